This design comes from an exercise in tuning for a short achievable clock period on the open sky130 flow, not from production work. Only simulation tests tie the RTL to the original design; equivalence was not proved. Order is by start time. A run may have started before the one above it ended, and the first run may already hold edits. The series may have gaps, and a smaller design here may also do less where the tests do not look. Power is estimated from default activity; no workload was simulated.

[flow/run.sh]
#!/bin/bash
# synth_recipe.tcl (not shown) runs the flow's synth.tcl, then flattens the netlist and writes it again
# the make line also repeats each setting of config.mk as NAME=value (left out here)
make -C /OpenROAD-flow-scripts/flow DESIGN_CONFIG=/design/flow/config.mk WORK_HOME=/design/flow/orfs CLKGATE_MAP_FILE= SYNTH_SCRIPT=/design/flow/synth_recipe.tcl finish
[flow/config.mk]
export PLATFORM = sky130hd
export DESIGN_NAME = mips_core
export DESIGN_NICKNAME = mips_core
export VERILOG_FILES = /design/flow/design.v
export SDC_FILE = /design/flow/constraint.sdc
export NUM_CORES = 4
export LEC_CHECK = 0
export CAP_MARGIN = 20
export CORE_MARGIN = 2
export CORE_UTILIZATION = 40
export SLEW_MARGIN = 20
[flow/design.v]
module pc(
    input [31:0] newpc,
    input clk,
    input reset,
    output [31:0] oldpc
    );
	reg [31:0] _pc;
	always@(posedge clk or posedge reset)
	begin
		if(reset) _pc <= 32'h00003000;
		else begin
			_pc  <= newpc;
		end
	end
	assign oldpc = _pc;
endmodule
module npc(
   	input [31:0] oldPC,
	input [15:0] beq_imm,
	input [25:0] addr,
	input [31:0] reg_in,
	input [31:0] PC_ID,
	input beq_zero,    
    input [1:0] PC_sel,   
    output reg [31:0] newPC,
	output reg Flush,
	input Stall1,
	input Stall2
    );
   wire [31:0] PC4;
   wire [31:0] PC4_ID;
   assign PC4 = oldPC + 4;
   assign PC4_ID = PC_ID + 4;
	always @(*) begin
		if(Stall1 || Stall2) begin
			newPC = oldPC;
			Flush = 0;
		end
		else
			case(PC_sel)
				2'b00:	begin
					newPC = PC4;
					Flush = 0;
				end
				2'b01:	begin			
					if(beq_zero == 1) begin
						newPC = PC4_ID + {{14{beq_imm[15]}},beq_imm[15:0],2'b00}; 
						Flush = 1;
					end
					else begin
						newPC = PC4;	
						Flush = 0;
					end
				end
				2'b10:  
					begin
						newPC = {{PC4[31:28]},addr[25:0],2'b00};
						Flush = 1;
					end
				2'b11:  
				begin
					newPC = reg_in; 
					Flush = 1;
				end
			endcase
	 end	 
endmodule
module IF_ID (clk, rst, IRWr, Flush,
PC_in, im_dout, 
PC, instr);
   input clk;
   input rst;
   input IRWr; 
   input Flush;
   input  [31:0] PC_in;
   input  [31:0] im_dout;
   output reg [31:0] PC;
   output reg [31:0] instr;
   always @(posedge clk or posedge rst) begin
      if ( rst ) begin
         PC <= 0;
         instr <= 0;
      end
      else if (IRWr) begin
         if(Flush) begin
            PC <= PC_in;
            instr <= 32'b0;
         end
         else begin
            PC <= PC_in;
            instr <= im_dout;
         end
      end
   end  
endmodule
module ctrl(
    input [5:0] opcode,
    input [5:0] func,
    output reg [1:0] RegDst,
    output reg ALUSrc,
    output reg MemRead,
    output reg RegWrite,
    output reg MemWrite,
    output reg [1:0] DatatoReg,
    output reg [1:0] PC_sel,
    output reg ExtOp,
    output reg [4:0] ALUCtrl,
    output reg ShamtSrc,
	output reg Branch
    );
	always @(opcode or func ) begin
		case(opcode)
		6'b000000:    
				case(func)
				  6'b100001:
				  begin
					  RegDst = 2'b01;
					  ALUSrc = 0;
					  MemRead = 0;
					  RegWrite = 1;
					  MemWrite = 0;
					  DatatoReg = 2'b00;
					  PC_sel = 2'b00;
					  ExtOp = 0;
					  ALUCtrl = 5'b00001;		
					  ShamtSrc = 0;
					  Branch = 0;
				  end
				  6'b100011:
				  begin
					  RegDst = 2'b01;
				    ALUSrc = 0;
					  MemRead = 0;
					  RegWrite = 1;
					  MemWrite = 0;
					  DatatoReg = 2'b00;
					  PC_sel = 2'b00;
					  ExtOp = 0;
					  ALUCtrl = 5'b00011;		
					  ShamtSrc = 0;
					  Branch = 0;
				  end								
					6'b100000:
					begin
					  RegDst = 2'b01;
						ALUSrc = 0;
						MemRead = 0;
						RegWrite = 1;
						MemWrite = 0;
						DatatoReg = 2'b00;
						PC_sel = 2'b00;
						ExtOp = 0;
						ALUCtrl = 5'b00010;		
						ShamtSrc = 0;
						Branch = 0;
					end								
					6'b100010:
					begin
					  RegDst = 2'b01;
						ALUSrc = 0;
						MemRead = 0;
						RegWrite = 1;
						MemWrite = 0;
						DatatoReg = 2'b00;
						PC_sel = 2'b00;
						ExtOp = 0;
						ALUCtrl = 5'b00100;		
						ShamtSrc = 0;
						Branch = 0;
					end
					6'b100101:
					begin
					  RegDst = 2'b01;
						ALUSrc = 0;
						MemRead = 0;
						RegWrite = 1;
						MemWrite = 0;
						DatatoReg = 2'b00;
						PC_sel = 2'b00;
						ExtOp = 0;
						ALUCtrl = 5'b00110;		
						ShamtSrc = 0;
						Branch = 0;
					end
					6'b100100:
					begin
					  RegDst = 2'b01;
						ALUSrc = 0;
						MemRead = 0;
						RegWrite = 1;
						MemWrite = 0;
						DatatoReg = 2'b00;
						PC_sel = 2'b00;
						ExtOp = 0;
						ALUCtrl = 5'b00101;		
						ShamtSrc = 0;
						Branch = 0;
					end
					6'b000000:
					begin
					  RegDst = 2'b01;
						ALUSrc = 0;
						MemRead = 0;
						RegWrite = 1;
						MemWrite = 0;
						DatatoReg = 2'b00;
						PC_sel = 2'b00;
						ExtOp = 0;
						ALUCtrl = 5'b10001;
						ShamtSrc = 1;
						Branch = 0;
					end
					6'b000010:
					begin
					  RegDst = 2'b01;
						ALUSrc = 0;
						MemRead = 0;
						RegWrite = 1;
						MemWrite = 0;
						DatatoReg = 2'b00;
						PC_sel = 2'b00;
						ExtOp = 0;
						ALUCtrl = 5'b10010;
						ShamtSrc = 1;
						Branch = 0;
					end
					6'b000011:
					begin
					  RegDst = 2'b01;
						ALUSrc = 0;
						MemRead = 0;
						RegWrite = 1;
						MemWrite = 0;
						DatatoReg = 2'b00;
						PC_sel = 2'b00;
						ExtOp = 0;
						ALUCtrl = 5'b10011;
						ShamtSrc = 1;
						Branch = 0;
					end
			    6'b001000:
			    begin
			      RegDst = 2'b00;
				    ALUSrc = 0;
				    MemRead = 0;
				    RegWrite = 0;
				    MemWrite = 0;
				    DatatoReg = 2'b00;
				    PC_sel = 2'b11;
				    ExtOp = 0;
				    ALUCtrl = 3'b000;			
				    ShamtSrc = 0;
					Branch = 1;
			    end
			    6'b101010:
			    begin
					  RegDst = 2'b01;
						ALUSrc = 0;
						MemRead = 0;
						RegWrite = 1;
						MemWrite = 0;
						DatatoReg = 2'b00;
						PC_sel = 2'b00;
						ExtOp = 0;
						ALUCtrl = 5'b01001;		
						ShamtSrc = 0;
						Branch = 0;
					end
					default:
					begin
						RegDst = 2'b00;
						ALUSrc = 0;
						MemRead = 0;
						RegWrite = 0;
						MemWrite = 0;
						DatatoReg = 2'b00;
						PC_sel = 2'b00;
						ExtOp = 0;
						ALUCtrl = 3'b000;
						ShamtSrc = 0;
						Branch = 0;
					end
				endcase  
			6'b001000:
			begin
			  RegDst = 2'b00;
				ALUSrc = 1;
				MemRead = 0;
				RegWrite = 1;
				MemWrite = 0;
				DatatoReg = 2'b00;
				PC_sel = 2'b00;
				ExtOp = 1;
				ALUCtrl = 5'b00010;		
				ShamtSrc = 0;
				Branch = 0;
			end
			6'b001010:
			begin
			  RegDst = 2'b00;
				ALUSrc = 1;
				MemRead = 0;
				RegWrite = 1;
				MemWrite = 0;
				DatatoReg = 2'b00;
				PC_sel = 2'b00;
				ExtOp = 1;
				ALUCtrl = 5'b01001;		
				ShamtSrc = 0;
				Branch = 0;
			end
			6'b001101:   
			 begin
				 RegDst = 2'b00;
				 ALUSrc = 1;
				 MemRead = 0;
				 RegWrite = 1;
				 MemWrite = 0;
				 DatatoReg = 2'b00;
				 PC_sel = 2'b00;
				 ExtOp = 0;
				 ALUCtrl = 5'b00110;				
				 ShamtSrc = 0;
				 Branch = 0;
			 end
			 6'b001111:
			 begin
			   RegDst = 2'b00;
				 ALUSrc = 1;
				 MemRead = 0;
				 RegWrite = 1;
				 MemWrite = 0;
				 DatatoReg = 2'b00;
				 PC_sel = 2'b00;
				 ExtOp = 0;
				 ALUCtrl = 5'b10100;		
				 ShamtSrc = 0;
				 Branch = 0;
			 end
			6'b000100:  
			begin
				RegDst = 2'b00;
				ALUSrc = 0;
				MemRead = 0;
				RegWrite = 0;
				MemWrite = 0;
				DatatoReg = 2'b00;
				PC_sel = 2'b01;
				ExtOp = 0;
				ALUCtrl = 5'b01011;			
				ShamtSrc = 0;
				Branch = 1;
			end
			6'b000101:  
			begin
				RegDst = 2'b00;
				ALUSrc = 0;
				MemRead = 0;
				RegWrite = 0;
				MemWrite = 0;
				DatatoReg = 2'b00;
				PC_sel = 2'b01;
				ExtOp = 0;
				ALUCtrl = 5'b01100;			
				ShamtSrc = 0;
				Branch = 1;
			end
			6'b000010:
			begin
			  RegDst = 2'b00;
				ALUSrc = 0;
				MemRead = 0;
				RegWrite = 0;
				MemWrite = 0;
				DatatoReg = 2'b00;
				PC_sel = 2'b10;
				ExtOp = 0;
				ALUCtrl = 3'b000;			
				ShamtSrc = 0;
				Branch = 1;
			end
			6'b000011:
			begin
			  RegDst = 2'b10;
				ALUSrc = 0;
				MemRead = 0;
				RegWrite = 1;
				MemWrite = 0;
				DatatoReg = 2'b10;
				PC_sel = 2'b10;
				ExtOp = 0;
				ALUCtrl = 3'b000;			
				ShamtSrc = 0;
				Branch = 1;
			end
			6'b100011:
			begin
			  RegDst = 2'b00;
				ALUSrc = 1;
				MemRead = 1;
				RegWrite = 1;
				MemWrite = 0;
				DatatoReg = 2'b01;
				PC_sel = 2'b00;
				ExtOp = 0;
				ALUCtrl = 5'b11111;			
				ShamtSrc = 0;
				Branch = 0;
			end
			6'b101011:
			begin
			  RegDst = 2'b00;
				ALUSrc = 1;
				MemRead = 0;
				RegWrite = 0;
				MemWrite = 1;
				DatatoReg = 2'b00;
				PC_sel = 2'b00;
				ExtOp = 0;
				ALUCtrl = 5'b11110;			
				ShamtSrc = 0;
				Branch = 0;
			end
			default:
					begin
						RegDst = 2'b00;
						ALUSrc = 0;
						MemRead = 0;
						RegWrite = 0;
						MemWrite = 0;
						DatatoReg = 2'b00;
						PC_sel = 2'b00;
						ExtOp = 0;
						ALUCtrl = 3'b000;
					  ShamtSrc = 0;
					  Branch = 0;
					end
		endcase
	 end
endmodule
module RegDst_mux(
		input [1:0] RegDst,
		input [20:16] Instrl_rs,
		input [15:11] Instrl_rt,
		output reg [4:0] Reg_rd
    );
	always@(RegDst or Instrl_rs or Instrl_rt)begin
		case(RegDst)
			2'b00: Reg_rd = Instrl_rs[20:16];
			2'b01: Reg_rd = Instrl_rt[15:11];		
			2'b10: Reg_rd = 5'b11111;
			default: Reg_rd = 5'b00000;
		endcase
	end
endmodule
module ALUSrc_mux(
	input [31:0] grf_out,
	input [31:0] extend_out,
	input ALUSrc,
	output reg [31:0] ALUSrc_mux_out
	);	
	always@(grf_out or extend_out or ALUSrc)begin
		if(ALUSrc == 1) ALUSrc_mux_out = extend_out;
		else ALUSrc_mux_out = grf_out;
	end
endmodule
module ShamtSrc_mux(
  input [4:0] in,
  input ShamtSrc,
  output reg [4:0] out);
  always@(in or ShamtSrc) begin
    if(ShamtSrc == 1) out = in;
    else out = 5'b00000;
  end
endmodule
module DatatoReg_mux(
	input [31:0] ALU_data,
	input [31:0] Mem_data,
	input [31:0] PC_data,
	input [1:0]  DatatoReg,
	output reg [31:0] DatatoReg_out
	);
	always@(ALU_data or Mem_data or DatatoReg or PC_data) begin
		case(DatatoReg)
			2'b00: DatatoReg_out = ALU_data;
			2'b01: DatatoReg_out = Mem_data;	
			2'b10: DatatoReg_out = PC_data - 4;		
			default: DatatoReg_out = 32'h0000_0000;
		endcase
	end
endmodule
module ForwardA_mux(
	input [1:0] ForwardA,
	input [31:0] grf_out_A,  
	input [31:0] dm,  
	input [31:0] ALURes,  
	output reg [31:0] out
);
	always@(*) begin
		if(ForwardA == 2'b00)
			out <= grf_out_A;
		else if(ForwardA == 2'b01)
			out <= dm;
		else if(ForwardA == 2'b10)
			out <= ALURes;
		else
			out <= grf_out_A;
	end
endmodule
module ForwardB_mux(
	input [1:0] ForwardB,
	input [31:0] grf_out_B,
	input [31:0] dm, 
	input [31:0] ALURes,
	output reg [31:0] out
);
	always@(*) begin
		if(ForwardB == 2'b00)
			out <= grf_out_B;
		else if(ForwardB == 2'b01)
			out <= dm;
		else if(ForwardB == 2'b10)
			out <= ALURes;
		else
			out <= grf_out_B;
	end
endmodule
module Mux_Gpr(
	input Gpr_sel,
	input [31:0] WrData,
	input [31:0] GprData,
	output reg [31:0] out
);
	always @(*) begin
		if(Gpr_sel)
			out <= WrData;
		else
			out <= GprData;
	end
endmodule
module gpr(
    input clk,
	input rst,
	input [4:0] rs,
    input [4:0] rt,
    input [4:0] rd,
    input [31:0] wd,
    input we,
    output [31:0] outa,
    output [31:0] outb
    );
	reg [31:0] Gpr[31:0];
	wire [31:0] out1;
	wire [31:0] out2;
	genvar g;
	generate
		for(g = 0; g < 32; g = g+1) begin : regs
			always @(posedge clk or posedge rst) begin
				if(rst)
					Gpr[g] <= 0;
				else if(we && rd == g)
					Gpr[g] <= (rd == 0)?0:wd;
			end
		end
	endgenerate
	assign Gpr_sel1 = wd && (rd == rs);
	assign Gpr_sel2 = wd && (rd == rt);
	Mux_Gpr mux1(Gpr_sel1,wd,Gpr[rs],out1);
	Mux_Gpr mux2(Gpr_sel2,wd,Gpr[rt],out2);
	assign outa = (rs == 0) ? 0: out1;
	assign outb = (rt == 0) ? 0: out2;
endmodule
module extend(
    input [15:0] in,
    input ExtOp,
    output reg[31:0] out
    );
	always@(in or ExtOp)begin
		if(ExtOp == 1) out = {{16{in[15]}},in[15:0]};
		else out = {{16{1'b0}},in[15:0]};
	end
endmodule
module Forward_EX(EX_MEM_RegRd, MEM_WB_RegRd, EX_MEM_RegWr, MEM_WB_RegWr, ID_EX_RegRs, ID_EX_RegRt,
ForwardA_EX, ForwardB_EX);
    input [4:0] EX_MEM_RegRd;
    input [4:0] MEM_WB_RegRd;
    input EX_MEM_RegWr;
    input MEM_WB_RegWr;
    input [4:0] ID_EX_RegRs;
    input [4:0] ID_EX_RegRt;
    output reg [1:0] ForwardA_EX;
    output reg [1:0] ForwardB_EX;
    always @(*) begin
        if(EX_MEM_RegWr && EX_MEM_RegRd != 5'b00000 && EX_MEM_RegRd == ID_EX_RegRs ) begin
            ForwardA_EX <= 2'b10;
            ForwardB_EX <= 2'b00;
        end
        else if (EX_MEM_RegWr && EX_MEM_RegRd != 5'b00000 && EX_MEM_RegRd == ID_EX_RegRt) begin
            ForwardA_EX <= 2'b00;
            ForwardB_EX <= 2'b10;
        end
        else if (MEM_WB_RegWr && MEM_WB_RegRd != 5'b00000 && MEM_WB_RegRd == ID_EX_RegRs) begin
            ForwardA_EX <= 2'b01;
            ForwardB_EX <= 2'b00;
        end
        else if (MEM_WB_RegWr && MEM_WB_RegRd != 5'b00000 && MEM_WB_RegRd == ID_EX_RegRt) begin
            ForwardA_EX <= 2'b00;
            ForwardB_EX <= 2'b01;
        end
        else begin
            ForwardA_EX <= 2'b00;
            ForwardB_EX <= 2'b00;
        end
    end
endmodule
module Forward_ID(EX_MEM_RegRd, MEM_WB_RegRd, EX_MEM_RegWr, MEM_WB_RegWr, IF_ID_RegRs, IF_ID_RegRt,
ForwardA_ID, ForwardB_ID);
    input [4:0] EX_MEM_RegRd;
    input [4:0] MEM_WB_RegRd;
    input EX_MEM_RegWr;
    input MEM_WB_RegWr;
    input [4:0] IF_ID_RegRs;
    input [4:0] IF_ID_RegRt;
    output reg [1:0] ForwardA_ID;
    output reg [1:0] ForwardB_ID;
    always @(*) begin
        if(EX_MEM_RegWr && EX_MEM_RegRd != 5'b00000 && EX_MEM_RegRd == IF_ID_RegRs ) begin
            ForwardA_ID <= 2'b10;
            ForwardB_ID <= 2'b00;
        end
        else if (EX_MEM_RegWr && EX_MEM_RegRd != 5'b00000 && EX_MEM_RegRd == IF_ID_RegRt) begin
            ForwardA_ID <= 2'b00;
            ForwardB_ID <= 2'b10;
        end
        else if (MEM_WB_RegWr && MEM_WB_RegRd != 5'b00000 && MEM_WB_RegRd == IF_ID_RegRs) begin
            ForwardA_ID <= 2'b01;
            ForwardB_ID <= 2'b00;
        end
        else if (MEM_WB_RegWr && MEM_WB_RegRd != 5'b00000 && MEM_WB_RegRd == IF_ID_RegRt) begin
            ForwardA_ID <= 2'b00;
            ForwardB_ID <= 2'b01;
        end
        else begin
            ForwardA_ID <= 2'b00;
            ForwardB_ID <= 2'b00;
        end
    end
endmodule
module ID_comp(Instr_Type,in_A,in_B,isValid);
    input [5:0] Instr_Type;
    input [31:0] in_A;
    input [31:0] in_B;
    output reg isValid;
    always @(*) begin
        if(Instr_Type == 6'b000100)
            isValid <= ~|(in_A ^ in_B)?1'b1:1'b0;
        else if(Instr_Type == 6'b000101)
            isValid <= ~|(in_A ^ in_B)?1'b0:1'b1;
        else
            isValid <= 1'b0;
    end
endmodule
module Hazard_Data(IF_ID_RegRs, IF_ID_RegRt, ID_EX_RegRt, ID_EX_MemRead, Stall);
    input [4:0] IF_ID_RegRs;
    input [4:0] IF_ID_RegRt;
    input [4:0] ID_EX_RegRt;
    input ID_EX_MemRead;
    output reg Stall;
    always @(*) begin
        if(ID_EX_MemRead && 
        ((ID_EX_RegRt == IF_ID_RegRs) || (ID_EX_RegRt == IF_ID_RegRt)))
            Stall <= 1;
        else
            Stall <= 0;
    end
endmodule
module Hazard_Ctrl_1(IF_ID_RegRs1, IF_ID_RegRt1, ID_EX_RegRd1, ID_EX_RegWrite, Branch, Stall1);
    input [4:0] IF_ID_RegRs1;
    input [4:0] IF_ID_RegRt1;
    input [4:0] ID_EX_RegRd1;
    input ID_EX_RegWrite;
    input Branch;
    output reg Stall1;
    always @(*) begin
        if(ID_EX_RegWrite && Branch &&
        ((ID_EX_RegRd1 == IF_ID_RegRs1) || (ID_EX_RegRd1 == IF_ID_RegRt1)))
            Stall1 <= 1;
        else
            Stall1 <= 0;
    end
endmodule
module Hazard_Ctrl_2(IF_ID_RegRs2, IF_ID_RegRt2, ID_EX_RegRt2, ID_EX_MemRead2, IRWr_IF,IRWr_ID,IRWr_EX,IRWr_MEM,Branch2);
    input [4:0] IF_ID_RegRs2;
    input [4:0] IF_ID_RegRt2;
    input [4:0] ID_EX_RegRt2;
    input ID_EX_MemRead2;
    input Branch2;
    output reg IRWr_IF;
    output reg IRWr_ID;
    output reg IRWr_EX;
    output reg IRWr_MEM;
    always @(*) begin
        if(ID_EX_MemRead2 && Branch2 &&
        ((ID_EX_RegRt2 == IF_ID_RegRs2) || (ID_EX_RegRt2 == IF_ID_RegRt2))) begin
            IRWr_IF <= 1'b0;
            IRWr_ID <= 1'b0;
            IRWr_EX <= 1'b1;
            IRWr_MEM <= 1'b1;
        end
        else begin
            IRWr_IF <= 1'b1;
            IRWr_ID <= 1'b1;
            IRWr_EX <= 1'b1;
            IRWr_MEM <= 1'b1;
        end
    end
endmodule
module ID_EX (clk, rst, IRWr, Stall1, Stall2,
PC_in, im_dout, grf_out_A_in, grf_out_B_in, reg_write_no_in, RegDst_in, ALUOp_in, ALUSrc_in, Branch_in, MemRead_in, MemWrite_in, RegWrite_in, DatatoReg_in,ext_in,ShamtSrc_in,
PC, instr, grf_out_A, grf_out_B, reg_write_no , RegDst, ALUOp, ALUSrc, Branch, MemRead, MemWrite, RegWrite, DatatoReg, ext, ShamtSrc);               
   input clk;
   input rst;
   input IRWr; 
   input Stall1;
   input Stall2;
   input [31:0] PC_in;
   input [31:0] im_dout;
   input [31:0] grf_out_A_in;
   input [31:0] grf_out_B_in;
   input [31:0] ext_in;
   input [4:0] reg_write_no_in;
   input [1:0] RegDst_in;
   input [4:0] ALUOp_in;
   input ALUSrc_in;
   input Branch_in;
   input MemRead_in;
   input MemWrite_in;
   input RegWrite_in;
   input [1:0] DatatoReg_in;
   input ShamtSrc_in;
   output reg [31:0] PC;
   output reg [31:0] instr;
   output reg [31:0] grf_out_A;
   output reg [31:0] grf_out_B;
   output reg [31:0] ext;
   output reg [4:0] reg_write_no;
   output reg [1:0] RegDst;
   output reg [4:0] ALUOp;
   output reg ALUSrc;
   output reg Branch;
   output reg MemRead;
   output reg MemWrite;
   output reg RegWrite;
   output reg [1:0] DatatoReg;
   output reg ShamtSrc;
   always @(posedge clk or posedge rst) begin
      if ( rst ) begin
         PC <= 0;
         instr <= 0;
         grf_out_A <= 0;
         grf_out_B <= 0;
         reg_write_no <= 0;
         RegDst <= 0;
         ALUOp <= 5'b00000;
         ALUSrc <= 0;
         Branch <= 0;
         MemRead <= 0;
         MemWrite <= 0;
         RegWrite <= 0;
         DatatoReg <= 2'b00;
         ext <= 0;
         ShamtSrc <= 0;
      end
      else if (IRWr) begin
         if(Stall1 || Stall2) begin
            PC <= PC_in;
            instr <= im_dout;
            grf_out_A <= grf_out_A_in;
            grf_out_B <= grf_out_B_in;
            reg_write_no <= reg_write_no_in;
            RegDst <= RegDst_in;
            ALUOp <= ALUOp_in;
            ALUSrc <= ALUSrc_in;
            Branch <= Branch_in;
            MemRead <= 0;
            MemWrite <= 0;
            RegWrite <= 0;
            DatatoReg <= DatatoReg_in;
            ext <= ext_in;
            ShamtSrc <= ShamtSrc_in;
         end
         else begin
            PC <= PC_in;
            instr <= im_dout;
            grf_out_A <= grf_out_A_in;
            grf_out_B <= grf_out_B_in;
            reg_write_no <= reg_write_no_in;
            RegDst <= RegDst_in;
            ALUOp <= ALUOp_in;
            ALUSrc <= ALUSrc_in;
            Branch <= Branch_in;
            MemRead <= MemRead_in;
            MemWrite <= MemWrite_in;
            RegWrite <= RegWrite_in;
            DatatoReg <= DatatoReg_in;
            ext <= ext_in;
            ShamtSrc <= ShamtSrc_in;
         end
      end
   end  
endmodule
module alu(
    input [31:0] A,
    input [31:0] B,  
    input [4:0] ALUOp,
    input [4:0] shamt,
    input [15:0] offset,
    output reg [31:0] C
    );
	 always @(*) begin
		case(ALUOp)
			5'b00001: C = A + B;  
			5'b00011: C = A - B;  
			5'b00010: C = $signed(A) + $signed(B);  
			5'b00100: C = $signed(A) - $signed(B);  
			5'b00110: C = A | B;  
			5'b00101: C = A & B;  
			5'b10100: C = {B[15:0],16'h0000};  
			5'b10001: C = B << shamt;  
			5'b10010: C = B >> shamt;  
			5'b10011: C = $signed(B) >>> shamt;  
			5'b01001: begin  
			     if($signed(A)<$signed(B)) C = 32'h0001;
			     else C = 32'h0000;
			   end
			5'b11110: C = $signed(A) + {{16{offset[15]}},offset[15:0]};
			5'b11111: C = $signed(A) + {{16{offset[15]}},offset[15:0]};
			default: C = 32'h0000_0000;
		endcase
	 end
endmodule
module EX_MEM (clk, rst, IRWr, 
ext_in, ALURes_in,   grf_out_B_in, reg_write_no_in, Branch_in, MemRead_in, MemWrite_in, RegWrite_in, DatatoReg_in,
ext, ALURes,   grf_out_B, reg_write_no, Branch, MemRead, MemWrite, RegWrite, DatatoReg);
   input clk;
   input rst;
   input IRWr;
   input [31:0] ext_in;
   input [31:0] ALURes_in;
   input [31:0] grf_out_B_in;
   input [4:0] reg_write_no_in;
   input Branch_in;
   input MemRead_in;
   input MemWrite_in;
   input RegWrite_in;
   input [1:0] DatatoReg_in;
   output reg [31:0] ext;
   output reg [31:0] ALURes;
   output reg [31:0] grf_out_B;
   output reg [4:0] reg_write_no;
   output reg Branch;
   output reg MemRead;
   output reg MemWrite;
   output reg RegWrite;
   output reg [1:0] DatatoReg;
   always @(posedge clk or posedge rst) begin
      if ( rst ) begin
         ext <= 0;
         ALURes <= 0;
         grf_out_B <= 0;
         reg_write_no <= 0;
         Branch <= 0;
         MemRead <= 0;
         MemWrite <= 0;
         RegWrite <= 0;
         DatatoReg <= 0;
      end
      else if (IRWr) begin
         ext <= ext_in;
         ALURes <= ALURes_in;
         grf_out_B <= grf_out_B_in;
         reg_write_no <= reg_write_no_in;
         Branch <= Branch_in;
         MemRead <= MemRead_in;
         MemWrite <= MemWrite_in;
         RegWrite <= RegWrite_in;
         DatatoReg <= DatatoReg_in;
      end
   end  
endmodule
module MEM_WB (clk, rst, IRWr, 
MemAddr_in, Mem_out_in, reg_write_no_in, RegWrite_in, DatatoReg_in,
MemAddr, Mem_out, reg_write_no, RegWrite, DatatoReg);
   input clk;
   input rst;
   input IRWr; 
   input [31:0] MemAddr_in;
   input [31:0] Mem_out_in;
   input [4:0] reg_write_no_in;
   input RegWrite_in;
   input [1:0] DatatoReg_in;
   output reg [31:0] MemAddr;
   output reg [31:0] Mem_out;
   output reg [4:0] reg_write_no;
   output reg RegWrite;
   output reg [1:0] DatatoReg;
   always @(posedge clk or posedge rst) begin
      if ( rst ) begin
         MemAddr <= 0;
         Mem_out <= 0;
         reg_write_no <= 0;
         RegWrite <= 0;
         DatatoReg <= 0;
      end
      else if (IRWr) begin
         MemAddr <= MemAddr_in;
         Mem_out <= Mem_out_in;
         reg_write_no <= reg_write_no_in;
         RegWrite <= RegWrite_in;
         DatatoReg <= DatatoReg_in;
      end
   end  
endmodule
module mips_core(
	input         clk,
	input         reset,
	output [31:0] imem_addr,
	input  [31:0] imem_rdata,
	output [31:0] dmem_addr,
	output [31:0] dmem_wdata,
	output        dmem_we,
	output        dmem_re,
	input  [31:0] dmem_rdata
	);
	wire [31:0] old_PC;
	wire [31:0] new_PC;
	wire beq_zero;
	wire [1:0]  PC_sel;
	wire [31:0] Instrl;
	wire ExtOp;
	wire [31:0] ext_out;
	wire [1:0]  Data_to_Reg_sel;
	wire [31:0] Data_to_Reg;
	wire [1:0]  RegDst;
	wire [4:0]  Reg_rd;
	wire RegWrite;
	wire [31:0] grf_out_A;
	wire [31:0] grf_out_B;
	wire ShamtSrc;
	wire ALUSrc;
	wire [31:0] ALUSrc_out;
	wire [4:0]  ALUCtr;
	wire [4:0]  Shamt;
	wire [31:0] ALU_out;	 
	wire [31:0] dm_data_out;
	wire MemWrite;
	wire MemRead;
	wire [31:0] PC_ID;
	wire [31:0] Instrl_ID;
	wire IRWr_IF;
	wire Flush;
	wire [31:0] grf_out_A_comp;
	wire [31:0] grf_out_B_comp;
	wire [1:0] ForwardA_ID;
	wire [1:0] ForwardB_ID;
	wire IRWr_ID;
	wire Stall1;
	wire Stall2;
	wire Branch;
	wire [31:0] PC_EX;
	wire [31:0] Instrl_EX;
	wire [31:0] grf_out_A_EX;
	wire [31:0] grf_out_B_EX;
	wire [4:0] reg_write_no_EX;
	wire [1:0] RegDst_EX;
	wire [4:0] ALUOp_EX;
	wire ALUSrc_EX;
	wire Branch_EX;
	wire MemRead_EX;
	wire MemWrite_EX;
	wire RegWrite_EX;
	wire [1:0] DatatoReg_EX;
	wire [31:0] ext_EX;
	wire ShmatSrc_EX;
	wire [31:0] grf_out_A_alu;
	wire [31:0] grf_out_B_alu;
	wire [1:0] ForwardA_EX;
	wire [1:0] ForwardB_EX;
	wire IRWr_EX;
	wire IRWr_MEM;
	wire [31:0] ext_MEM;
	wire [31:0] ALURes_MEM;
	wire [31:0] grf_out_B_MEM;
	wire [4:0] reg_write_no_MEM;
	wire Branch_MEM;
	wire MemRead_MEM;
	wire MemWrite_MEM;
	wire RegWrite_MEM;
	wire [1:0] DatatoReg_MEM;
	wire [31:0] ALURes_WB;
	wire [31:0] Mem_out_WB;
	wire [4:0] reg_write_no_WB;
	wire RegWrite_WB;
	wire [1:0] DatatoReg_WB;
	assign imem_addr = old_PC;
	assign Instrl = imem_rdata;
	npc NPC(old_PC,Instrl_ID[15:0],Instrl_ID[25:0],grf_out_A,PC_ID,beq_zero,PC_sel,new_PC,Flush,Stall1,Stall2);
	pc  PC(new_PC,clk,reset,old_PC);
	IF_ID if_id(clk,reset,IRWr_IF,Flush,old_PC,Instrl,PC_ID,Instrl_ID);
	ctrl CTRL(Instrl_ID[31:26],Instrl_ID[5:0],RegDst,ALUSrc,MemRead,RegWrite,MemWrite,Data_to_Reg_sel,PC_sel,ExtOp,ALUCtr,ShamtSrc,Branch);
	RegDst_mux REGDST(RegDst,Instrl_ID[20:16],Instrl_ID[15:11],Reg_rd);
	gpr GRF(clk,reset,Instrl_ID[25:21],Instrl_ID[20:16],reg_write_no_WB,Data_to_Reg,RegWrite_WB,grf_out_A,grf_out_B);
	extend EXTEND(Instrl_ID[15:0],ExtOp,ext_out);
	Forward_ID FrID(reg_write_no_EX,reg_write_no_MEM,RegWrite_MEM,RegWrite_WB,Instrl_ID[25:21],Instrl_ID[20:16],ForwardA_ID, ForwardB_ID);
	ForwardA_mux FrA_ID(ForwardA_ID,grf_out_A,Data_to_Reg,ALU_out,grf_out_A_comp);
	ForwardB_mux FrB_ID(ForwardB_ID,grf_out_B,Data_to_Reg,ALU_out,grf_out_B_comp);
	ID_comp comp(Instrl_ID[31:26],grf_out_A_comp,grf_out_B_comp,beq_zero);
	Hazard_Data HzDt(Instrl_ID[25:21],Instrl_ID[20:16],Instrl_EX[20:16],MemRead_EX,Stall1);
	Hazard_Ctrl_1 HzCt1(Instrl_ID[25:21],Instrl_ID[20:16],reg_write_no_EX,RegWrite_EX,Branch_EX,Stall2);
	Hazard_Ctrl_2 HzCt2(Instrl_ID[25:21],Instrl_ID[20:16],Instrl_EX[20:16],MemRead_EX,IRWr_IF,IRWr_ID,IRWr_EX,IRWr_MEM,Branch_EX);
	ID_EX id_ex(clk,reset,IRWr_ID,Stall1,Stall2,PC_ID,Instrl_ID,grf_out_A,grf_out_B,Reg_rd,RegDst,ALUCtr,ALUSrc,Branch,MemRead,MemWrite,RegWrite,Data_to_Reg_sel,ext_out, ShamtSrc,
				PC_EX,Instrl_EX,grf_out_A_EX,grf_out_B_EX,reg_write_no_EX,RegDst_EX,ALUOp_EX,ALUSrc_EX,Branch_EX,MemRead_EX,MemWrite_EX,RegWrite_EX,DatatoReg_EX,ext_EX, ShmatSrc_EX);  
	Forward_EX FrEX(reg_write_no_MEM,reg_write_no_WB,RegWrite_MEM,RegWrite_WB,Instrl_EX[25:21],Instrl_EX[20:16],ForwardA_EX,ForwardB_EX);
	ForwardA_mux FrA_EX(ForwardA_EX,grf_out_A_EX,Data_to_Reg,ALURes_MEM,grf_out_A_alu);
	ForwardB_mux FrB_EX(ForwardB_EX,grf_out_B_EX,Data_to_Reg,ALURes_MEM,grf_out_B_alu);
	ALUSrc_mux ALUSRC(grf_out_B_alu,ext_EX,ALUSrc_EX,ALUSrc_out);
	ShamtSrc_mux SHAMTSRC(Instrl_EX[10:6],ShmatSrc_EX,Shamt);
	alu ALU(grf_out_A_alu,ALUSrc_out,ALUOp_EX,Shamt,Instrl_EX[15:0],ALU_out);
	EX_MEM ex_mem(clk,reset,IRWr_EX,ext_EX,ALU_out,grf_out_B_alu,reg_write_no_EX,Branch_EX,MemRead_EX,MemWrite_EX,RegWrite_EX,DatatoReg_EX,
					ext_MEM,ALURes_MEM,grf_out_B_MEM,reg_write_no_MEM,Branch_MEM,MemRead_MEM,MemWrite_MEM,RegWrite_MEM,DatatoReg_MEM);
	assign dmem_addr  = ALURes_MEM;
	assign dmem_wdata = grf_out_B_MEM;
	assign dmem_we    = MemWrite_MEM;
	assign dmem_re    = MemRead_MEM;
	assign dm_data_out = dmem_rdata;
	MEM_WB mem_wb(clk,reset,IRWr_MEM,ALURes_MEM,dm_data_out,reg_write_no_MEM,RegWrite_MEM,DatatoReg_MEM,
					ALURes_WB,Mem_out_WB,reg_write_no_WB,RegWrite_WB,DatatoReg_WB);
	DatatoReg_mux DATATOREG(ALURes_WB,Mem_out_WB,PC_EX,DatatoReg_WB,Data_to_Reg);
endmodule
[flow/constraint.sdc]
create_clock -name core_clock -period 12.5 [get_ports {clk}]
set_input_delay 2.5000 -clock core_clock [delete_from_list [all_inputs] [get_ports {clk}]]
set_output_delay 2.5000 -clock core_clock [all_outputs]
set_load 0.01 [all_outputs]
==> run summary, run 1 <==
Finish:
- The finished cells cover 95,220 um2.
- The area growth from synthesis to layout is 13.88%.
- The fraction of final layout cells with drive strength greater than 1 is 9.191%.
- The final net count is 10,270.

CTS:
- The number of buffers created by CTS is 156.
- The TritonCTS clock tree is done.
- The number of sinks on the clock net is 1,375.
- The root buffer selected by CTS is clkbuf_16.
- After clock tree synthesis, the clock-pin slew on the worst setup and hold paths is 60 ps.
- The clock reaches the later pin of the worst-skew pair after 870 ps.
- The deepest clock path buffer count is 3.
- The setup fix buffers added after clock tree synthesis is 0.
- The H-tree generated during clock tree synthesis spans 4 levels.
- Hold repair after CTS inserted 0 buffers.
- Gates resized during post-CTS repair numbered 0.

Power:
- The worst-case IR drop observed on VDD is 157.7 uV.
- For this design the static power due to leakage is 40.50 nW.
- The design draws 12.63 mW.
- The ratio of total power to cell area is 132.7 nW/um2.

STA:
- The post-route clock period utilization is 95.34%.
- Static timing analysis puts the maximum clock frequency at 83.91 MHz.
- In this run the tightest slew margin relative to its limit is 14.13%.
- At the pin with the least slew margin, the transition time is 1288 ps.
- The count of endpoints failing hold in the final timing report is 0.
- Between clock sinks in the finished design, the worst skew comes to 56.78 ps.
- The total count of max-transition violations in the final report is 0.
- The total negative slack is 0 ps.
- The setup violation total in the final timing report is 0.
- The final-layout worst hold slack is 350.4 ps.
- The post-layout minimum cycle time is 11,920 ps.
- Setup repair after global routing left no endpoint under its margin.

Logic synthesis:
- The synthesized area divided by synthesized cell count is 8.293 um2.
- The register bit count reported by yosys is 1,375.
- The sequential fraction of the synthesis area is 41.15%.
- The leading cell type by number of instances after synthesis is nand2_1.
- The number of unique standard cell types used by synthesis is 107.
- The netlist area before placement is 83,620 um2.
- Counting every net in the synthesized netlist gives 10,370.
- After synthesis, the share of flip-flops with an asynchronous set or reset is 100.0%.
- In the synthesized netlist, the cells that appear most often are nand2_1, dfrtp_1, o21ai_0.
- The number of warning messages in the yosys log is 29.
- The cell count after synthesis came out at 10,080.
- In the post-synthesis netlist, the biggest area contributors are dfrtp_1, nand2_1, o21ai_0.
- Counting flops with a built-in enable in the synthesized netlist gives 0.
- The area fraction of the dominant cell type after synthesis is 41.09%.
- Among all flip-flop cells after synthesis, the most frequent one is dfrtp_1.
- The cell taking the most area after synthesis is dfrtp_1.

Worst setup path:
- Counting stages on the worst path, the most repeated cell is a21oi_1.
- The maximum fanout along the worst path is 17.
- The required time of the worst setup path is 13,210 ps.
- STA classifies the critical path startpoint as a register.
- The cell with the largest stage delay on the worst path is o41ai_2.
- Data arrives at the worst endpoint at 12,620 ps.
- The worst setup path is of the reg2reg kind.
- The length in cells of the worst reg-to-reg path is 34.
- The delay contributed by the slowest stage of the critical path is 1070 ps.
- The critical path endpoint category is a register.

Global route:
- The number of antenna violations at the first check in global routing is 49.
- The wire length of the first global-routing pass is 697,900 um.
- The residual overflow from global routing is 0.
- Global routing used 46.92% of the available tracks.
- The pin count of the biggest net entering global routing is 166.
- The number of global-route vias before repair was 84,890.

Drt:
- The wire length after detailed routing is 513,100 um.
- The number of iterations in the first detailed-routing pass is 13.
- In the final routed layout, each cell accounts on average for 39.72 um.
- In the routed design, unresolved DRC markers number 0.
- The via-per-instance ratio is 7.082.
- The detail route stage leaves a number of antenna-violating nets equal to 0.
- The overall via count from detail_route is 91,470.
- The first-iteration detailed-routing DRC count is 15,860.

Placement:
- The placed instances occupy a cell area of 89,620 um2.
- Once detailed placement completed, the half-perimeter wirelength came to 344,400 um.
- Routability-driven placement finished with a final weighted congestion of 1.045.
- The count of buffers inserted at the top-level ports is 163.

Floorplanning:
- The floorplan step set the die height to 461.2 um.
- The die is 461.2 um wide.
- The floorplan step defined a die boundary enclosing 212,700 um2.
- The I/O pin total is 164.
- The number of rows in the core area is 167.
- The floorplan step defined a core boundary enclosing 207,500 um2.
- The starting density of the core is 40.30%.

Flow run:
- The tool flagged a number of max-cap violations equal to 0.

Worst hold path:
- The min-delay analysis places its worst path in the category reg2reg.
- The cell depth of the worst min-delay path is 0.

Outcome:
- The run finished with no timing, DRC or antenna violations.
==> power breakdown <==
| group | internal (mW) | leakage [nW] | switching, mW |
|---|---|---|---|
| combinational | 0.910 | 19.1 | 1.75 |
| clock | 2.84 | 2.65 | 2.11 |
| sequential | 4.67 | 18.8 | 0.359 |
==> flip-flops by register name, summed over array words and instances, names as in the netlist, 2 cells and up <==
| register | count |
|---|---|
| ex_mem.reg_write_no | 5 |
| ex_mem.grf_out_B | 32 |
| id_ex.grf_out_A | 32 |
| id_ex.grf_out_B | 32 |
| ex_mem.ALURes | 32 |
| mem_wb.Mem_out | 32 |
| id_ex.instr | 26 |
| mem_wb.MemAddr | 32 |
| id_ex.ALUOp | 5 |
| mem_wb.DatatoReg | 2 |
| mem_wb.reg_write_no | 5 |
| id_ex.PC | 32 |
| if_id.PC | 32 |
| id_ex.DatatoReg | 2 |
| id_ex.reg_write_no | 5 |
| ex_mem.DatatoReg | 2 |
| PC._pc | 32 |
| if_id.instr | 32 |
| GRF.Gpr | 992 |
==> critical path: cells and delay by family, from the launching register on <==
kind            cells  cell delay (ps)
simple gates       13             4960
compound gates     15             4910
buf+inv             3              810
fa+ha+maj           1              390
flops               1              320
mux                 1              160
xor+xnor            1              140
==> cells in the final DEF (no fill, tap or decap), drive strengths merged, types with 48 or more instances in the layout <==
cell,Yosys,layout
a21o,55,55
a21oi,394,394
a221oi,98,98
a22o,90,90
a22oi,793,793
a31oi,73,73
and3,68,68
buf,133,410
clkbuf,703,213
clkdlybuf4s50,0,163
dfrtp,1373,1373
ha,218,218
inv,146,148
mux2i,125,125
nand2,2013,2013
nand3,231,231
nand4,161,161
nor2,541,541
nor3,175,175
nor4,65,65
o211ai,57,57
o21ai,1350,1350
o221ai,50,50
o22ai,74,74
o31ai,53,53
or3,48,48
xnor2,154,154
xor2,67,67
==> kinds of logic after synthesis <==
family	share of synthesized area, %
xor+xnor	2.315
compound gates	27.95
simple gates	18.83
buf+inv	4.522
fa+ha+maj	3.358
flops	41.15
mux	1.873
==> final timing paths <==
kind,startpoint,endpoint,slack [ps]
worst max-delay path,mem_wb.reg_write_no[3],if_id.instr[23],580
worst min-delay path,ex_mem.DatatoReg[1],mem_wb.DatatoReg[1],350
worst max register to register,mem_wb.reg_write_no[3],if_id.instr[23],580
worst min register to register,ex_mem.DatatoReg[1],mem_wb.DatatoReg[1],350
max in group asynchronous,reset,id_ex.instr[10],7830
min in group asynchronous,reset,GRF.Gpr[11][14],2170
==> metal layers <==
layer / up-vias / part of all wire (%) / track usage (%)
met5: - / 0.12 / 0.6429
met4: 47 / 9.3 / 35.08
met3: 2431 / 14 / 19.26
met2: 7787 / 40 / 64.83
met1: 44420 / 37 / 58.04
li1: 36790 / - / -
==> layout make-up <==
type                       instances  area, um2
clock buffer                     213       4481
tap                             2788       3488
inverter                         148      559.3
sequential                      1375      34420
fill                           20310     112300
antenna                           31      77.57
clock inverter                    64      947.2
timing repair buffer             573       4866
multi-input combinational       7724      46390
==> per-stage QoR <==
step	utilization, %	worst slack, ps	instances
after global routing	45.86	72.37	12890
after detailed placement	43.19	958.7	12610
final	45.89	583.0	12920
after floorplan	-	-9022	10080
after global placement	43.17	1131	12600
after CTS	45.81	898.8	12880
==> run 2: changes to the inputs <==
==> flow/design.v (replaced) <==
module mips_core(
	input         clk,
	input         reset,
	output [31:0] imem_addr,
	input  [31:0] imem_rdata,
	output [31:0] dmem_addr,
	output [31:0] dmem_wdata,
	output        dmem_we,
	output        dmem_re,
	input  [31:0] dmem_rdata
	);
	reg [31:0] pc;
	reg [31:0] pc_id;
	reg [31:0] ins;
	reg [31:1] rs_oh, rt_oh;      
	reg        wt_a, wt_b;        
	reg [31:0] a_x;               
	reg [31:0] b_x;               
	reg [31:0] s_x;               
	reg [4:0]  sh_x;
	reg        op_add, op_sub, op_or, op_and, op_lui, op_sll, op_srl, op_sra, op_slt;
	reg [4:0]  rwn_x, rt_x;
	reg        rw_x, mr_x, mw_x, br_x;
	reg [1:0]  d2r_x;
	reg [31:0] alu_m, st_m;
	reg [4:0]  rwn_m;
	reg        rw_m, mr_m, mw_m;
	reg [1:0]  d2r_m;
	reg [31:0] wnm_w;             
	reg [31:0] mem_w;             
	reg        selm_w, nznm_w;
	reg [4:0]  rwn_w;
	reg        rw_w;
	reg [31:0] gpr [1:31];
	wire [31:0] wd = selm_w ? mem_w : wnm_w;
	wire        wd_nz = selm_w ? (|mem_w) : nznm_w;
	wire [5:0] op = ins[31:26];
	wire [5:0] fn = ins[5:0];
	wire [4:0] rs = ins[25:21];
	wire [4:0] rt = ins[20:16];
	wire [4:0] rd = ins[15:11];
	wire [15:0] imm = ins[15:0];
	wire rtype  = (op == 6'b000000);
	wire i_addu = rtype & (fn == 6'b100001);
	wire i_subu = rtype & (fn == 6'b100011);
	wire i_add  = rtype & (fn == 6'b100000);
	wire i_sub  = rtype & (fn == 6'b100010);
	wire i_or   = rtype & (fn == 6'b100101);
	wire i_and  = rtype & (fn == 6'b100100);
	wire i_sll  = rtype & (fn == 6'b000000);
	wire i_srl  = rtype & (fn == 6'b000010);
	wire i_sra  = rtype & (fn == 6'b000011);
	wire i_jr   = rtype & (fn == 6'b001000);
	wire i_slt  = rtype & (fn == 6'b101010);
	wire i_addi = (op == 6'b001000);
	wire i_slti = (op == 6'b001010);
	wire i_ori  = (op == 6'b001101);
	wire i_lui  = (op == 6'b001111);
	wire i_beq  = (op == 6'b000100);
	wire i_bne  = (op == 6'b000101);
	wire i_j    = (op == 6'b000010);
	wire i_jal  = (op == 6'b000011);
	wire i_lw   = (op == 6'b100011);
	wire i_sw   = (op == 6'b101011);
	wire r_alu   = i_addu | i_subu | i_add | i_sub | i_or | i_and | i_sll | i_srl | i_sra | i_slt;
	wire c_rw    = r_alu | i_addi | i_slti | i_ori | i_lui | i_jal | i_lw;
	wire c_br    = i_jr | i_beq | i_bne | i_j | i_jal;
	wire [4:0] reg_rd = r_alu ? rd : (i_jal ? 5'd31 : rt);
	wire [1:0] c_d2r = {i_jal, i_lw};
	wire [31:0] sext = {{16{imm[15]}}, imm};
	wire [31:0] zext = {16'b0, imm};
	reg [31:0] ga, gb;
	integer k;
	always @(*) begin
		ga = 32'b0; gb = 32'b0;
		for (k = 1; k < 32; k = k + 1) begin
			ga = ga | ({32{rs_oh[k]}} & gpr[k]);
			gb = gb | ({32{rt_oh[k]}} & gpr[k]);
		end
	end
	wire [31:0] outa = (wt_a & wd_nz) ? wd : ga;
	wire [31:0] outb = (wt_b & wd_nz) ? wd : gb;
	wire stall = (mr_x & ((rt_x == rs) | (rt_x == rt))) |
	             (rw_x & br_x & ((rwn_x == rs) | (rwn_x == rt)));
	wire fa_ex = rw_m & (rwn_x != 5'd0) & (rwn_x == rs);
	wire fb_ex = ~fa_ex & rw_m & (rwn_x != 5'd0) & (rwn_x == rt);
	wire fa_wb = ~fa_ex & ~fb_ex & rw_w & (rwn_m != 5'd0) & (rwn_m == rs);
	wire fb_wb = ~fa_ex & ~fb_ex & ~fa_wb & rw_w & (rwn_m != 5'd0) & (rwn_m == rt);
	wire [31:0] alu_out;
	wire [31:0] cx = (fa_ex | fa_wb) ? outb : outa;
	wire [31:0] cy = (fa_ex | fb_ex) ? alu_out : ((fa_wb | fb_wb) ? wd : outb);
	wire eq = (cx == cy);
	wire take = ~stall & ((i_beq & eq) | (i_bne & ~eq));
	wire flush = take | (~stall & (i_j | i_jal | i_jr));
	wire [31:0] pc4 = pc + 32'd4;
	wire [31:0] btgt = pc_id + 32'd4 + {sext[29:0], 2'b00};
	wire [31:0] npc_nb = stall ? pc :
	                     (i_j | i_jal) ? {pc4[31:28], ins[25:0], 2'b00} :
	                     i_jr ? outa : pc4;
	wire [31:0] npc = take ? btgt : npc_nb;
	wire ma = rw_x & (rwn_x != 5'd0) & (rwn_x == rs);
	wire mb = rw_x & (rwn_x != 5'd0) & (rwn_x == rt);
	wire wa = rw_m & (rwn_m != 5'd0) & (rwn_m == rs);
	wire wb = rw_m & (rwn_m != 5'd0) & (rwn_m == rt);
	wire [31:0] pcm4 = pc_id - 32'd4;
	wire [31:0] wnm_n = (d2r_m == 2'b00) ? alu_m : ((d2r_m == 2'b10) ? pcm4 : 32'b0);
	wire [31:0] wd_n = (d2r_m == 2'b01) ? dmem_rdata : wnm_n;
	wire [31:0] a_n = ma ? alu_out : ((~mb & wa) ? wd_n : outa);
	wire [31:0] s_n = (~ma & mb) ? alu_out : ((~ma & ~mb & ~wa & wb) ? wd_n : outb);
	wire [31:0] b_n = (i_lw | i_sw | i_addi | i_slti) ? sext : ((i_ori | i_lui) ? zext : s_n);
	reg [31:0] alu_r;
	always @(*) begin
		alu_r = 32'b0;
		if (op_add) alu_r = a_x + b_x;
		if (op_sub) alu_r = a_x - b_x;
		if (op_or)  alu_r = a_x | b_x;
		if (op_and) alu_r = a_x & b_x;
		if (op_lui) alu_r = {b_x[15:0], 16'b0};
		if (op_sll) alu_r = b_x << sh_x;
		if (op_srl) alu_r = b_x >> sh_x;
		if (op_sra) alu_r = $signed(b_x) >>> sh_x;
		if (op_slt) alu_r = {31'b0, $signed(a_x) < $signed(b_x)};
	end
	assign alu_out = alu_r;
	assign imem_addr  = pc;
	assign dmem_addr  = alu_m;
	assign dmem_wdata = st_m;
	assign dmem_we    = mw_m;
	assign dmem_re    = mr_m;
	wire [4:0] nrs = imem_rdata[25:21];
	wire [4:0] nrt = imem_rdata[20:16];
	wire [31:1] nrs_oh, nrt_oh;
	genvar d;
	generate
		for (d = 1; d < 32; d = d + 1) begin : dec
			assign nrs_oh[d] = (nrs == d);
			assign nrt_oh[d] = (nrt == d);
		end
	endgenerate
	always @(posedge clk or posedge reset) begin
		if (reset) begin
			pc <= 32'h00003000;
			pc_id <= 32'b0;
			ins <= 32'b0;
			rs_oh <= 31'b0;
			rt_oh <= 31'b0;
			wt_a <= 1'b0;
			wt_b <= 1'b0;
		end else begin
			pc <= npc;
			pc_id <= pc;
			ins <= flush ? 32'b0 : imem_rdata;
			rs_oh <= ~{31{flush}} & nrs_oh;
			rt_oh <= ~{31{flush}} & nrt_oh;
			wt_a <= ~flush & (nrs != 5'd0) & (nrs == rwn_m);
			wt_b <= ~flush & (nrt != 5'd0) & (nrt == rwn_m);
		end
	end
	always @(posedge clk or posedge reset) begin
		if (reset) begin
			a_x <= 32'b0; b_x <= 32'b0; s_x <= 32'b0; sh_x <= 5'b0;
			op_add <= 1'b0; op_sub <= 1'b0; op_or <= 1'b0; op_and <= 1'b0; op_lui <= 1'b0;
			op_sll <= 1'b0; op_srl <= 1'b0; op_sra <= 1'b0; op_slt <= 1'b0;
			rwn_x <= 5'b0; rt_x <= 5'b0;
			rw_x <= 1'b0; mr_x <= 1'b0; mw_x <= 1'b0; br_x <= 1'b0;
			d2r_x <= 2'b0;
		end else begin
			a_x <= a_n; b_x <= b_n; s_x <= s_n;
			sh_x <= (i_sll | i_srl | i_sra) ? ins[10:6] : 5'b0;
			op_add <= i_addu | i_add | i_addi | i_lw | i_sw;
			op_sub <= i_subu | i_sub;
			op_or  <= i_or | i_ori;
			op_and <= i_and;
			op_lui <= i_lui;
			op_sll <= i_sll;
			op_srl <= i_srl;
			op_sra <= i_sra;
			op_slt <= i_slt | i_slti;
			rwn_x <= reg_rd; rt_x <= rt;
			rw_x <= c_rw & ~stall;
			mr_x <= i_lw & ~stall;
			mw_x <= i_sw & ~stall;
			br_x <= c_br;
			d2r_x <= c_d2r;
		end
	end
	always @(posedge clk or posedge reset) begin
		if (reset) begin
			alu_m <= 32'b0; st_m <= 32'b0; rwn_m <= 5'b0;
			rw_m <= 1'b0; mr_m <= 1'b0; mw_m <= 1'b0; d2r_m <= 2'b0;
		end else begin
			alu_m <= alu_out; st_m <= s_x; rwn_m <= rwn_x;
			rw_m <= rw_x; mr_m <= mr_x; mw_m <= mw_x; d2r_m <= d2r_x;
		end
	end
	always @(posedge clk or posedge reset) begin
		if (reset) begin
			wnm_w <= 32'b0; mem_w <= 32'b0; selm_w <= 1'b0; nznm_w <= 1'b0;
			rwn_w <= 5'b0; rw_w <= 1'b0;
		end else begin
			wnm_w <= wnm_n; mem_w <= dmem_rdata; selm_w <= (d2r_m == 2'b01);
			nznm_w <= |wnm_n;
			rwn_w <= rwn_m; rw_w <= rw_m;
		end
	end
	genvar g;
	generate
		for (g = 1; g < 32; g = g + 1) begin : regs
			always @(posedge clk or posedge reset) begin
				if (reset)
					gpr[g] <= 32'b0;
				else if (rw_w && rwn_w == g)
					gpr[g] <= wd;
			end
		end
	endgenerate
endmodule
==> run 2 against run 1 <==
  * Still clean
  * Combinational power rose by 39%
  * Clock power increased by 3%
  * Critical path depth is 19 lower
  * Setup slack gained 3300 ps
  * Die area down 7.5%
  * Cell count down 14%
  * Global-route usage fell by 5.5 points
  * Hold slack worse by 3.9 ps
  * Count of clock-buffer cells in the layout rose by 7
  * Total power grew 17%
  * Clock skew is 18 ps higher
  * Synthesized cell count is 15% lower
  * Critical path type unchanged
==> run summary, run 2 <==
Worst setup path:
- For the worst setup path, the data arrival time is 9330 ps.
- Of all nets on the critical path, the largest fanout is 74.
- The startpoint identified for the worst register-to-register timing path is selm_w.
- The cell class contributing the biggest share of worst-path delay is simple AND/OR/NAND/NOR gates.
- The critical path endpoint category is a register.
- For flop-to-flop paths, the worst setup slack is 3870 ps.
- The critical path class is reg2reg.
- The slowest stage of the critical path is the nor4b_1 cell.
- The worst register-to-register path ends at rt_oh[6].
- STA puts the critical path data required time at 13,190 ps.
- On the worst path, the slowest cell contributes a delay of 1000 ps.
- The length in cells of the worst reg-to-reg path is 15.
- In this design, the critical path's most frequently occurring cell is buf_4.
- The worst setup path is launched from a register.
- The combined buffer and inverter count along the critical path is 3.
- Walking the worst path, the cells encountered are buf_4 -> o21a_1 -> o31a_2 -> buf_4 -> mux2i_4 -> o221ai_2 -> a21oi_1 -> nor4b_1 -> o221a_2 -> nand4_1 -> or4b_1 -> nor3_4 -> o21a_4 -> buf_4 -> nor3_1.

CTS:
- The later-pin clock latency in the skew report is 870 ps.
- After clock tree synthesis, the clock-pin slew on the worst setup and hold paths is 60 ps.
- The root buffer selected by CTS is clkbuf_16.
- The H-tree level count is 4.
- Counting along the longest clock path gives a buffer depth of 3.
- The number of buffers created by CTS is 161.
- TritonCTS built the clock tree.
- In this run, post-CTS hold repair placed 0 buffers.
- After clock tree synthesis, the repair step resized 0 gates.
- Once the clock tree was built, the setup fixing pass inserted 0 buffers.
- The tree built by TritonCTS fans out to 1,424 sinks.

Logic synthesis:
- Yosys mapped a number of flops with a built-in enable equal to 0.
- The commonest cells after synthesis are dfrtp_1, nand2_1, nor2_1.
- The dominant synthesized flop cell is dfrtp_1.
- When the netlist entered floorplanning its net count stood at 8,759.
- The number of unique standard cell types used by synthesis is 96.
- Counting every instance in the synthesized netlist gives 8,535.
- The most common cell in the synthesized netlist is dfrtp_1.
- The netlist area before placement is 77,330 um2.
- By area the synthesized netlist is led by dfrtp_1, a22oi_1, a21oi_1.
- The area fraction of the dominant cell type after synthesis is 46.02%.
- The fraction of registers with async set or reset after synthesis is 100.0%.
- The cell taking the most area after synthesis is dfrtp_1.
- The number of warning messages in the yosys log is 2.
- The register bit count reported by yosys is 1,424.
- The sequential fraction of the synthesis area is 46.09%.
- The synthesized area divided by synthesized cell count is 9.060 um2.

Global route:
- The number of antenna violations at the first check in global routing came to 45.
- Global routing finished with a remaining overflow of 0.
- The total track usage is 41.40%.
- The wire length of the first global-routing pass is 578,900 um.
- The number of global-route vias before repair is 72,780.
- The pin count of the biggest net entering global routing is 164.

Power:
- The clock network burns 34.7% of the power.
- The fraction of power consumed by sequential logic is 40.2%.
- The final total power is 14.78 mW.
- Combinational cells account for 25.1% of the total power.
- In this run the power spent charging and discharging nets is 5.291 mW.
- The standby leakage power is 37.10 nW.
- The switching fraction of total power is 35.81%.
- The worst ir drop on vdd is 119.5 uV.
- Power spread over the standard cell area amounts to 168.0 nW/um2.
- Cell internal power was estimated by the tool at 9.485 mW.

Drt:
- In the routed design, unresolved DRC markers number 0.
- The via-per-instance ratio is 7.102.
- The number of iterations in the first detailed-routing pass is 15.
- The number of nets still failing antenna checks after routing is 0.
- In the final routed layout, each cell accounts on average for 37.84 um.
- The overall via count from detail_route is 78,620.
- The wire length after detailed routing is 418,900 um.
- The first-iteration detailed-routing DRC count is 13,400.

Flow run:
- The max-capacitance violation count is 0.

STA:
- Setup repair after global routing left no endpoint under its margin.
- On the final layout, the worst hold slack is 346.5 ps.
- For the pin with the worst max-slew slack, the measured transition is 1291 ps.
- The total negative slack is 0 ps.
- The post-route clock period utilization is 69.07%.
- The post-layout minimum cycle time is 8634 ps.
- The count of endpoints failing hold in the final timing report came to 0.
- Across all setup checks in the final design, the least slack found is 3866 ps.
- The clock arrives with 74.52 ps of skew.
- The total count of max-transition violations in the final report was 0.
- The setup violation total in the final timing report is 0.
- For this run, the top clock speed supported by timing is 115.8 MHz.
- The worst-case headroom to the max-slew limit is 12.86%.

Placement:
- The placed instances occupy a cell area of 82,060 um2.
- Timing analysis after detailed placement gives a worst setup slack of 4149 ps.
- The placer congestion estimate is 1.061.
- Including well taps, the total number of placed cells is 10,740.
- The half-perimeter wire length of the detailed placement result is 275,100 um.
- During placement, the flow inserted port buffers numbering 163.

Finish:
- Counting flops per register, the top entry is gpr.
- The final net count is 8,603.
- The library cell used most frequently in the layout, excluding fill and tap cells, is dfrtp_1.
- The combined area of the multi-input logic cells is 38,950 um2.
- Cells with a size suffix above 1 make up 10.33% of the layout.
- The share of the core filled with cells in the final layout is 45.73%.
- In the layout the commonest cells are dfrtp_1, nand2_1, nor2_1.
- The design area is 87,970 um2.
- The area growth from synthesis to layout is 13.76%.
- For this run, the number of standard cells in the final layout without fillers is 11,070.
- The combined flip-flop and latch cell area is 35,730 um2.
- The number of flip-flops under the largest register name is 992.
- The fill cell total of the finished layout is 18,390.

Outcome:
- The run finished with no timing, DRC or antenna violations.

Floorplanning:
- For this design the top-level I/O count stands at 164.
- The die is 443.7 um tall.
- The area enclosed by the die boundary is 196,800 um2.
- The total area inside the core boundary comes to 192,400 um2.
- The number of rows in the core area is 161.
- The width of the chip is 443.7 um.
- The starting density of the core is 40.20%.

Worst hold path:
- The start point of the worst hold path is s_x[23].
- The cell depth of the worst min-delay path is 0.
- The class of the tightest hold or removal check is reg2reg.
- The worst hold endpoint is st_m[23].
[run 2: worst max path at each step]
| stage | endpoint | slack [ps] | from | depth (start not counted) |
|---|---|---|---|---|
| floorplan | a_x[0] | -9710 | reset | 1 |
| global placement | rt_oh[3] | 4330 | selm_w | 16 |
| detailed placement | rt_oh[6] | 4150 | selm_w | 16 |
| CTS | rt_oh[25] | 4120 | selm_w | 16 |
| global route | rt_oh[5] | 3590 | selm_w | 16 |
| finish | rt_oh[6] | 3870 | selm_w | 15 |
[run 2: layout make-up]
type	instances	share of cell area [%]
antenna	35	0.09956
clock buffer	220	5.231
clock inverter	73	1.225
inverter	148	0.6358
multi-input combinational	6214	44.28
sequential	1424	40.62
tap	2526	3.593
timing repair buffer	430	4.317
[run 2: cells by family (layout without fill, tap and decap cells)]
group	Yosys count	count (layout)	synth area share [%]
muxes	214	214	3.867
other	0	35	0
DFF	1424	1424	46.09
buffers and inverters	897	871	4.498
adders and majority gates	158	158	2.586
xor gates and xnor gates	161	161	1.824
and+or+nand+nor	2650	2650	15.50
AOI/OAI and AO/OA	3031	3031	25.64
[run 2: per-layer routing]
metal | up-vias | GRT usage, % | part of all wire (%) | wire (um)
met5 | - | 1.001 | 0.13 | 558
met4 | 44 | 29.25 | 9.2 | 38530
met3 | 2299 | 16.23 | 14 | 59140
met2 | 6810 | 58.02 | 40 | 168600
met1 | 38250 | 51.81 | 36 | 152100
li1 | 31210 | - | - | -
[run 2: power by group through the flow]
stage / registers (mW) / clock network (mW) / logic [mW]
global placement: 5.96 / 0 / 3.48
finish: 5.94 / 5.12 / 3.71
detailed placement: 5.97 / 0 / 3.54
global route: 5.98 / 5.33 / 3.93
floorplan: 5.73 / 0 / 2.19
CTS: 5.90 / 5.14 / 3.56
==> run 3: changes to the inputs <==
==> flow/design.v (replaced) <==
module mips_core(
	input         clk,
	input         reset,
	output [31:0] imem_addr,
	input  [31:0] imem_rdata,
	output [31:0] dmem_addr,
	output [31:0] dmem_wdata,
	output        dmem_we,
	output        dmem_re,
	input  [31:0] dmem_rdata
	);
	reg [31:0] pc;
	reg [31:0] pc_id;
	reg [31:0] pcid4;             
	reg [31:0] ins;
	reg        vld;               
	reg [31:1] p1_oh, p2_oh;
	reg        p1_wd, p2_wd;
	reg        selb;              
	reg        fa_ex, fb_ex, fa_wb, fb_wb;  
	reg [31:0] a_x;               
	reg [31:0] b_x;               
	reg [31:0] s_x;               
	reg [31:0] shin_x;            
	reg        fill_x;            
	reg [3:0]  shh_x;             
	reg [7:0]  shl_x;             
	reg        op_ar, cin_x, op_or, op_and, op_lui, op_sll, op_srl, op_sra, op_slt;
	reg [4:0]  rwn_x, rt_x;
	reg        rw_x, mr_x, mw_x, br_x;
	reg [1:0]  d2r_x;
	reg [31:0] alu_m, st_m;
	reg [4:0]  rwn_m;
	reg        rw_m, mr_m, mw_m;
	reg [1:0]  d2r_m;
	reg [31:0] wd;                
	reg [4:0]  rwn_w;
	reg        rw_w;
	reg [31:0] gpr [1:31];
	function [32:0] pfx_add;
		input [31:0] x, y;
		input        ci;
		reg [31:0] p, g, pn, gn, c;
		integer i, s;
		begin
			p = x ^ y;
			g = x & y;
			g[0] = g[0] | (p[0] & ci);
			for (s = 1; s < 32; s = s * 2) begin
				pn = p; gn = g;
				for (i = s; i < 32; i = i + 1) begin
					gn[i] = g[i] | (p[i] & g[i - s]);
					pn[i] = p[i] & p[i - s];
				end
				p = pn; g = gn;
			end
			c = {g[30:0], ci};
			pfx_add = {g[31], (x ^ y) ^ c};
		end
	endfunction
	wire [31:0] insv = vld ? ins : 32'b0;
	wire [5:0] op = insv[31:26];
	wire [5:0] fn = insv[5:0];
	wire [4:0] rs = insv[25:21];
	wire [4:0] rt = insv[20:16];
	wire [4:0] rd = insv[15:11];
	wire [15:0] imm = insv[15:0];
	wire rtype  = (op == 6'b000000);
	wire i_addu = rtype & (fn == 6'b100001);
	wire i_subu = rtype & (fn == 6'b100011);
	wire i_add  = rtype & (fn == 6'b100000);
	wire i_sub  = rtype & (fn == 6'b100010);
	wire i_or   = rtype & (fn == 6'b100101);
	wire i_and  = rtype & (fn == 6'b100100);
	wire i_sll  = rtype & (fn == 6'b000000);
	wire i_srl  = rtype & (fn == 6'b000010);
	wire i_sra  = rtype & (fn == 6'b000011);
	wire i_jr   = rtype & (fn == 6'b001000);
	wire i_slt  = rtype & (fn == 6'b101010);
	wire i_addi = (op == 6'b001000);
	wire i_slti = (op == 6'b001010);
	wire i_ori  = (op == 6'b001101);
	wire i_lui  = (op == 6'b001111);
	wire i_beq  = (op == 6'b000100);
	wire i_bne  = (op == 6'b000101);
	wire i_j    = (op == 6'b000010);
	wire i_jal  = (op == 6'b000011);
	wire i_lw   = (op == 6'b100011);
	wire i_sw   = (op == 6'b101011);
	wire r_alu   = i_addu | i_subu | i_add | i_sub | i_or | i_and | i_sll | i_srl | i_sra | i_slt;
	wire c_rw    = r_alu | i_addi | i_slti | i_ori | i_lui | i_jal | i_lw;
	wire c_br    = i_jr | i_beq | i_bne | i_j | i_jal;
	wire [4:0] reg_rd = r_alu ? rd : (i_jal ? 5'd31 : rt);
	wire [1:0] c_d2r = {i_jal, i_lw};
	wire [31:0] sext = {{16{imm[15]}}, imm};
	wire [31:0] zext = {16'b0, imm};
	reg [31:0] port1, port2;
	integer k;
	always @(*) begin
		port1 = {32{p1_wd}} & wd;
		port2 = {32{p2_wd}} & wd;
		for (k = 1; k < 32; k = k + 1) begin
			port1 = port1 | ({32{p1_oh[k]}} & gpr[k]);
			port2 = port2 | ({32{p2_oh[k]}} & gpr[k]);
		end
	end
	wire [31:0] outa = selb ? port2 : port1;
	wire [31:0] outb = selb ? port1 : port2;
	wire [32:0] sum_c = pfx_add(a_x, b_x, cin_x);
	wire [31:0] sum = sum_c[31:0];
	wire lt = (a_x[31] != ~b_x[31]) ? a_x[31] : sum[31];
	wire [31:0] sh1 = ({32{shh_x[0]}} & shin_x) |
	                  ({32{shh_x[1]}} & {{8{fill_x}}, shin_x[31:8]}) |
	                  ({32{shh_x[2]}} & {{16{fill_x}}, shin_x[31:16]}) |
	                  ({32{shh_x[3]}} & {{24{fill_x}}, shin_x[31:24]});
	reg [31:0] sr;
	integer q;
	always @(*) begin
		sr = 32'b0;
		for (q = 0; q < 8; q = q + 1)
			sr = sr | ({32{shl_x[q]}} & (({{32{fill_x}}, sh1}) >> q));
	end
	reg [31:0] sr_rev;
	integer r;
	always @(*) for (r = 0; r < 32; r = r + 1) sr_rev[r] = sr[31 - r];
	wire [31:0] oth = ({32{op_or}}  & (a_x | b_x)) |
	                  ({32{op_and}} & (a_x & b_x)) |
	                  ({32{op_lui}} & {b_x[15:0], 16'b0}) |
	                  ({32{op_sll}} & sr_rev) |
	                  ({32{op_srl | op_sra}} & sr);
	wire [31:0] alu_out = op_ar ? sum : (op_slt ? {31'b0, lt} : oth);
	wire f_ex = fa_ex | fb_ex;
	wire f_wb = fa_wb | fb_wb;
	wire [31:0] cx = port1;
	wire eq_reg = f_wb ? (cx == wd) : (cx == port2);
	wire [31:0] pp = a_x ^ b_x;
	wire [31:0] gg = a_x & b_x;
	wire [31:0] cneed = pp ^ cx;                   
	wire [31:0] cout  = gg | (pp & ~cx);           
	wire eq_ar  = (cneed == {cout[30:0], cin_x});
	wire eq_slt = (cx[31:1] == 31'b0) & (cx[0] == lt);
	wire eq_oth = (oth == cx);
	wire eq_ex  = op_ar ? eq_ar : (op_slt ? eq_slt : eq_oth);
	wire eq = f_ex ? eq_ex : eq_reg;
	wire stall = (mr_x & ((rt_x == rs) | (rt_x == rt))) |
	             (rw_x & br_x & ((rwn_x == rs) | (rwn_x == rt)));
	wire jmp  = ~stall & (i_j | i_jal | i_jr);
	wire tk_eq = ~stall & i_beq;
	wire tk_ne = ~stall & i_bne;
	wire take = eq ? tk_eq : tk_ne;
	wire flush = eq ? (tk_eq | jmp) : (tk_ne | jmp);
	wire [31:0] pc4 = pfx_add(pc, 32'd4, 1'b0);
		wire [31:0] btgt = pfx_add(pcid4, {sext[29:0], 2'b00}, 1'b0);
	wire [31:0] npc_nb = stall ? pc :
	                     (i_j | i_jal) ? {pc4[31:28], insv[25:0], 2'b00} :
	                     i_jr ? outa : pc4;
	wire [31:0] npc_eq = tk_eq ? btgt : npc_nb;
	wire [31:0] npc_ne = tk_ne ? btgt : npc_nb;
	wire [31:0] npc = eq ? npc_eq : npc_ne;
	wire ma = rw_x & (rwn_x != 5'd0) & (rwn_x == rs);
	wire mb = rw_x & (rwn_x != 5'd0) & (rwn_x == rt);
	wire wa = rw_m & (rwn_m != 5'd0) & (rwn_m == rs);
	wire wb = rw_m & (rwn_m != 5'd0) & (rwn_m == rt);
	wire [31:0] pcm4 = pfx_add(pc_id, 32'hfffffffc, 1'b0);
	wire [31:0] wnm_n = (d2r_m == 2'b00) ? alu_m : ((d2r_m == 2'b10) ? pcm4 : 32'b0);
	wire [31:0] wd_n = (d2r_m == 2'b01) ? dmem_rdata : wnm_n;
	wire wd_nz_n = (d2r_m == 2'b01) ? (|dmem_rdata) : (|wnm_n);
	wire [31:0] a_n = ma ? alu_out : ((~mb & wa) ? wd_n : ({32{vld}} & outa));
	wire [31:0] s_n = (~ma & mb) ? alu_out : ((~ma & ~mb & ~wa & wb) ? wd_n : ({32{vld}} & outb));
	reg [31:0] s_n_rev;
	integer r2;
	always @(*) for (r2 = 0; r2 < 32; r2 = r2 + 1) s_n_rev[r2] = s_n[31 - r2];
	wire sub_n = i_subu | i_sub | i_slt | i_slti;
	wire [31:0] b_pre = (i_lw | i_sw | i_addi | i_slti) ? sext : ((i_ori | i_lui) ? zext : s_n);
	wire [31:0] b_n = sub_n ? ~b_pre : b_pre;
	assign imem_addr  = pc;
	assign dmem_addr  = alu_m;
	assign dmem_wdata = st_m;
	assign dmem_we    = mw_m;
	assign dmem_re    = mr_m;
	wire [4:0] nrs = imem_rdata[25:21];
	wire [4:0] nrt = imem_rdata[20:16];
	wire [31:1] nrs_oh, nrt_oh;
	genvar d;
	generate
		for (d = 1; d < 32; d = d + 1) begin : dec
			assign nrs_oh[d] = (nrs == d);
			assign nrt_oh[d] = (nrt == d);
		end
	endgenerate
	wire rd_nz = (reg_rd != 5'd0);
	wire m_nz  = (rwn_x != 5'd0);
	wire nfa_ex = rw_x & rd_nz & (reg_rd == nrs);
	wire nfb_ex = ~nfa_ex & rw_x & rd_nz & (reg_rd == nrt);
	wire nfa_wb = ~nfa_ex & ~nfb_ex & rw_m & m_nz & (rwn_x == nrs);
	wire nfb_wb = ~nfa_ex & ~nfb_ex & ~nfa_wb & rw_m & m_nz & (rwn_x == nrt);
	wire nselb = nfa_ex | nfa_wb;
	wire nwt_a = wd_nz_n & (nrs != 5'd0) & (nrs == rwn_m);
	wire nwt_b = wd_nz_n & (nrt != 5'd0) & (nrt == rwn_m);
	always @(posedge clk or posedge reset) begin
		if (reset) begin
			pc <= 32'h00003000;
			pc_id <= 32'b0;
			pcid4 <= 32'd4;
			ins <= 32'b0;
			vld <= 1'b0;
			p1_oh <= 31'b0; p2_oh <= 31'b0;
			p1_wd <= 1'b0; p2_wd <= 1'b0;
			selb <= 1'b0;
			fa_ex <= 1'b0; fb_ex <= 1'b0; fa_wb <= 1'b0; fb_wb <= 1'b0;
		end else begin
			pc <= npc;
			pc_id <= pc;
			pcid4 <= pc4;
			ins <= imem_rdata;
			vld <= ~flush;
			p1_oh <= nselb ? (nrt_oh & ~{31{nwt_b}}) : (nrs_oh & ~{31{nwt_a}});
			p2_oh <= nselb ? (nrs_oh & ~{31{nwt_a}}) : (nrt_oh & ~{31{nwt_b}});
			p1_wd <= nselb ? nwt_b : nwt_a;
			p2_wd <= nselb ? nwt_a : nwt_b;
			selb <= nselb;
			fa_ex <= nfa_ex;
			fb_ex <= nfb_ex;
			fa_wb <= nfa_wb;
			fb_wb <= nfb_wb;
		end
	end
	always @(posedge clk or posedge reset) begin
		if (reset) begin
			a_x <= 32'b0; b_x <= 32'b0; s_x <= 32'b0;
			shin_x <= 32'b0; fill_x <= 1'b0; shh_x <= 4'b0; shl_x <= 8'b0;
			op_ar <= 1'b0; cin_x <= 1'b0; op_or <= 1'b0; op_and <= 1'b0; op_lui <= 1'b0;
			op_sll <= 1'b0; op_srl <= 1'b0; op_sra <= 1'b0; op_slt <= 1'b0;
			rwn_x <= 5'b0; rt_x <= 5'b0;
			rw_x <= 1'b0; mr_x <= 1'b0; mw_x <= 1'b0; br_x <= 1'b0;
			d2r_x <= 2'b0;
		end else begin
			a_x <= a_n; b_x <= b_n; s_x <= s_n;
			shin_x <= i_sll ? s_n_rev : s_n;
			fill_x <= i_sra & s_n[31];
			shh_x <= {insv[10:9] == 2'd3, insv[10:9] == 2'd2, insv[10:9] == 2'd1, insv[10:9] == 2'd0};
			shl_x <= 8'b1 << insv[8:6];
			op_ar  <= i_addu | i_add | i_addi | i_lw | i_sw | i_subu | i_sub;
			cin_x  <= sub_n;
			op_or  <= i_or | i_ori;
			op_and <= i_and;
			op_lui <= i_lui;
			op_sll <= i_sll;
			op_srl <= i_srl;
			op_sra <= i_sra;
			op_slt <= i_slt | i_slti;
			rwn_x <= reg_rd; rt_x <= rt;
			rw_x <= c_rw & ~stall;
			mr_x <= i_lw & ~stall;
			mw_x <= i_sw & ~stall;
			br_x <= c_br;
			d2r_x <= c_d2r;
		end
	end
	always @(posedge clk or posedge reset) begin
		if (reset) begin
			alu_m <= 32'b0; st_m <= 32'b0; rwn_m <= 5'b0;
			rw_m <= 1'b0; mr_m <= 1'b0; mw_m <= 1'b0; d2r_m <= 2'b0;
		end else begin
			alu_m <= alu_out; st_m <= s_x; rwn_m <= rwn_x;
			rw_m <= rw_x; mr_m <= mr_x; mw_m <= mw_x; d2r_m <= d2r_x;
		end
	end
	always @(posedge clk or posedge reset) begin
		if (reset) begin
			wd <= 32'b0; rwn_w <= 5'b0; rw_w <= 1'b0;
		end else begin
			wd <= wd_n; rwn_w <= rwn_m; rw_w <= rw_m;
		end
	end
	genvar g;
	generate
		for (g = 1; g < 32; g = g + 1) begin : regs
			always @(posedge clk or posedge reset) begin
				if (reset)
					gpr[g] <= 32'b0;
				else if (rw_w && rwn_w == g)
					gpr[g] <= wd;
			end
		end
	endgenerate
endmodule
==> flow/flow/run.sh (new file) <==
#!/bin/bash
# Own layout flow: the standard layout (standard.sh) with two changes.
# 1. Synthesis leaves adders as plain gates for abc (no full/half-adder cells),
#    so abc can shape the carry logic for speed; registers are unchanged.
# 2. ORFS's timing repair is asked to leave a larger setup slack than the standard
#    flow does, so that it keeps sizing and buffering the slowest paths.
# The constraints (constraint.sdc) are the standard flow's, unchanged.
set -euo pipefail
bash standard.sh ADDER_MAP_FILE= synth > synth.log 2>&1
bash standard.sh ADDER_MAP_FILE= SETUP_SLACK_MARGIN=9.5 TNS_END_PERCENT=100 finish > layout.log 2>&1
==> flow/standard.sh (new file) <==
#!/bin/bash
# synth_recipe.tcl (not shown) runs the flow's synth.tcl, then flattens the netlist and writes it again
# the make line also repeats each setting of config.mk as NAME=value (left out here)
make -C /OpenROAD-flow-scripts/flow DESIGN_CONFIG=/design/flow/config.mk WORK_HOME=/design/flow/orfs CLKGATE_MAP_FILE= SYNTH_SCRIPT=/design/flow/synth_recipe.tcl "${@:-finish}"
--- a/flow/config.mk
+++ b/flow/config.mk
@@ -5,7 +5,7 @@
 export SDC_FILE = /design/flow/constraint.sdc
 export NUM_CORES = 4
 export LEC_CHECK = 0
-export CAP_MARGIN = 20
+export CAP_MARGIN = 40
 export CORE_MARGIN = 2
 export CORE_UTILIZATION = 40
-export SLEW_MARGIN = 20
+export SLEW_MARGIN = 40
removed: flow/run.sh
==> run 3 against run 2 <==
  * Design area rose by 13%
  * Critical path depth rose by 1
  * Synthesized area is 0.34% lower
  * Largest cell class unchanged
  * Clock power shrank 0.8%
  * Count of clock-buffer cells in the layout fell by 12
  * Total power down 16%
  * Clock skew down 32 ps
  * Synthesized cell count decreased by 16%
  * Via count shrank 4.3%
  * Sequential share of layout area fell by 3.4 points
==> run summary, run 3 <==
Power:
- The switching fraction of total power is 29.87%.
- The share of total power in the clock network is 41.1%.
- The standby leakage power is 44.50 nW.
- The internal portion of the total power is 8.677 mW.
- In this run the power spent charging and discharging nets is 3.696 mW.
- For this design the ratio of total power to cell area is 124.4 nW/um2.
- The combinational cell fraction of total power is 15.8%.
- The fraction of power consumed by sequential logic is 43.2%.
- The worst ir drop on vdd is 163.6 uV.

Logic synthesis:
- Sorting the synthesized cells by area gives the leading types as dfrtp_1, mux2_2, a22oi_1.
- Summing the sequential cell areas from Yosys gives 47.61% of the chip area.
- The synthesized area divided by synthesized cell count is 10.72 um2.
- The cell count after synthesis is 7,191.
- dfrtp_1 is the most common cell in the netlist.
- The share of synthesized area in the top cell type comes to 47.51%.
- The register bit count reported by yosys is 1,466.
- The number of unique standard cell types used by synthesis is 87.
- The fraction of registers with async set or reset after synthesis is 100.0%.
- The dominant synthesized flop cell is dfrtp_1.
- The count of flip-flops with a built-in enable after synthesis is 0.
- The cell taking the most area after synthesis is dfrtp_1.
- The netlist area before placement is 77,060 um2.
- For this run, the number of Yosys warnings is 2.
- When the netlist entered floorplanning its net count stood at 7,257.
- Sorting the synthesized cells by how often they occur yields dfrtp_1, a22oi_1, mux2_2.

STA:
- Setup repair after global routing could not meet its margin everywhere.
- The final-layout worst hold slack is 341.6 ps.
- Setup violations remaining at the end of the flow were counted as 0.
- For this run, the top clock speed supported by timing is 221.9 MHz.
- The count of endpoints failing hold in the final timing report is 0.
- The least setup slack across all paths after layout is 7994 ps.
- The post-layout minimum cycle time is 4506 ps.
- The worst-case headroom to the max-slew limit is 27.50%.
- The worst path uses 36.05% of the clock period.
- For the final database, setup skew stands at 42.37 ps.
- The total negative slack is 0 ps.
- The actual slew at the worst max-slew pin is 1057 ps.
- The total count of max-transition violations in the final report is 0.

Finish:
- Leaving out fill and tap cells, the most frequent cells in the layout are dfrtp_1, a22oi_1, mux2_2.
- The final net count is 7,769.
- The fraction of final layout cells with drive strength greater than 1 is 39.73%.
- The area growth from synthesis to layout is 29.06%.
- The most common library cell in the layout ignoring fill and taps is dfrtp_1.
- The combined flip-flop and latch cell area is 36,980 um2.
- The multi-input combinational cells in the finished layout cover a total of 41,790 um2.
- For this run, the share of the core covered by cells in the final layout is 51.81%.
- The layout has 16,500 filler cells.
- Counting flops per register, the top entry is gpr.
- The count of non-filler cells in the finished layout is 10,370.
- The number of flip-flops under the largest register name is 992.

Floorplanning:
- The die height is 442.9 um.
- Once the floorplan was initialized, standard cells occupied 40.14% of the core.
- The width of the chip is 442.9 um.
- The area enclosed by the die boundary is 196,200 um2.
- 164 I/O pins were placed.
- In this run the core area contains 161 standard-cell rows.
- The core region is 192,000 um2.

Global route:
- Across every metal layer, demand over resource in global routing totals 40.62%.
- The pin count of the biggest net entering global routing is 82.
- The residual overflow from global routing is 0.
- The number of global-route vias before repair is 71,090.
- The number of antenna violations at the first check in global routing is 24.
- The first global-routing pass estimated 564,400 um of wire.
- Global routing used 18.28% of the available met3 tracks.
- The peak-usage layer in the global routing report is met2.
- The met2 capacity usage during global routing is 54.71%.
- The met1 demand-to-capacity share in global routing is 51.66%.

Drt:
- After the first detailed-routing iteration, the DRC count stood at 14,240.
- The number of nets still failing antenna checks after routing is 0.
- After detailed routing, the average wire length per cell comes to 40.26 um.
- Wires add up to 417,600 um.
- The overall via count from detail_route is 75,220.
- The first TritonRoute pass finished after 15 iterations.
- In the routed layout, each cell is associated on average with a via count of 7.252.
- The total DRC errors in the routed layout is 0.

CTS:
- Counting along the longest clock path gives a buffer depth of 3.
- The clock edge transition at the registers on the reported setup and hold paths is 70 ps.
- TritonCTS built the clock tree.
- The root buffer selected by CTS is clkbuf_16.
- The number of sinks on the clock net is 1,466.
- The clock tree synthesis step divided the H-tree into 4 levels.
- The number of buffers created by CTS is 158.
- At the later pin of the worst-skew pair, clock insertion delay measures 870 ps.

Worst setup path:
- The critical path endpoint category is a register.
- The worst setup path is of the reg2reg kind.
- The kind of cell with the highest combined delay along the critical path is simple AND/OR/NAND/NOR gates.
- The maximum fanout along the worst path is 25.
- Counting buffers and inverters, the worst setup path is 16 cells deep.
- Traced cell by cell, the critical path runs through buf_8 -> a22oi_1 -> nand4_1 -> nor4_1 -> buf_4 -> a21oi_1 -> xnor2_1 -> nor4_1 -> nand4_1 -> o31ai_4 -> and3b_1 -> o2bb2ai_1 -> nor3b_4 -> buf_12 -> buf_16 -> mux2_4.
- Measured in cells, the most critical reg-to-reg path has a length of 16.
- STA classifies the critical path startpoint as a register.
- In this design, the stage delay of the slowest critical-path cell is 630 ps.
- The combined buffer and inverter count along the critical path is 4.
- The data arrival time of the critical path is 5220 ps.
- The largest individual stage delay along the critical path comes from the cell dfrtp_4.
- The required time of the worst setup path is 13,220 ps.

Outcome:
- The flow ran to the end and the layout has no timing, DRC or antenna violations.

Flow run:
- The tool flagged a number of max-cap violations equal to 0.

Placement:
- Prior to clock tree synthesis, the placed netlist has a worst setup slack of 6571 ps.
- The placer congestion estimate is 1.014.
- The half-perimeter wire length of the detailed placement result is 238,800 um.
- In this run, placement finished with an instance count of 9,482.
- The count of buffers inserted at the top-level ports is 163.

Worst hold path:
- The cell depth of the worst min-delay path is 0.
- In this run the worst hold path is classified as reg2reg.
run 3: cell type report:
class	count	share of cell area, %
clock inverter	84	1.097
inverter	113	0.4730
tap	2526	3.178
timing repair buffer	997	11.54
multi-input combinational	4967	42.02
clock buffer	208	4.480
sequential	1466	37.18
antenna	12	0.03019
run 3: routing by layer:
metal / wire, um / part of all wire [%] / vias up
met5: 413 / 0.099 / -
met1: 149800 / 36 / 37410
met4: 39390 / 9.4 / 33
li1: - / - / 28270
met3: 66840 / 16 / 2376
met2: 161100 / 39 / 7132
run 3: logic make-up after synthesis:
family,synth area share (%)
AOI/OAI and AO/OA,18.14
and+or+nand+nor,9.909
DFF,47.61
muxes,16.09
buffers and inverters,3.754
xor gates and xnor gates,3.841
adders and majority gates,0.6624
run 3: final timing paths:
| path | start | endpoint | slack [ps] |
|---|---|---|---|
| max | p2_oh[12] | pc[21] | 7990 |
| max reg2reg | p2_oh[12] | pc[21] | 7990 |
| max in group asynchronous | reset | st_m[10] | 9540 |
| min in group asynchronous | reset | gpr[10][6] | 2020 |
| min reg2reg | s_x[14] | st_m[14] | 340 |
| min | s_x[14] | st_m[14] | 340 |
run 3: what timing repair did:
action | in CTS | in global routing
pin swaps | 201 | 228
hold buffers | 0 | 0
resized for setup | 1599 | 379
gates cloned | 50 | 12
buffers inserted | 398 | 127
endpoints found under the setup margin | 1575 | 507
run 3: stage by stage:
stage	power, mW	instance area [um2]
finish	12.37	99460
global route	12.64	99430
CTS	12.19	96660
detailed placement	6.789	81970
global placement	6.776	81650
floorplan	6.209	77070
run 3: worst register-to-register path: cells and delay by family, from the launching register on:
kind	cells	cell delay, ps
AND/OR/NAND/NOR	6	1380
buffers and inverters	4	960
AO/OA/AOI/OAI	4	910
flip-flops	1	630
multiplexers	1	310
XOR/XNOR	1	180
run 3: power by group through the flow:
stage / Combinational, mW / Sequential, mW / Clock, mW
CTS: 1.79 / 5.32 / 5.08
floorplan: 0.927 / 5.28 / 0
finish: 1.95 / 5.34 / 5.08
global route: 2.02 / 5.35 / 5.26
detailed placement: 1.34 / 5.45 / 0
global placement: 1.33 / 5.44 / 0
==> run 4: changes to the inputs <==
--- a/flow/config.mk
+++ b/flow/config.mk
@@ -7,5 +7,5 @@
 export LEC_CHECK = 0
 export CAP_MARGIN = 40
 export CORE_MARGIN = 2
-export CORE_UTILIZATION = 40
+export CORE_UTILIZATION = 50
 export SLEW_MARGIN = 40
==> run 4 against run 3 <==
  * Still clean
  * Global-route usage up 10 points
  * Synthesized area unchanged
  * Count of clock-buffer cells in the layout up 12
  * Wire length about the same
  * Combinational power about the same
  * Hold slack better by 3.8 ps
  * First-iteration DRC count up 14%
  * Design area down 0.64%
  * Core utilization up 13 points
  * Non-clock buffer count down 23
  * Critical path depth up 3
  * Critical path type unchanged
==> run summary, run 4 <==
Outcome:
- The flow ran to the end and the layout has no timing, DRC or antenna violations.

STA:
- At the pin with the least slew margin, the transition time is 1138 ps.
- Static timing analysis puts the maximum clock frequency at 216.3 MHz.
- The worst-case headroom to the max-slew limit is 23.98%.
- The post-route clock period utilization is 36.99%.
- Between clock sinks in the finished design, the worst skew comes to 40.41 ps.
- The least setup slack across all paths after layout is 7876 ps.
- Setup repair after global routing could not meet its margin everywhere.
- The count of endpoints failing hold in the final timing report is 0.
- The total negative slack is 0 ps.
- Setup violations remaining at the end of the flow were counted as 0.
- The worst path in the final design needs a cycle of 4624 ps, including I/O delays and setup.
- The total count of max-transition violations in the final report is 0.

Power:
- The internal power is 8.818 mW.
- In this run the static leakage power is 44.42 nW.
- The ratio of total power to cell area is 126.2 nW/um2.
- The combinational cell fraction of total power is 15.4%.
- The share of total power in the clock network is 41.7%.
- The fraction of power consumed by sequential logic is 42.8%.
- The worst ir drop on vdd is 139.7 uV.
- The switching fraction of total power is 29.30%.
- The power spent charging and discharging nets is 3.654 mW.

Worst hold path:
- The path class of the tightest hold or removal check is reg2reg.

Drt:
- The overall via count from detail_route is 75,950.
- The wire length on met3 is 76,450 um.
- The via-per-instance ratio is 7.688.
- The routed length on met2 is 154,300 um.
- The number of nets still failing antenna checks after routing is 0.
- The highest metal layer with signal wires is met5.
- The wire length after detailed routing is 417,600 um.
- After detailed routing, the average wire length per cell comes to 42.27 um.
- After detailed routing, the wire length on met1 is 148,300 um.
- The detailed router finished its first iteration with 16,220 violations.
- The total DRC errors in the routed layout is 0.
- The first detailed-routing pass ran for 11 iterations.

Logic synthesis:
- The synthesized area divided by synthesized cell count is 10.72 um2.
- Among all flip-flop cells after synthesis, the most frequent one is dfrtp_1.
- The number of unique standard cell types used by synthesis is 87.
- The number of warning messages in the yosys log is 2.
- The netlist area before placement is 77,060 um2.
- When the netlist entered floorplanning its net count stood at 7,257.
- The leading cell type by number of instances after synthesis is dfrtp_1.
- The cell count after synthesis is 7,191.
- After synthesis, the share of flip-flops with an asynchronous set or reset is 100.0%.
- The synthesized design devotes to its leading area cell type 47.51% of total area.
- By count the netlist is led by dfrtp_1, a22oi_1, mux2_2.
- Counting flops with a built-in enable in the synthesized netlist gives 0.
- In the post-synthesis netlist, the biggest area contributors are dfrtp_1, mux2_2, a22oi_1.
- dfrtp_1 takes more of the synthesized area than any other cell.
- Synthesis inferred 1,466 register bits.
- The sequential fraction of the synthesis area is 47.61%.

CTS:
- The deepest clock path buffer count is 3.
- The later-pin clock latency in the skew report is 830 ps.
- Hold repair after CTS inserted 0 buffers.
- The H-tree level count is 4.
- The clock edge transition at the registers on the reported setup and hold paths is 60 ps.
- CTS saw 1,466 sinks.
- The number of buffers created by CTS is 160.
- The root buffer selected by CTS is clkbuf_16.
- The TritonCTS clock tree is done.

Flow run:
- The max-capacitance violation count is 0.

Floorplanning:
- The die is 396.6 um tall.
- From left edge to right edge, the die measures 396.6 um.
- The region available for standard cell placement spans 153,500 um2.
- The area enclosed by the die boundary is 157,300 um2.
- In this run the count of I/O pins placed on the die edge is 164.
- In this run the core area contains 144 standard-cell rows.
- For this configuration, the core starts out at a cell density of 50.20%.

Global route:
- The residual overflow from global routing is 0.
- The number of global-route vias before repair is 70,450.
- Global routing used 51.09% of the available tracks across all layers.
- The wire length of the first global-routing pass is 563,600 um.
- The number of antenna violations at the first check in global routing is 26.
- Entering global routing, the biggest net connects 76 pins.

Worst setup path:
- The required time of the worst setup path is 13,200 ps.
- The worst setup path is of the reg2reg kind.
- Data arrives at the worst endpoint at 5320 ps.
- The kind of launch point of the worst setup path is a register.
- STA classifies the critical path endpoint as a register.
- The maximum fanout along the worst path is 22.

Finish:
- The most common library cell in the layout ignoring fill and taps is dfrtp_1.
- The fill cell total of the finished layout is 11,930.
- The share of the core filled with cells in the final layout is 64.38%.
- In the layout the commonest cells are dfrtp_1, a22oi_1, mux2_2.
- The register bank with the most flops is gpr.
- The combined flip-flop and latch cell area is 36,980 um2.
- At the end of the flow, the number of nets in the layout was 7,748.
- In the final layout, the multi-input gates occupy 41,870 um2.
- Cells with a size suffix above 1 make up 39.42% of the layout.
- The register with the most flip-flops in the layout has 992 of them.
- The area growth from synthesis to layout is 28.24%.

Placement:
- During placement, the flow inserted port buffers numbering 163.
- The post-place setup slack is 6716 ps.
- The half-perimeter wire length of the detailed placement result is 240,700 um.
- Routability-driven placement finished with a final weighted congestion of 1.029.
==> run 4: layer usage <==
metal  vias up  GRT usage (%)
li1      28230              -
met1     37510          66.09
met3      2483          28.46
met2      7681          65.07
met4        40          31.17
met5         -          2.494
==> run 4: worst paths after layout <==
| kind | start | end | slack, ps | cells past startpoint |
|---|---|---|---|---|
| setup / recovery | p1_oh[23] | pc[21] | 7880 | 19 |
| hold / removal | s_x[3] | st_m[3] | 350 | 0 |
| setup reg to reg | p1_oh[23] | pc[21] | 7880 | 19 |
| hold reg to reg | s_x[3] | st_m[3] | 350 | 0 |
| max in group asynchronous | reset | pc[5] | 9510 | 7 |
| min in group asynchronous | reset | gpr[25][26] | 1910 | 2 |
==> run 4: final cells by class <==
| cell class | count | share of cell area, % |
|---|---|---|
| multi-input combinational | 4966 | 42.37 |
| sequential | 1466 | 37.42 |
| timing repair buffer | 974 | 11.37 |
| clock buffer | 220 | 4.678 |
| tap | 2044 | 2.588 |
| clock inverter | 75 | 1.065 |
| inverter | 113 | 0.4646 |
| antenna | 20 | 0.05064 |
| timing repair inverter | 1 | 0.005064 |
==> run 4: cell families (layout without fill, tap and decap cells) <==
family / Yosys count / count (layout) / share of synthesized area (%)
fa+ha+maj: 51 / 51 / 0.6624
buf+inv: 759 / 1383 / 3.754
mux: 1109 / 1109 / 16.09
xor+xnor: 338 / 338 / 3.841
other cells: 0 / 20 / 0
flops: 1466 / 1466 / 47.61
simple gates: 1503 / 1503 / 9.909
compound gates: 1965 / 1965 / 18.14
==> run 4: critical path, cell delays in order (launching register included) <==
cell and delay [ps]:
dfrtp_4 670, buf_6 480, a22oi_1 180, nand4_1 200
nor4_4 60, buf_6 170, buf_4 170, buf_4 150
nand2_1 100, o211ai_1 120, a311oi_1 370, and4_1 230
nand3_1 120, nor4_4 300, buf_4 210, nor4_4 70
nor3b_4 220, buf_12 180, buf_16 170, mux2_4 310
==> run 4: per-stage QoR <==
step	total power [mW]	instances	cell area (um2)	hold slack [ps]
global route	12.74	9864	98790	348.3
detailed placement	6.767	9003	81490	334.7
floorplan	6.209	7191	77070	331.2
finish	12.47	9879	98830	345.5
CTS	12.21	9681	95090	347.6
global placement	6.740	8994	81170	332.9
==> run 4: power by group through the flow <==
stage | sequential [mW] | clock, mW | combinational (mW)
floorplan | 5.28 | 0 | 0.927
global placement | 5.44 | 0 | 1.30
detailed placement | 5.44 | 0 | 1.33
CTS | 5.31 | 5.19 | 1.72
global route | 5.35 | 5.40 | 1.99
finish | 5.34 | 5.21 | 1.92
==> run 4: timing repair <==
action	4_1_cts	5_1_grt
pin swaps	231	212
buffers inserted	338	166
gates resized for setup	1494	476
endpoints found under the setup margin	1879	705
cloned	45	12

==> what the ideal ports hide <==
How much do the figures lean on ideal ports? The routed layouts below were timed once more, with nothing changed but the port constraints.
Step 1, drivers: a clkbuf_16 drives clk and a buf_2 each remaining input, both assumed.
Step 2 also shifts input and output timing later by t, the mid clock arrival at the registers, as if the neighbouring blocks saw the same clock.
Slacks: no drivers / after step 1 / after step 2; pairs: no drivers / after step 1.
| run | t, ns | setup WS [ns] | worst hold slack (ns) | clock arrival spread, ns |
|---|---|---|---|---|
| run 1 | 0.946 | 0.583 / 0.583 / 0.583 | 0.350 / 0.350 / 0.350 | 0.057 / 0.057 |
| run 2 | 0.936 | 3.866 / 3.866 / 3.866 | 0.346 / 0.346 / 0.346 | 0.081 / 0.081 |
| run 3 | 0.952 | 7.994 / 7.994 / 7.332 | 0.342 / 0.342 / 0.342 | 0.043 / 0.042 |
| run 4 | 0.899 | 7.876 / 7.876 / 7.358 | 0.345 / 0.345 / 0.345 | 0.043 / 0.043 |
After both steps setup and hold are still met in every run listed. The setup slack of run 3, which loses most, moves by 0.000 ns with the drivers and by -0.662 ns with both steps.
